This is an optimization exercise on Yosys and OpenROAD, whose aim is small area, not a production implementation.
Where RTL was checked, it was by simulation tests only, not by an equivalence proof against the original.
Order is by start time. A run may have started before the one above it ended, and the first run may already hold edits.
The series may have gaps, and a smaller design here may also do less where the tests do not look.
No functional check of the RTL was part of run 6.

**flow/design.v**
```verilog
module UDL_CNT #(
    parameter N_BIT=4
) (
    input clk, rst, en, d_nu, pl,
    input [N_BIT-1:0] pin,
    output reg [N_BIT-1:0] cnt
);
    always @(posedge clk or posedge rst) begin
        if (rst) cnt <= 0;
        else begin
            if (en) begin
               if (pl) cnt <= pin;
               else if (d_nu) cnt <= cnt-1;
               else cnt <= cnt+1;
            end
        end
    end
endmodule
module CNT #(
    parameter N_BIT=4
) (
    input clk, rst, en, d_nu,
    output reg [N_BIT-1:0] cnt
);
    always @(posedge clk or posedge rst) begin
        if (rst) cnt <= 0;
        else begin
            if (en) begin
                if (d_nu) cnt <= cnt-1;
                else cnt <= cnt+1;
            end
        end
    end
endmodule
module D_FF_Reg #(parameter N_BIT=1)(
	input clk,rst,en,
    input [N_BIT-1:0] d,
	output reg [N_BIT-1:0] q);
	always @(posedge clk or posedge rst) begin
		if (rst) q <= 0;
		else if (en) q <= d;
	end
endmodule
module T_FF (
    input clk, rst, t,
    output reg q
);
    always @(posedge clk or posedge rst) begin
        if (rst) q<=0;
        else if (t) q<=~q;
    end
endmodule
module Edge_Trigger (
    input clk, rst, in,
    output wire out
);
    reg [1:0] state;
    always @(posedge clk or posedge rst) begin
        if (rst) state <= 0;
        else
            begin
                if (state==0) state <= in ? 1 : 0;
                else if (state==1) state <= in ? 2 : 0;
                else state <= in ? 2 : 0;
            end
    end
    assign out= (state==1) ? 1 : 0;
endmodule
module Sync_Gen #(parameter SYNC = 192, parameter BACK_P = 96,
                parameter DISP = 1280, parameter FRONT_P = 32,
                parameter DISP_OUT = 1) (
    input clk, rst, en,
    output eol,sync,
    output reg d,
    output [$clog2(SYNC+BACK_P+DISP+FRONT_P)-1:0] coord
);
    parameter N_CNT=SYNC+BACK_P+DISP+FRONT_P;
    parameter N_BIT=$clog2(N_CNT);
    wire [N_BIT-1:0] cnt_out, cnt_pin;
    wire p_e;
    assign cnt_pin=0;
    UDL_CNT #(.N_BIT(N_BIT)) Core_CNT (.clk(clk),.rst(rst),.en(en),
                                        .d_nu(1'b0),.pl(p_e),.pin(cnt_pin),
                                        .cnt(cnt_out));
    assign p_e=cnt_out==N_CNT-1;
    assign eol=p_e&en;
    assign sync=cnt_out>SYNC-1;
    always @(cnt_out) begin
        if (DISP_OUT) begin
            if ((cnt_out>(SYNC+BACK_P-1))&(cnt_out<(N_CNT-FRONT_P))) d=1;
            else d=0;
        end else d=1;
    end
    assign coord=d ? cnt_out-SYNC-BACK_P : 0;
endmodule
module VGA_Sync #(
    parameter SYNC_H = 192,
    parameter BP_H = 96,
    parameter DISP_H = 1280,
    parameter FP_H = 32,
    parameter SYNC_V = 2,
    parameter BP_V = 33,
    parameter DISP_V = 480,
    parameter FP_V = 10
)  (
		input clk,rst,en,
		output vga_blank_n,vga_sync_n,vga_hsync,vga_vsync,eof,
        output [$clog2(DISP_H/2)-1:0] x_coord,
        output [$clog2(DISP_V)-1:0] y_coord
);
    parameter N_BIT_H = $clog2(SYNC_H+BP_H+DISP_H+FP_H);
    parameter N_BIT_V = $clog2(SYNC_V+BP_V+DISP_V+FP_V);
    parameter N_BIT_RH = $clog2(DISP_H/2);
    parameter N_BIT_RV = $clog2(DISP_V);
    wire eol, d_h, d_v;
    wire [N_BIT_H-1:0] x_coord_raw;
    wire [N_BIT_V-1:0] y_coord_raw;
	Sync_Gen #(.SYNC(SYNC_H),.BACK_P(BP_H),.DISP(DISP_H),.FRONT_P(FP_H))
                HSYNC (.clk(clk),.rst(rst),.en(en),.eol(eol),
                .sync(vga_hsync),.d(d_h),.coord(x_coord_raw));
	Sync_Gen #(.SYNC(SYNC_V),.BACK_P(BP_V),.DISP(DISP_V),.FRONT_P(FP_V))
                VSYNC (.clk(clk),.rst(rst),.en(eol),.eol(eof),
                .sync(vga_vsync),.d(d_v),.coord(y_coord_raw));
    assign x_coord=x_coord_raw[N_BIT_RH:1];
    assign y_coord=y_coord_raw[N_BIT_RV-1:0];
    assign vga_blank_n=d_h&d_v;
    assign vga_sync_n=1'b0;
endmodule
module CI_Gen #(
    parameter FONT_W=10, parameter FONT_H=12,
    parameter SCREEN_W=640, parameter SCREEN_H=480
) (
    input [$clog2(SCREEN_W)-1:0] px,
    input [$clog2(SCREEN_H)-1:0] py,
    output [$clog2((SCREEN_W/FONT_W) * (SCREEN_H/FONT_H))-1:0] ci,
    output off_limits
);
parameter NCW       =   SCREEN_W/FONT_W;
parameter NCH       =   SCREEN_H/FONT_H;
parameter X_LIM     =   NCW * FONT_W;
parameter Y_LIM     =   NCH * FONT_H;
reg [$clog2(NCW)-1:0] cx;
reg [$clog2(NCH)-1:0] cy;
reg ol_x, ol_y;
assign off_limits = ol_x | ol_y;
always @(*) begin       : X_handler
    if (px<X_LIM) begin
        cx=px/FONT_W;
        ol_x=1'b0;
    end else begin
        cx=0;
        ol_x=1'b1;
    end
end
always @(*) begin       : Y_handler
    if (py<Y_LIM) begin
        cy=py/FONT_H;
        ol_y=1'b0;
    end else begin
        cy=0;
        ol_y=1'b1;
    end
end
assign ci = off_limits ? 0 : NCW*cy+cx;
endmodule
module FI_Gen #(
    parameter FONT_W=8, parameter FONT_H=10,
    parameter SCREEN_W=640, parameter SCREEN_H=480
) (
    input [$clog2(SCREEN_W)-1:0] px,
    input [$clog2(SCREEN_H)-1:0] py,
    output [$clog2(FONT_W*FONT_H)-1:0] fi
);
    wire [$clog2(FONT_W)-1:0] fx;
    wire [$clog2(FONT_H)-1:0] fy;
    assign fx = px%FONT_W;
    assign fy = py%FONT_H;
    assign fi = FONT_W*fy+fx;
endmodule
module Font_BMP #(
    parameter FONT_W=10,
    parameter FONT_H=12
) (
    input en,
    input off_limits,
    input [6:0] cc,
    input [$clog2(FONT_W*FONT_H)-1:0] fi,
    input [FONT_W*FONT_H-1:0]font_mem_dout,
	 output reg [$clog2(95)-1:0]font_mem_addr,
    output reg pxi
);
reg [6:0] cpc;
reg cc_np;
always @(*) begin
    if (cc >= 32 & cc < 127) begin
        cpc=cc-7'd32;
        cc_np=1'b0;
    end else begin
        cpc=7'd0;
        cc_np=1'b1;
    end
end
always @(*) begin
	font_mem_addr = 0;
    if (off_limits | fi>=FONT_W*FONT_H | cc_np) pxi=1'b0;
    else begin
        if (en) begin
			font_mem_addr=cpc;
			pxi=font_mem_dout[fi];
        end else pxi=1'b0;
    end
end
endmodule
module Theme_Handler (
    input pxi,
    input [2:0] theme,
    output reg [7:0] R,G,B
);
    localparam WoK  = 3'd0;  
    localparam KoW  = 3'd1;  
    localparam KoG  = 3'd2;  
    localparam KoGY = 3'd3;  
    localparam GoK  = 3'd4;  
    localparam WoB  = 3'd5;  
    localparam GYoK = 3'd6;  
    localparam PoK  = 3'd7;  
    always @(*) begin
        case (theme)
            WoK: begin
                if (pxi) begin
                    R=8'd255;
                    G=8'd255;
                    B=8'd255;
                end else begin
                    R=8'd0;
                    G=8'd0;
                    B=8'd0;
                end
            end
            KoW: begin
                if (pxi) begin
                    R=8'd0;
                    G=8'd0;
                    B=8'd0;
                end else begin
                    R=8'd255;
                    G=8'd255;
                    B=8'd255;
                end
            end
            KoG: begin
                if (pxi) begin
                    R=8'd0;
                    G=8'd0;
                    B=8'd0;
                end else begin
                    R=8'd42;
                    G=8'd87;
                    B=8'd42;
                end
            end
            KoGY: begin
                if (pxi) begin
                    R=8'd0;
                    G=8'd0;
                    B=8'd0;
                end else begin
                    R=8'd170;
                    G=8'd170;
                    B=8'd170;
                end
            end
            GoK: begin
                if (pxi) begin
                    R=8'd0;
                    G=8'd170;
                    B=8'd0;
                end else begin
                    R=8'd0;
                    G=8'd0;
                    B=8'd0;
                end
            end
            WoB: begin
                if (pxi) begin
                    R=8'd255;
                    G=8'd255;
                    B=8'd255;
                end else begin
                    R=8'd0;
                    G=8'd0;
                    B=8'd60;
                end
            end
            GYoK: begin
                if (pxi) begin
                    R=8'd170;
                    G=8'd170;
                    B=8'd170;
                end else begin
                    R=8'd0;
                    G=8'd0;
                    B=8'd0;
                end
            end
            PoK: begin
                if (pxi) begin
                    R=8'd244;
                    G=8'd112;
                    B=8'd246;
                end else begin
                    R=8'd0;
                    G=8'd0;
                    B=8'd0;
                end
            end
            default: begin
                R=8'd0;
                G=8'd0;
                B=8'd0;
            end
        endcase
    end
endmodule
module BCD_7Seg(
	input [3:0] A,
	output [6:0] HEX0);
	reg [6:0] HEX0_N;
	always @(A) begin
		case (A)
			4'h0: HEX0_N=7'b0111111;
			4'h1: HEX0_N=7'b0000110;
			4'h2: HEX0_N=7'b1011011;
			4'h3: HEX0_N=7'b1001111;
			4'h4: HEX0_N=7'b1100110;
			4'h5: HEX0_N=7'b1101101;
			4'h6: HEX0_N=7'b1111101;
			4'h7: HEX0_N=7'b0000111;
			4'h8: HEX0_N=7'b1111111;
			4'h9: HEX0_N=7'b1101111;
			4'ha: HEX0_N=7'b1110111;
			4'hb: HEX0_N=7'b1111100;
			4'hc: HEX0_N=7'b0111001;
			4'hd: HEX0_N=7'b1011110;
			4'he: HEX0_N=7'b1111001;
			4'hf: HEX0_N=7'b1110001;
			default: HEX0_N=7'd0;
		endcase
	end
	assign HEX0 = ~HEX0_N;
endmodule
module Mem_Controller #(
	parameter M_WIDTH=8,
	parameter M_DEPTH=8192) (
	input clk, rst, 
	input [2:0] cmd,
	input [$clog2(M_DEPTH)-1:0] addr,
	input [M_WIDTH-1:0] din1,din2, mem_out,
	output reg [M_WIDTH-1:0] dout1, dout2, mem_in,
	output reg mem_w_nr,
	output reg [$clog2(M_DEPTH)-1:0] mem_addr,
	output op_cplt_flag);
	reg [3:0] state;
	localparam  idle=4'b0000,
				r1_1=4'b0001,
				r1_2=4'b0010,
				r1_3=4'b0011,
				r2_1=4'b0100,
				r2_2=4'b0101,
				r2_3=4'b0110,
				r2_4=4'b0111,
				w1_1=4'b1000,
				w1_2=4'b1001,
				w2_1=4'b1100,
				w2_2=4'b1101,
				w2_3=4'b1110,
				op_cplt=4'b1111;
	always @(posedge clk or posedge rst) begin : next_state_control
		if (rst) state <= idle;
		else begin
			case (state)
				idle: begin
					case (cmd)
						3'b100: state <= r1_1;
						3'b101: state <= r2_1;
						3'b110: state <= w1_1;
						3'b111: state <= w2_1; 
						default: state <= idle;
					endcase
				end
				r1_1: state <= r1_2;
				r1_2: state <= r1_3;
				r1_3: state <= op_cplt;
				r2_1: state <= r2_2;
				r2_2: state <= r2_3;
				r2_3: state <= r2_4;
				r2_4: state <= op_cplt;
				w1_1: state <= w1_2;
				w1_2: state <= op_cplt;
				w2_1: state <= w2_2;
				w2_2: state <= w2_3;
				w2_3: state <= op_cplt;
				op_cplt: state <= cmd[2] ? op_cplt : idle;
				default: state <= idle; 
			endcase
		end
	end
	assign op_cplt_flag = state==op_cplt ? 1'b1 : 1'b0;
	always @(posedge clk or posedge rst) begin : mem_control
		if (rst) begin
			mem_addr <= 0;
			mem_w_nr <= 0;
			mem_in <= 0;
			dout1 <= 0;
			dout2 <= 0;	
		end else begin
			case (state)
				r1_1: begin
					mem_addr <= addr;
					mem_w_nr <= 1'b0;
				end 
				r1_3: dout1 <= mem_out;
				r2_1: begin
					mem_addr <= addr;
					mem_w_nr <= 1'b0;
				end
				r2_2: mem_addr <= addr+1;
				r2_3: dout1 <= mem_out;
				r2_4: dout2 <= mem_out;
				w1_1: begin
					mem_addr <= addr;
					mem_w_nr <= 1'b1;
					mem_in <= din1;
				end
				w1_2: mem_w_nr <= 1'b0;
				w2_1: begin
					mem_addr <= addr;
					mem_w_nr <= 1'b1;
					mem_in <= din1;
				end
				w2_2: begin
					mem_addr <= addr+1;
					mem_in <= din2;
				end
				w2_3: mem_w_nr <= 1'b0;
			endcase
		end
	end
endmodule
module Axes_Checker #(
	parameter OFFSET=7,
	parameter WIDTH=5,
	parameter W_LEN=600,
	parameter H_LEN=450,
	parameter SCREEN_W=640,
   parameter SCREEN_H=480) (
	input [$clog2(SCREEN_W)-1:0] px,
   input [$clog2(SCREEN_H)-1:0] py,
   input en,
   output pxy_line);
	localparam ARR_LEN=WIDTH*2;
	reg x_ax, y_ax;
	reg x_arr, y_arr;
	assign pxy_line=(x_ax|y_ax|x_arr|y_arr)&en;
	always @(*) begin: x_ax_check
		x_ax=1'b0;
		if (px >= OFFSET & px < OFFSET+W_LEN) begin
			if (py-OFFSET <= WIDTH/2 | OFFSET-py <= WIDTH/2) x_ax=1'b1;
		end
	end
	always @(*) begin: y_ax_check
		y_ax=1'b0;
		if (py >= OFFSET & py < OFFSET+H_LEN) begin
			if (px-OFFSET <= WIDTH/2 | OFFSET-px <= WIDTH/2) y_ax=1'b1;
		end
	end
	always @(*) begin: x_arr_check
		x_arr=1'b0;
		if (px >= OFFSET+W_LEN & px < OFFSET+W_LEN+ARR_LEN) begin
			if (py-OFFSET <= (ARR_LEN-(px-OFFSET-W_LEN))/2 |
				OFFSET-py <= (ARR_LEN-(px-OFFSET-W_LEN))/2) x_arr=1'b1;
		end
	end
	always @(*) begin: y_arr_check
		y_arr=1'b0;
		if (py >= OFFSET+H_LEN & py < OFFSET+H_LEN+ARR_LEN) begin
			if (px-OFFSET <= (ARR_LEN-(py-OFFSET-H_LEN))/2 |
				OFFSET-px <= (ARR_LEN-(py-OFFSET-H_LEN))/2) y_arr=1'b1;
		end
	end
endmodule
module Buff_Controller (
	input clk, rst, en, trg,
	input [7:0] data_in,
	output [12:0] mem_addr,
	output [100*8-1:0] out
);
	localparam START_LOC = 13'h800;
	reg [6:0] tmp_addr;
	wire [6:0] cnt_out;
	wire [7:0] core_buf [99:0];
	wire [99:0] en_line;
	genvar idx;
	generate
		for (idx = 0; idx<100; idx=idx+1) begin: gen_loop
			assign out[8*(idx+1)-1:8*idx]= core_buf[idx];
			D_FF_Reg #(.N_BIT(8)) buf_reg (.clk(clk),.rst(rst),.en(en_line[idx]),.d(data_in),.q(core_buf[idx]));
		end
	endgenerate
	wire cnt_en;
	wire refr;  
	assign cnt_en = trg | refr;
	UDL_CNT #(.N_BIT(7)) buf_line_CNT (
		.clk(clk),.rst(rst),.en(cnt_en),
		.d_nu(1'b0),.pl(cnt_out==7'd100),
		.pin(7'd0),.cnt(cnt_out));
	assign refr = cnt_out > 7'd0;
	assign en_line = refr ? 100'h1 << cnt_out-1 : 100'h0;
	assign mem_addr = en ? START_LOC+cnt_out : 13'h0;
endmodule
module PX_Lin_Interpol #(
    parameter N_COLS=20,
    parameter SCREEN_W=640,
    parameter SCREEN_H=480
) (
    input [8*N_COLS-1:0] col_hs,
    input [$clog2(SCREEN_W)-1:0] px,
    input [$clog2(SCREEN_H)-1:0] py,
    input en,
    output reg pxy_line
);
    parameter DW = SCREEN_W/N_COLS;
    parameter X_MAX = DW*(N_COLS-1);
    wire [7:0] col_hs_mx [N_COLS-1:0];
    genvar idx;
    generate
        for (idx=0;idx<N_COLS;idx=idx+1) begin: col_assign
            assign col_hs_mx[idx]=col_hs[8*(idx+1)-1:8*idx];
        end
    endgenerate
    reg [$clog2(N_COLS)-1:0] col_idx;
    reg [7:0] px_liny;
    reg oob;
    reg [$clog2(DW)+8-1:0]tmp_mul;  
    always @(*) begin: y_interpolation
        col_idx=px/DW;
        oob=0;
        tmp_mul=0;
        if (px > X_MAX) begin
            px_liny=0;
            oob=1;
        end else if (px % DW == 0) begin
            px_liny=col_hs_mx[col_idx];
        end else begin
            if (col_hs_mx[col_idx+1] >= col_hs_mx[col_idx]) begin
                tmp_mul=(col_hs_mx[col_idx+1]-col_hs_mx[col_idx])*(px%DW);
                px_liny=tmp_mul/DW+col_hs_mx[col_idx];
            end else begin
                tmp_mul=(col_hs_mx[col_idx]-col_hs_mx[col_idx+1])*(px%DW);
                px_liny=col_hs_mx[col_idx]-tmp_mul/DW;
            end
        end
    end
    always @(*) begin: px_evaluation
        if (oob | ~en) pxy_line=1'b0;
        else if (py/2==px_liny) pxy_line=1'b1;
        else pxy_line=1'b0;
    end
endmodule
module Graph_TH_Handler (
	input [5:0] px_code,
	output [7:0] graph_R, graph_G, graph_B);
	reg [10:0] tmp_R, tmp_G, tmp_B;  
	localparam HUM_R=255;
	localparam HUM_G=0;
	localparam HUM_B=0;
	localparam TEMP_R=0;
	localparam TEMP_G=255;
	localparam TEMP_B=0;
	localparam MAGX_R=0;
	localparam MAGX_G=0;
	localparam MAGX_B=255;
	localparam MAGY_R=200;
	localparam MAGY_G=0;
	localparam MAGY_B=200;
	localparam MAGZ_R=150;
	localparam MAGZ_G=175;
	localparam MAGZ_B=0;
	always @(*) begin
		tmp_R=(px_code[0] ? HUM_R : 0)+(px_code[1] ? TEMP_R : 0)+
				(px_code[2] ? MAGX_R : 0)+(px_code[3] ? MAGY_R : 0)+
				(px_code[4] ? MAGZ_R : 0);
		tmp_G=(px_code[0] ? HUM_G : 0)+(px_code[1] ? TEMP_G : 0)+
				(px_code[2] ? MAGX_G : 0)+(px_code[3] ? MAGY_G : 0)+
				(px_code[4] ? MAGZ_G : 0);
		tmp_B=(px_code[0] ? HUM_B : 0)+(px_code[1] ? TEMP_B : 0)+
				(px_code[2] ? MAGX_B : 0)+(px_code[3] ? MAGY_B : 0)+
				(px_code[4] ? MAGZ_B : 0);
	end
	assign graph_R=(tmp_R > 255 | px_code[5]) ? 255 : tmp_R;
	assign graph_G=(tmp_G > 255 | px_code[5]) ? 255 : tmp_G;
	assign graph_B=(tmp_B > 255 | px_code[5]) ? 255 : tmp_B;
endmodule
module Font_ROM (
	input clk,
	input [6:0] addr,
	output [314:0] dout
);
	reg [314:0] rom [0:94];
	reg [6:0] addr_q;
	initial $readmemh("font_rom.hex", rom);
	always @(posedge clk) addr_q <= addr;
	assign dout = (addr_q < 7'd95) ? rom[addr_q] : 315'd0;
endmodule
module Txt_Renderer(
	input              CLOCK_50,
	input              RST_N,         
	input       [3:1]  KEY,
	input       [9:0]  SW,
	output      [6:0]  HEX3,
	output      [6:0]  HEX5,
	output             LEDR0,
	input       [31:0] from_hps,
	output      [7:0]  hps_dout1,     
	output      [7:0]  hps_dout2,     
	output             hps_op_cplt,   
	output      [2:0]  hps_sens_mode, 
	output      [3:1]  hps_sens_t,    
	output             hps_graph,     
	output      [12:0] p1_addr,
	output             p1_we,
	output      [7:0]  p1_w,
	input       [7:0]  p1_r,
	output      [12:0] p2_addr,
	input       [7:0]  p2_r,
	output VGA_CLK,
	output VGA_BLANK_N,
	output VGA_HS,
	output VGA_VS,
	output [7:0]VGA_R,
	output [7:0]VGA_B,
	output [7:0]VGA_G
);
	wire rst;
	assign rst = ~RST_N;
	wire [31:0] to_HPS, from_HPS;
	assign from_HPS = from_hps;
	wire [12:0] p2_char_addr, p2_graph_addr;
	wire [314:0] font_data;
	wire [6:0] font_addr;
	Font_ROM font_rom (.clk(CLOCK_50), .addr(font_addr), .dout(font_data));
	 Mem_Controller #(.M_WIDTH(8),.M_DEPTH(8192)) mem_controller
	(
		.clk(CLOCK_50), .rst(rst),
		.cmd(from_HPS[31:29]),
		.addr(from_HPS[28:16]),
		.din1(from_HPS[7:0]),
		.din2(from_HPS[15:8]),
		.mem_out(p1_r),
		.dout1(to_HPS[7:0]),
		.dout2(to_HPS[15:8]),
		.mem_in(p1_w),
		.mem_w_nr(p1_we),
		.mem_addr(p1_addr),
		.op_cplt_flag(to_HPS[31])
	);
	wire screen_eof;
	wire [9:0] px_x, px_x_p1;
	wire [8:0] px_y;
	 VGA_Sync vga_sync (
		.clk(CLOCK_50), .rst(rst), .en(SW[9]),
		.vga_blank_n(VGA_BLANK_N), .vga_sync_n(),
		.vga_hsync(VGA_HS),.vga_vsync(VGA_VS),.eof(screen_eof),
		.x_coord(px_x), .y_coord(px_y));
	assign px_x_p1 = px_x + 1;  
	wire [9:0] ci;  
	wire px_off_lims;
	CI_Gen #(.FONT_W(15),.FONT_H(21),.SCREEN_W(640),.SCREEN_H(480)) char_index_gen (
		.px(px_x_p1), .py(px_y), .ci(ci),.off_limits(px_off_lims));
	wire [8:0] fi;  
	FI_Gen #(.FONT_W(15),.FONT_H(21),.SCREEN_W(640),.SCREEN_H(480)) font_index_gen (
		.px(px_x_p1), .py(px_y), .fi(fi));
	wire [6:0] px_char;
	assign p2_char_addr = {3'b000,ci};
	assign px_char = p2_r[6:0];
	wire pxi;
	Font_BMP #(.FONT_W(15),.FONT_H(21)) font_bitmap_mem (
		.en(SW[9]),
		.off_limits(px_off_lims), .cc(px_char), .fi(fi),
		.font_mem_dout(font_data), .font_mem_addr(font_addr),
		.pxi(pxi));
	wire th_switcher;
	wire [2:0] th;
	Edge_Trigger TH_SW (.clk(CLOCK_50),.rst(rst),.in(~KEY[3]),.out(th_switcher));
	CNT #(.N_BIT(3)) theme (.clk(CLOCK_50), .rst(rst), .en(th_switcher), .d_nu(1'b0), .cnt(th));
	wire [7:0] txt_R, txt_G, txt_B;
	Theme_Handler TH (
		.pxi(pxi),.theme(th),.R(txt_R),.G(txt_G),.B(txt_B));
	T_FF TFF (.clk(CLOCK_50),.rst(rst),.t(1'b1),.q(VGA_CLK));
	wire sens_mode_en;
	wire [2:0] sens_mode;
	Edge_Trigger sens_mode_SW (.clk(CLOCK_50), .rst(rst), .in(~KEY[2]), .out(sens_mode_en));
	CNT #(.N_BIT(3)) sens_mode_CNT (.clk(CLOCK_50), .rst(rst), .en(sens_mode_en), .d_nu(1'b0), .cnt(sens_mode));
	assign to_HPS[30:28] = sens_mode;
	BCD_7Seg sens_mode_7seg (.A({1'b0,sens_mode}),.HEX0(HEX5));
	wire sens_t_en;
	wire [3:0] sens_t, sens_t_mod;
	assign sens_t[3]=1'b0;
	Edge_Trigger sens_t_SW (.clk(CLOCK_50), .rst(rst), .in(~KEY[1]), .out(sens_t_en));
	UDL_CNT #(.N_BIT(3)) sens_t_CNT (.clk(CLOCK_50), .rst(rst), .en(sens_t_en), .d_nu(1'b0),
											.pl(sens_t[2:0]==3'b110),.pin(3'h0),.cnt(sens_t[2:0]));
	assign sens_t_mod = (sens_t+1)<<1;
	assign to_HPS[27:24] = sens_t_mod;
	BCD_7Seg sens_t_7seg (.A(sens_t_mod),.HEX0(HEX3));
	assign p2_addr = SW[0] ? (SW[1] ? 13'h800+SW[8:2] : p2_graph_addr) : p2_char_addr;
	wire hs_update_trg, trg_addr;
	assign trg_addr = p1_addr==13'h8A0;
	Edge_Trigger hs_update_ET (.clk(CLOCK_50), .rst(rst), .in(trg_addr),.out(hs_update_trg));
	reg led_set;
	assign LEDR0=led_set;
	always @(posedge CLOCK_50 or posedge rst) begin
		if (rst) led_set <= 1'b0;
		else if (hs_update_trg) led_set<=1'b1;
	end
	wire [100*8-1:0] hs_buf;
	Buff_Controller Buff_CNTL(
		.clk(CLOCK_50), .rst(rst), .en(SW[0]), .trg(hs_update_trg),
		.data_in(p2_r),
		.mem_addr(p2_graph_addr),
		.out(hs_buf)
	);
	wire [5:0] pxy_control;
	wire [3:0] r_shift;
	assign r_shift=SW[8:6];
	localparam OFFSET=7;
	genvar interpol_idx;
	generate
		for (interpol_idx=0;interpol_idx<5;interpol_idx=interpol_idx+1) begin: PX_Interpolator_Gen
			if (interpol_idx<2) begin
				PX_Lin_Interpol #(
					 .N_COLS(20),
					 .SCREEN_W(640),
					 .SCREEN_H(480)
				) PX_Interpol (
					 .col_hs(hs_buf[(20*(interpol_idx+1)*8)-1:(20*interpol_idx*8)]),
					 .px(px_x-r_shift-OFFSET),.py(480-px_y),.en(SW[0]&sens_mode[interpol_idx]),
					 .pxy_line(pxy_control[interpol_idx])
				);
			end else begin
				PX_Lin_Interpol #(
					 .N_COLS(20),
					 .SCREEN_W(640),
					 .SCREEN_H(480)
				) PX_Interpol (
					 .col_hs(hs_buf[(20*(interpol_idx+1)*8)-1:(20*interpol_idx*8)]),
					 .px(px_x-r_shift-OFFSET),.py(480-px_y),.en(SW[0]&sens_mode[2]),
					 .pxy_line(pxy_control[interpol_idx])
				);
			end
		end
	endgenerate
	Axes_Checker #(
		.OFFSET(7),.WIDTH(5),
		.W_LEN(600),.H_LEN(450),
		.SCREEN_W(640),.SCREEN_H(480)) axes_checker (
		.px(px_x-r_shift),.py(480-px_y),
		.en(SW[0]),
		.pxy_line(pxy_control[5]));
	wire [7:0] graph_R, graph_G, graph_B;
	Graph_TH_Handler G_TH_Handler (.px_code(pxy_control),
												.graph_R(graph_R), .graph_G(graph_G), .graph_B(graph_B));
	assign VGA_R = SW[0] ? graph_R : txt_R;
	assign VGA_G = SW[0] ? graph_G : txt_G;
	assign VGA_B = SW[0] ? graph_B : txt_B;
	assign to_HPS[23] = SW[0];
	assign to_HPS[22:16] = 7'd0;
	assign hps_dout1     = to_HPS[7:0];
	assign hps_dout2     = to_HPS[15:8];
	assign hps_op_cplt   = to_HPS[31];
	assign hps_sens_mode = to_HPS[30:28];
	assign hps_sens_t    = to_HPS[27:25];
	assign hps_graph     = to_HPS[23];
endmodule
```
**flow/font_rom.hex**
```
0000000000000000000000000000000000000000000000000000000000000000000000000000000
0000000000000000000030006000000000010002000400080010002000400000000000000000000
000000000000000000000000000000000000000000090013002200cc00980000000000000000000
00000000000000000000240048000007f00480090012007e0048009001200000000000000000000
000000000000040010001000f8031004000c000e00030002008c00f000800080000000000000000
000000000000000000006001200260049009000cc00100140049011000180000000000000000000
000000000000000000011c01cc038805900920218007001a0024004800600000000000000000000
0000000000000000000000000000000000000000000400180010006000c00000000000000000000
0000000004000800000010002000200080018001000400080010000000800000000000000000000
0000000000800200080010004000800100020004000800180010001000300000000000000000000
000000000000000000000000000110014003000f002500080010000000000000000000000000000
000000000000000000000000000040008001001fc00400080010000000000000000000000000000
0000008002000800100030006000000000000000000000000000000000000000000000000000000
000000000000000000000000000000000000001fc00000000000000000000000000000000000000
0000000000000000000030006000400000000000000000000000000000000000000000000000000
0000000000800100060008001000400080010004000800300040008002000000000000000000000
0000000000000000000038009802100430082032402c80430084018800e00000000000000000000
00000000000000000000fc006000800180020006000800180020006800e00000000000000000000
00000000000000000000fc0018002001800200080010002000c0008800e00000000000000000000
0000000000000000000078018c0200040004000700180060008001cc00e00000000000000000000
0000000000000000000040008001000ff004200880130024005000c001800000000000000000000
0000000000000000000030019802000400080019001e00040008001003e00000000000000000000
0000000000000000000030019802100c30084018c01d80020004011801c00000000000000000000
0000000000000000000010002000400080030004000800300040010003f80000000000000000000
000000000000000000007003100430082018801e002600840108011003c00000000000000000000
000000000000000000001c00c8030004000bc0188020804100c6008800e00000000000000000000
0000000000000000000030006000400000000000000c00180010000000000000000000000000000
000001000400100020006000c000000000000004001800300000000000000000000000000000000
000000000000000000000001000100018001c000800200180040010000000000000000000000000
00000000000000000000000000000007f0000000003f80000000000000000000000000000000000
00000000000000000000000010006001000c0030003000100018001000000000000000000000000
00000000000000000000100070000000000100020018002000c0008001e00000000000000000000
0000000000003e0002000400e40648089013203840408082008c00e000000000000000000000000
00000000000000000000000204060804300fc018801300240068005000c00180000000000000000
000000000000000000000000f803180420184010c01f002300840108031803e0000000000000000
0000000000000000000000007003b800100010006000400080030004011801c0000000000000000
0000000000000000000000007c03900430184020c06100430184010c031001f0000000000000000
000000000000000000000003f800100020004000803f000200040008001007e0000000000000000
0000000000000000000000000400080030002000401f80030002000c000807f0000000000000000
000000000000000000000000f003300c200860104078800100060008023003c0000000000000000
0000000000000000000000030402180410086030403f80410086030402180410000000000000000
000000000000000000000000fc004000800100020004000800100020004003e0000000000000000
00000000000000000000000078019006000800180020004000c00100030007e0000000000000000
0000000000000000000000030c0210062004600d800f801a002600c803180420000000000000000
000000000000000000000003f80010002000c000800100060004000800300020000000000000000
0000000000000000000000010402080c10096016406a805500ca018c07180430000000000000000
0000000000000000000000010c030806200a60164064804b008a011802180430000000000000000
0000000000000000000000007003b00410186020406080410182010c033001c0000000000000000
0000000000000000000000000c0010002000600f8031004301840108031803e0000000000000000
0000000000000000f0002000f003300410186020406080410182010c033001c0000000000000000
0000000000000000000000030c02100620046004801f006301840108031803e0000000000000000
000000000000000000000000f003300400180018001c000e00040008023003c0000000000000000
0000000000000000000000002000c00080010006000400080030002000c00ff0000000000000000
000000000000000000000000f003300420086030402180410086030402180410000000000000000
000000000000000000000000400080008005000a001600640088011002300c20000000000000000
00000000000000000000000188033006700ea015404a80d90132020604080818000000000000000
0000000000000000000000010c03100260048007000c00180068009803100430000000000000000
000000000000000000000000400080030002000c001400680098011004301820000000000000000
000000000000000000000003fc00180060008003000c00100060008003000fe0000000000000000
0000000000003c00040010002000600080008002000200080008002000200780000000000000000
0000000000004000400080010001000200060004000800080010003000200040000000000000000
0000000000000f001000200040008001000200040008001000200040008001e0000000000000000
0000000000000000000000000000000000000000001100220048005000c00180000000000000000
0000000000000001fe0000000000000000000000000000000000000000000000000000000000000
0000000000000000000000000000000000000000000000000000000000000080018001000000000
000000000000000000000001780318041008c01e002000620078000000000000000000000000000
0000000000000000000000000001f00630084010c061004300cc00ec00100030004000c00000000
0000000000000000000000000003e0046000400040018002008c00e000000000000000000000000
000000000000000000000000000178039004300820104021806600b801000200040008000000000
0000000000000000000000000001e00460004000407f8043008400f000000000000000000000000
000000000000000000000000000040008001000200040008001001f80040008003003c000000000
00000000000000001f00c0010403f80010002003c0088031002201f800000000000000000000000
0000000000000000000000000006100430084030c021004300cc00ec00100030004000c00000000
0000000000000000000000000000800100060004000800300020007c00000000060004000000000
0000000000000780080000000000800000000004000000000020003c00000000020000000000000
000000000000000000000000000618042004400d800d80120044010800180020004000800000000
0000000000000000000000000007800180030002000400080010002000400080010003c00000000
0000000000000000000000000006480990112032404c808901b601b400000000000000000000000
0000000000000000000000000006100430084030c021004300cc00e400000000000000000000000
0000000000000000000000000000e006600860104060804300c4007000000000000000000000000
0000000000000100030004000c01f00630084010c061004300cc00e400000000000000000000000
0000000000002000400080010002f007200860104020804300cc017000000000000000000000000
000000000000000000000000000010006000400100030006001401c800000000000000000000000
0000000000000000000000000001e0063008001c000f0002008400f000000000000000000000000
0000000000000000000000000007c000800100030002000c000801f8004000c0000000000000000
00000000000000000000000000027007200c2010c02080410086010400000000000000000000000
0000000000000000000000000000c001c0068009001100420086010400000000000000000000000
00000000000000000000000000032006e00d402a806500920126020400000000000000000000000
0000000000000000000000000002180220068007000c0034004c010800000000000000000000000
00000000000003800c0010002000c000c0068009001100420086010400000000000000000000000
000000000000000000000000000ff000c001000400180060018003f000000000000000000000000
00000000000000006000300020004000800100020003000800100020004000800e0000000000000
0000000000000400080010002000400180010002000400080010006000400080010002000000000
00000000000000000c002000400080030000000c007000200020004000800100038000000000000
0000000000000000000000000000000000000000000000000000000000000000000000000000000
```
**flow/run.sh**
```bash
#!/bin/bash
# synth_recipe.tcl (not shown) runs the flow's synth.tcl, then flattens the netlist and writes it again
# the make line also repeats each setting of config.mk as NAME=value (left out here)
make -C /OpenROAD-flow-scripts/flow DESIGN_CONFIG=/design/flow/config.mk WORK_HOME=/design/flow/orfs CLKGATE_MAP_FILE= SYNTH_SCRIPT=/design/flow/synth_recipe.tcl finish
```
**flow/config.mk**
```make
export PLATFORM = sky130hd
export DESIGN_NAME = Txt_Renderer
export DESIGN_NICKNAME = Txt_Renderer
export VERILOG_FILES = /design/flow/design.v
export SDC_FILE = /design/flow/constraint.sdc
export NUM_CORES = 4
export LEC_CHECK = 0
export CAP_MARGIN = 20
export CORE_MARGIN = 2
export CORE_UTILIZATION = 40
export SLEW_MARGIN = 20
export SYNTH_MEMORY_MAX_BITS = 65536
```
**flow/constraint.sdc**
```tcl
create_clock -name core_clock -period 30.0 [get_ports {CLOCK_50}]
set_input_delay 6.0000 -clock core_clock [delete_from_list [all_inputs] [get_ports {CLOCK_50}]]
set_output_delay 6.0000 -clock core_clock [all_outputs]
set_load 0.01 [all_outputs]
```
==> impl_metrics.yaml, run 1 <==
outcome:
  run_status: "complete, no violations"
setup_path:
  crit_path_end_kind: "output port"
  r2r-start: "vga_sync.VSYNC.Core_CNT.cnt[0]"
  crit_slowest_cell: "nor2_4"
  crit_path_start_kind: "input port"
  r2r_setup_slack_ns: 10.90
  reg2regPathDepth: 58
  crit_arrival_ns: 22.83
  crit_path_max_fanout: 17
  slowest_delay_ns: 0.71
  crit_top_cell: "a21oi_1"
  worstPathRequired_ns: 24.00
  crit_type: "input port to output port"
die:
  die_w_um: 465.6
  ios: 165
  start_util_pct: 40.23
  core_mm2: 0.2119
  rows: 169
  die_h_um: 465.6
  die_area_mm2: 0.2168
drt:
  routedWlPerCell_um: 31.92
  drtIter0Drc: 11580
  post-route-drc-count: 0
  via_count: 83130
  routed_wl_mm: 398.2
  dr.pass1.iters: 9
  ant_nets: 0
  via_per_inst: 6.664
cells_and_area:
  area_delta_synth_final_pct: 11.39
  design_area_mm2: 0.09494
  final_nets: 10390
  drive_gt1_share_pct: 14.98
timing:
  setup_viol: 0
  fin_crit_ns: 28.83
  setup_tns_ns: 0
  rsz0062_at_grt: "no"
  setup_slack_ns: 1.166
  relSlewSlack_pct: 15.44
  finClkSkew_ns: 0.05408
  fin_crit_sh_pct: 96.11
  fmaxAchievable_mhz: 34.68
  tightest_slew_ns: 1.264
  drv_slew: 0
  report.final.hold_viol_count: 0
yosys:
  synth_ff_type: "dfrtp_1"
  synth_edf_count: 0
  ys_ff_latch: 1030
  synth_area_leaders: "dfrtp_1 26%, mux2_2 9.2%, ha_1 7.4%"
  synthesis.instances: 9604
  netlist_area_mm2: 0.08524
  async_flop_share_pct: 86.31
  synth.avg_cell_area_um2: 8.875
  synth.distinct_cells: 128
  ys.warnings.count: 32
  synth_top_area_cell: "dfrtp_1"
  seq_area_frac_synth_pct: 29.41
  synth_top_area_share_pct: 26.10
hold_path:
  min_path_type: "register to register"
  hold_depth: 1
  holdPathEnd: "TFF.q"
  hold_path_startpoint: "TFF.q"
job:
  maxCapViolCount: 0
clock_network:
  numClockSinks: 1030
  cts_tree: "yes"
  numCtsBuffers: 116
  cts_root_buffer: "clkbuf_16"
  clockBufferDepth: 3
  clk_pin_slew_ns: 0.06
  hold_buffers: 0
  postCtsSetupBuffers: 0
  htree_num_levels: 3
  clk_latency_ns: 0.83
global_route:
  gr-usage-all-layers_pct: 35.56
  grt_overflow: 0
  grt_pass1_wl_mm: 570.5
  grt_max_degree: 172
  grt_pass1_vias: 80270
  antenna_found_initial: 20
placed_design:
  io_buffers: 162
  detailedPlace.worstSlack_ns: 1.209
  postPlaceCellArea_mm2: 0.09067
  gp_congestion: 1.054
  hpwl_mm: 275.7
-- synthesized netlist by cell type (128+ instances only) --
| master | number |
|---|---|
| ha_1 | 503 |
| dfrtp_1 | 889 |
| inv_1 | 514 |
| dfxtp_1 | 141 |
| nand3_1 | 216 |
| mux2_2 | 693 |
| nor2_1 | 632 |
| a21o_1 | 128 |
| clkbuf_1 | 524 |
| a22o_1 | 132 |
| o21ai_0 | 524 |
| nor3_1 | 202 |
| nand4_1 | 131 |
| fa_1 | 281 |
| a22oi_1 | 270 |
| nand2_1 | 982 |
| a21oi_1 | 554 |
| and2_1 | 139 |
| xnor2_1 | 272 |
| a221oi_1 | 161 |
| nand2b_1 | 141 |
-- worst max-delay path by stage --
stage / from / to / slack (ns) / cells past startpoint
detailed placement: SW[7] / VGA_R[0] / 1.21 / 69
CTS: SW[7] / VGA_R[0] / 1.20 / 69
finish: SW[8] / VGA_R[0] / 1.17 / 65
floorplan: SW[8] / VGA_R[0] / 4.94 / 66
global placement: SW[7] / VGA_R[0] / 1.28 / 71
global route: SW[7] / VGA_R[0] / 0.12 / 69
-- critical path: cells and delay by family --
| family | cells | cell delay (ns) |
|---|---|---|
| AND/OR/NAND/NOR | 18 | 4.38 |
| adder cells (fa/ha/maj) | 11 | 4.31 |
| buffers and inverters | 10 | 2.20 |
| AO/OA/AOI/OAI | 22 | 4.92 |
| multiplexers | 1 | 0.27 |
| XOR/XNOR | 3 | 0.68 |
-- logic make-up after synthesis --
| group | share of synthesized area (%) |
|---|---|
| AO/OA/AOI/OAI | 20.78 |
| XOR/XNOR | 3.978 |
| adder cells (fa/ha/maj) | 14.02 |
| buffers and inverters | 5.327 |
| flip-flops | 29.41 |
| multiplexers | 11.01 |
| other | 0.004400 |
| AND/OR/NAND/NOR | 15.47 |
-- final cells by class --
class | count | area, um2
antenna | 9 | 22.52
clock buffer | 151 | 3276
clock inverter | 67 | 889.6
fill | 20480 | 116900
inverter | 526 | 1976
multi-input combinational | 7393 | 56090
sequential | 1030 | 25070
tap | 2821 | 3530
timing repair buffer | 478 | 4088
-- placed cells by master, fill, tap and decap left out, types with 60 or more instances in the layout --
| master | synthesis | final |
|---|---|---|
| a211oi_1 | 60 | 60 |
| a21o_1 | 128 | 128 |
| a21oi_1 | 554 | 554 |
| a221oi_1 | 161 | 161 |
| a222oi_1 | 68 | 68 |
| a22o_1 | 132 | 132 |
| a22oi_1 | 270 | 270 |
| a31oi_1 | 103 | 99 |
| and2_1 | 139 | 139 |
| buf_4 | 9 | 314 |
| clkbuf_16 | 0 | 117 |
| clkdlybuf4s50_1 | 0 | 153 |
| dfrtp_1 | 889 | 889 |
| dfxtp_1 | 141 | 141 |
| fa_1 | 281 | 280 |
| ha_1 | 503 | 497 |
| inv_1 | 514 | 511 |
| mux2_2 | 693 | 693 |
| mux2i_1 | 111 | 110 |
| nand2_1 | 982 | 977 |
| nand2b_1 | 141 | 141 |
| nand3_1 | 216 | 216 |
| nand4_1 | 131 | 131 |
| nor2_1 | 632 | 600 |
| nor2b_1 | 65 | 65 |
| nor3_1 | 202 | 176 |
| o211ai_1 | 71 | 71 |
| o21a_1 | 70 | 70 |
| o21ai_0 | 524 | 520 |
| xnor2_1 | 272 | 270 |
| xor2_1 | 107 | 106 |
-- metrics by stage --
step,hold slack (ns),util [%],instances
2_1_floorplan,0.4193,-,9605
3_3_place_gp,0.4203,42.77,12250
3_5_place_dp,0.4337,42.79,12250
4_1_cts,0.4460,44.76,12460
5_1_grt,0.4731,44.80,12470
6_report,0.4380,44.81,12480
-- routing by layer --
metal	track usage, %	share of wire, %
met1	45.95	39
met2	51.52	41
met3	12.62	13
met4	19.48	6.7
met5	0.7027	0.11
-- timing repair --
| item | CTS | global route |
|---|---|---|
| setup endpoints to repair | 0 | 3 |
| resized for setup | 0 | 1 |
| hold endpoints to repair | 0 | 0 |
Power of run 1 is not shown: default switching activity piles up to over one toggle a cycle in this logic, so the estimate is an artifact.
## Run 2: large edit since run 1, in outline
flow/design.v: 783 -> 2120 lines; modules unchanged: 3
  Axes_Checker: edited, 42 -> 22 lines
  PX_Lin_Interpol: edited, 49 -> 44 lines
  Graph_TH_Handler: edited, 34 -> 9 lines
  Font_ROM: edited, 11 -> 1551 lines, shown in part
  Txt_Renderer: edited, 169 -> 258 lines
  removed: UDL_CNT, CNT, D_FF_Reg, T_FF, Edge_Trigger, Sync_Gen, VGA_Sync, CI_Gen, FI_Gen, Font_BMP, Buff_Controller
==> module Axes_Checker as of run 2 <==
module Axes_Checker (
	input [9:0] px,
	input [8:0] py,
	output pxy_line);
	function [2:0] hw(input [3:0] a);
		hw = (4'd10 - a) >> 1;
	endfunction
	function in_arrow(input [3:0] a, input [3:0] d);
		reg [2:0] h;
		begin
			h = hw(a);
			in_arrow = ({1'b0, d} + h >= 5'd7) && ({1'b0, d} <= 5'd7 + h);
		end
	endfunction
	wire px_5_9 = (px >= 10'd5) & (px <= 10'd9);
	wire py_5_9 = (py >= 9'd5) & (py <= 9'd9);
	wire x_ax  = (px >= 10'd7) & (px <= 10'd606) & py_5_9;
	wire y_ax  = (py >= 9'd7) & (py <= 9'd456) & px_5_9;
	wire x_arr = (px >= 10'd607) & (px <= 10'd616) & (py[8:4] == 5'd0) & in_arrow(px[3:0] + 4'd1, py[3:0]);
	wire y_arr = (py >= 9'd457) & (py <= 9'd466) & (px[9:4] == 6'd0) & in_arrow(py[3:0] + 4'd7, px[3:0]);
	assign pxy_line = x_ax | y_ax | x_arr | y_arr;
endmodule
==> module PX_Lin_Interpol as of run 2 <==
module PX_Lin_Interpol (
    input [7:0] E,
    input [7:0] O,
    input w,
    input [4:0] f,
    input [7:0] Y,
    output pxy
);
    function [9:0] add9(input [8:0] a, input [8:0] b, input ci);
        integer k; reg c; reg [8:0] s;
        begin
            c = ci;
            for (k = 0; k < 9; k = k + 1) begin
                s[k] = a[k] ^ b[k] ^ c;
                c = (a[k] & b[k]) | (c & (a[k] ^ b[k]));
            end
            add9 = {c, s};
        end
    endfunction
    wire [7:0] c0 = w ? O : E;
    wire [9:0] d_full = add9({1'b0, O}, ~{1'b0, E}, 1'b1);     
    wire sd = d_full[8];
    wire nz = |d_full[7:0];
    wire neg = w ? (~sd & nz) : sd;
    wire [7:0] x = d_full[7:0] ^ {8{sd}};                       
    reg [12:0] acc;
    reg [12:0] pp, sm;
    reg cr;
    integer b, k;
    always @(*) begin
        acc = sd ? {8'b0, f} : 13'b0;
        for (b = 0; b < 5; b = b + 1) begin
            pp = f[b] ? ({5'b0, x} << b) : 13'b0;
            cr = 1'b0;
            for (k = 0; k < 13; k = k + 1) begin
                sm[k] = acc[k] ^ pp[k] ^ cr;
                cr = (acc[k] & pp[k]) | (cr & (acc[k] ^ pp[k]));
            end
            acc = sm;
        end
    end
    wire [9:0] g_full = add9({1'b0, Y}, ~{1'b0, c0}, ~neg);    
    assign pxy = (g_full[8:0] ^ {9{neg}}) == {1'b0, acc[12:5]};
endmodule
==> module Graph_TH_Handler as of run 2 <==
module Graph_TH_Handler (
	input [5:0] px_code,
	output [7:0] graph_R, graph_G, graph_B);
	wire hum = px_code[0], tmp = px_code[1], mgx = px_code[2];
	wire mgy = px_code[3], mgz = px_code[4], ax = px_code[5];
	assign graph_R = (ax | hum | (mgy & mgz)) ? 8'd255 : mgy ? 8'd200 : mgz ? 8'd150 : 8'd0;
	assign graph_G = (ax | tmp) ? 8'd255 : mgz ? 8'd175 : 8'd0;
	assign graph_B = (ax | mgx) ? 8'd255 : mgy ? 8'd200 : 8'd0;
endmodule
==> module Font_ROM, changes in run 2, first 34 of 1560 lines <==
@@ -1,11 +1,1551 @@
 module Font_ROM (
-	input clk,
-	input [6:0] addr,
-	output [314:0] dout
+	input [6:0] cc,
+	input [4:0] fy,
+	input [3:0] fx,
+	output p
 );
-	reg [314:0] rom [0:94];
-	reg [6:0] addr_q;
-	initial $readmemh("font_rom.hex", rom);
-	always @(posedge clk) addr_q <= addr;
-	assign dout = (addr_q < 7'd95) ? rom[addr_q] : 315'd0;
+wire new_n18, new_n19, new_n20, new_n21, new_n22, new_n23, new_n24,
+    new_n25, new_n26, new_n27, new_n28, new_n29, new_n30, new_n31, new_n32,
+    new_n33, new_n34, new_n35, new_n36, new_n37, new_n38, new_n39, new_n40,
+    new_n41, new_n42, new_n43, new_n44, new_n45, new_n46, new_n47, new_n48,
+    new_n49, new_n50, new_n51, new_n52, new_n53, new_n54, new_n55, new_n56,
+    new_n57, new_n58, new_n59, new_n60, new_n61, new_n62, new_n63, new_n64,
+    new_n65, new_n66, new_n67, new_n68, new_n69, new_n70, new_n71, new_n72,
+    new_n73, new_n74, new_n75, new_n76, new_n77, new_n78, new_n79, new_n80,
+    new_n81, new_n82, new_n83, new_n84, new_n85, new_n86, new_n87, new_n88,
+    new_n89, new_n90, new_n91, new_n92, new_n93, new_n94, new_n95, new_n96,
+    new_n97, new_n98, new_n99, new_n100, new_n101, new_n102, new_n103,
+    new_n104, new_n105, new_n106, new_n107, new_n108, new_n109, new_n110,
+    new_n111, new_n112, new_n113, new_n114, new_n115, new_n116, new_n117,
+    new_n118, new_n119, new_n120, new_n121, new_n122, new_n123, new_n124,
+    new_n125, new_n126, new_n127, new_n128, new_n129, new_n130, new_n131,
+    new_n132, new_n133, new_n134, new_n135, new_n136, new_n137, new_n138,
+    new_n139, new_n140, new_n141, new_n142, new_n143, new_n144, new_n145,
+    new_n146, new_n147, new_n148, new_n149, new_n150, new_n151, new_n152,
+    new_n153, new_n154, new_n155, new_n156, new_n157, new_n158, new_n159,
==> module Txt_Renderer as of run 2 <==
module Txt_Renderer(
	input              CLOCK_50,
	input              RST_N,         
	input       [3:1]  KEY,
	input       [9:0]  SW,
	output      [6:0]  HEX3,
	output      [6:0]  HEX5,
	output             LEDR0,
	input       [31:0] from_hps,
	output      [7:0]  hps_dout1,     
	output      [7:0]  hps_dout2,     
	output             hps_op_cplt,   
	output      [2:0]  hps_sens_mode, 
	output      [3:1]  hps_sens_t,    
	output             hps_graph,     
	output      [12:0] p1_addr,
	output             p1_we,
	output      [7:0]  p1_w,
	input       [7:0]  p1_r,
	output      [12:0] p2_addr,
	input       [7:0]  p2_r,
	output VGA_CLK,
	output VGA_BLANK_N,
	output VGA_HS,
	output VGA_VS,
	output [7:0]VGA_R,
	output [7:0]VGA_B,
	output [7:0]VGA_G
);
	wire rst;
	assign rst = ~RST_N;
	function [11:0] add12(input [11:0] a, input [11:0] b, input ci);
		integer k; reg c; reg [11:0] s;
		begin
			c = ci;
			for (k = 0; k < 12; k = k + 1) begin
				s[k] = a[k] ^ b[k] ^ c;
				c = (a[k] & b[k]) | (c & (a[k] ^ b[k]));
			end
			add12 = s;
		end
	endfunction
	function [12:0] inc13(input [12:0] a);
		integer k; reg c; reg [12:0] s;
		begin
			c = 1'b1;
			for (k = 0; k < 13; k = k + 1) begin
				s[k] = a[k] ^ c;
				c = a[k] & c;
			end
			inc13 = s;
		end
	endfunction
	function [12:0] dec13(input [12:0] a);
		integer k; reg c; reg [12:0] s;
		begin
			c = 1'b1;
			for (k = 0; k < 13; k = k + 1) begin
				s[k] = a[k] ^ c;
				c = ~a[k] & c;
			end
			dec13 = s;
		end
	endfunction
	Mem_Controller mem_controller (
		.clk(CLOCK_50), .rst(rst),
		.cmd(from_hps[31:29]),
		.addr(from_hps[28:16]),
		.din1(from_hps[7:0]),
		.din2(from_hps[15:8]),
		.mem_out(p1_r),
		.dout1(hps_dout1),
		.dout2(hps_dout2),
		.mem_in(p1_w),
		.mem_w_nr(p1_we),
		.mem_addr(p1_addr),
		.op_cplt_flag(hps_op_cplt)
	);
	reg [10:0] hc;
	reg [9:0]  vc;
	wire h_last = hc == 11'd1599;
	wire eol    = SW[9] & (hc == 11'd1311);
	wire [10:0] hc_inc = inc13({2'b0, hc});
	wire [9:0]  vc_dec = dec13({3'b0, vc});
	always @(posedge CLOCK_50 or posedge rst) begin
		if (rst) hc <= 11'd1312;
		else if (SW[9]) hc <= h_last ? 11'd0 : hc_inc;
	end
	always @(posedge CLOCK_50 or posedge rst) begin
		if (rst) vc <= 10'd515;
		else if (eol) vc <= (vc == 10'd0) ? 10'd524 : vc_dec;
	end
	wire dh = ~(hc[10] & (hc[9] | hc[8]));           
	wire dv = (vc != 10'd0) & (vc <= 10'd480);
	wire [9:0] px_x = dh ? hc[10:1] : 10'd0;
	assign VGA_HS      = ~((hc >= 11'd1312) & (hc <= 11'd1503));
	assign VGA_VS      = ~((vc == 10'd515) | (vc == 10'd514));
	assign VGA_BLANK_N = dh & dv;
	reg vclk;
	always @(posedge CLOCK_50 or posedge rst) begin
		if (rst) vclk <= 1'b0;
		else vclk <= ~vclk;
	end
	assign VGA_CLK = vclk;
	reg [3:0] fx;
	reg [5:0] cx;
	reg [4:0] fy;
	reg [4:0] cy;
	wire x_rst = SW[9] & (hc == 11'd1279);
	wire x_inc = SW[9] & hc[0] & (hc < 11'd1279);
	wire y_rst = eol & (vc == 10'd1);
	wire y_inc = eol & (vc >= 10'd2) & (vc <= 10'd480);
	wire fx_wrap = fx == 4'd14;
	wire fy_wrap = fy == 5'd20;
	wire [3:0] fx_n = x_rst ? 4'd1 : x_inc ? (fx_wrap ? 4'd0 : inc13({9'b0, fx})) : fx;
	wire [5:0] cx_n = x_rst ? 6'd0 : (x_inc & fx_wrap) ? inc13({7'b0, cx}) : cx;
	wire [4:0] fy_n = y_rst ? 5'd0 : y_inc ? (fy_wrap ? 5'd0 : inc13({8'b0, fy})) : fy;
	wire [4:0] cy_n = y_rst ? 5'd0 : (y_inc & fy_wrap) ? inc13({8'b0, cy}) : cy;
	always @(posedge CLOCK_50 or posedge rst) begin
		if (rst) begin
			fx <= 4'd1; cx <= 6'd0; fy <= 5'd0; cy <= 5'd0;
		end else begin
			fx <= fx_n; cx <= cx_n; fy <= fy_n; cy <= cy_n;
		end
	end
	wire off_lims = (cx >= 6'd42) | (cy >= 5'd22);
	wire [11:0] ci_sum = add12(add12({2'b0, cy, 5'b0}, {4'b0, cy, 3'b0}, 1'b0),
	                           add12({6'b0, cy, 1'b0}, {6'b0, cx}, 1'b0), 1'b0);
	wire [9:0] ci = off_lims ? 10'd0 : ci_sum[9:0];
	wire [6:0] cc = p2_r[6:0];
	wire cc_ok = (cc[6] | cc[5]) & ~(&cc);            
	wire txt_ok = ~off_lims & cc_ok & SW[9];
	wire font_pix;
	Font_ROM font_rom (.cc(cc), .fy(fy_n), .fx(fx_n), .p(font_pix));
	reg pxr;
	always @(posedge CLOCK_50) pxr <= txt_ok & font_pix;
	wire pxi = txt_ok & pxr;
	reg [3:1] key_q1, key_q2;
	always @(posedge CLOCK_50 or posedge rst) begin
		if (rst) begin
			key_q1 <= 3'b0; key_q2 <= 3'b0;
		end else begin
			key_q1 <= ~KEY; key_q2 <= key_q1;
		end
	end
	wire [3:1] key_edge = key_q1 & ~key_q2;
	reg [2:0] th, sens_mode, sens_t1;    
	always @(posedge CLOCK_50 or posedge rst) begin
		if (rst) begin
			th <= 3'd0; sens_mode <= 3'd0; sens_t1 <= 3'd1;
		end else begin
			if (key_edge[3]) th <= inc13({10'b0, th});
			if (key_edge[2]) sens_mode <= inc13({10'b0, sens_mode});
			if (key_edge[1]) sens_t1 <= (sens_t1 == 3'd7) ? 3'd1 : inc13({10'b0, sens_t1});
		end
	end
	assign hps_sens_mode = sens_mode;
	assign hps_sens_t    = sens_t1;
	assign hps_graph     = SW[0];
	BCD_7Seg sens_mode_7seg (.A({1'b0, sens_mode}), .HEX0(HEX5));
	BCD_7Seg sens_t_7seg    (.A({sens_t1, 1'b0}),   .HEX0(HEX3));
	wire [7:0] txt_R, txt_G, txt_B;
	Theme_Handler TH (.pxi(pxi), .theme(th), .R(txt_R), .G(txt_G), .B(txt_B));
	reg trg_q1, trg_q2;
	always @(posedge CLOCK_50 or posedge rst) begin
		if (rst) begin
			trg_q1 <= 1'b0; trg_q2 <= 1'b0;
		end else begin
			trg_q1 <= p1_addr == 13'h8A0; trg_q2 <= trg_q1;
		end
	end
	wire trg = trg_q1 & ~trg_q2;
	reg led_set;
	always @(posedge CLOCK_50 or posedge rst) begin
		if (rst) led_set <= 1'b0;
		else if (trg) led_set <= 1'b1;
	end
	assign LEDR0 = led_set;
	reg [6:0] cnt;
	reg full;        
	wire refr = cnt != 7'd0;
	always @(posedge CLOCK_50 or posedge rst) begin
		if (rst) begin
			cnt <= 7'd0; full <= 1'b0;
		end else begin
			if (trg | refr) cnt <= (cnt == 7'd100) ? 7'd0 : inc13({6'b0, cnt});
			if (cnt == 7'd100) full <= 1'b1;
		end
	end
	reg [7:0] col [0:99];
	genvar j;
	generate
		for (j = 0; j < 100; j = j + 1) begin : cols
			always @(posedge CLOCK_50)
				if (cnt == j + 1) col[j] <= p2_r;
		end
	endgenerate
	assign p2_addr = SW[0] ? {6'b010000, SW[1] ? SW[8:2] : cnt} : {3'b000, ci};
	wire [2:0] r_shift = SW[8:6];
	wire [9:0] px_a = add12({2'b0, px_x}, {9'h1ff, ~r_shift}, 1'b1);    
	wire [9:0] p0 = add12({2'b0, px_x}, 12'hff9, 1'b0);
	wire [5:0] f_full = add12({7'b0, p0[4:0]}, {9'h1ff, ~r_shift}, 1'b1);
	wire brw = f_full[5];
	wire [4:0] f_g = f_full[4:0];
	wire [4:0] i0 = p0[9:5];
	wire [4:0] i0m = dec13({8'b0, i0});
	wire [4:0] ci_g = brw ? i0m : i0;
	wire oob = (ci_g > 5'd19) | ((ci_g == 5'd19) & (f_g != 5'd0));
	wire [8:0] py   = dv ? vc[8:0] : 9'd480;
	wire [7:0] Y    = py[8:1];
	wire [3:0] h_o0 = i0[4:1];
	wire [3:0] h_e0 = h_o0 + i0[0];
	wire [3:0] h_o1 = i0m[4:1];
	wire [3:0] h_e1 = h_o1 + i0m[0];
	wire sw_eo = ci_g[0];
	reg  [10:0] sel_e;
	reg  [9:0]  sel_o;
	integer n;
	always @(*) begin
		for (n = 0; n < 11; n = n + 1) sel_e[n] = brw ? (h_e1 == n) : (h_e0 == n);
		for (n = 0; n < 10; n = n + 1) sel_o[n] = brw ? (h_o1 == n) : (h_o0 == n);
	end
	wire [11:0] dl0 = add12({5'b0, cnt}, ~{7'b0, i0}, 1'b0);    
	wire [11:0] dl1 = add12({5'b0, cnt}, ~{7'b0, i0}, 1'b1);    
	wire [11:0] dl = brw ? dl1 : dl0;
	wire dl_neg = dl[11];
	wire [4:0] pxy;
	genvar k;
	generate
		for (k = 0; k < 5; k = k + 1) begin : curves
			reg [7:0] ev, od;
			integer m;
			always @(*) begin
				ev = 8'd0; od = 8'd0;
				for (m = 0; m < 10; m = m + 1) begin
					ev = ev | ({8{sel_e[m]}} & col[20*k + 2*m]);
					od = od | ({8{sel_o[m]}} & col[20*k + 2*m + 1]);
				end
			end
			wire v0 = full | (~dl_neg & (dl[10:0] >= 20*k + 1));
			wire v1 = full | (~dl_neg & (dl[10:0] >= 20*k + 2));
			wire [7:0] e_m = ev & {8{sw_eo ? v1 : v0}};
			wire [7:0] o_m = od & {8{sw_eo ? v0 : v1}};
			wire hit;
			PX_Lin_Interpol lerp (.E(e_m), .O(o_m), .w(sw_eo), .f(f_g), .Y(Y), .pxy(hit));
			wire en_k = (k < 2) ? sens_mode[k] : sens_mode[2];
			assign pxy[k] = hit & ~oob & en_k;
		end
	endgenerate
	wire axes;
	Axes_Checker axes_checker (.px(px_a), .py(py), .pxy_line(axes));
	wire [7:0] graph_R, graph_G, graph_B;
	Graph_TH_Handler G_TH_Handler (.px_code({axes, pxy}),
		.graph_R(graph_R), .graph_G(graph_G), .graph_B(graph_B));
	assign VGA_R = SW[0] ? graph_R : txt_R;
	assign VGA_G = SW[0] ? graph_G : txt_G;
	assign VGA_B = SW[0] ? graph_B : txt_B;
endmodule
removed: flow/font_rom.hex
==> run 2 against run 1 <==
Net effect: still clean on timing, DRC and antenna; setup slack got worse by 0.21 ns; final area down 36%; final cell count down 46%; area after synthesis down 37%; critical endpoint is now VGA_B[6].
==> impl_metrics.yaml, run 2 <==
cells_and_area:
  regMostFlops: "col"
  layout.cells.non_filler: 6758
  mostFrequentLayoutCell: "edfxtp_1"
  seq_area_mm2: 0.02681
  largest_reg_flops: 800
  top_regs: "col: 800 flops, mem_controller.mem_addr: 13 flops, hc: 11 flops"
  area_delta_synth_final_pct: 13.69
  final_nets: 5388
  final_cell_mix: "800 x edfxtp_1, 524 x nand2_1, 452 x nor2_1"
  nFillCells: 12200
  design_area_mm2: 0.06075
  drive_gt1_share_pct: 9.428
  multi_input_area_mm2: 0.02501
yosys:
  synthAdderAreaFrac_pct: 13.13
  synth_most_common_cell: "edfxtp_1"
  async_flop_share_pct: 12.07
  synth_compound_area_share_pct: 14.60
  synth.distinct_cells: 121
  synth_top_area_share_pct: 44.96
  seq_area_frac_synth_pct: 50.17
  synth_top_area_cell: "edfxtp_1"
  ys_ff_latch: 911
  synth_ff_type: "edfxtp_1"
  synth.avg_cell_area_um2: 11.18
  netlist_area_mm2: 0.05343
  synth_area_leaders: "edfxtp_1 45%, fa_1 9.4%, dfrtp_1 4.8%"
  synthesis.instances: 4780
  ys.warnings.count: 7
  synth-xor-area-share_pct: 2.147
  synth.top_cells.by_count: "800 x edfxtp_1, 524 x nand2_1, 456 x nor2_1"
  synth_edf_count: 800
  synthSimpleGateAreaFrac_pct: 15.09
  synth_top_family_by_area: "simple AND/OR/NAND/NOR gates"
  synth_mux_area_share_pct: 1.328
setup_path:
  worstPathRequired_ns: 24.00
  crit_path_max_fanout: 27
  crit_arrival_ns: 23.05
  crit_path_start_kind: "input port"
  crit_top_cell: "fa_1"
  crit_slowest_cell: "nor3b_4"
  crit_type: "input port to output port"
  slowest_delay_ns: 0.62
  crit_path_end_kind: "output port"
placed_design:
  dp_cells: 6585
  hpwl_mm: 158.0
  io_buffers: 162
  gp_congestion: 1.067
  detailedPlace.worstSlack_ns: 0.7061
  postPlaceCellArea_mm2: 0.05756
timing:
  setup_tns_ns: 0
  setup_viol: 0
  finClkSkew_ns: 0.05766
  fin_crit_sh_pct: 96.83
  rsz0062_at_grt: "no"
  tightest_slew_ns: 1.277
  setup_slack_ns: 0.9518
  fmaxAchievable_mhz: 34.43
  fin_crit_ns: 29.05
  relSlewSlack_pct: 14.29
  report.final.hold_viol_count: 0
  drv_slew: 0
clock_network:
  clk_pin_slew_ns: 0.06
  cts_root_buffer: "clkbuf_16"
  htree_num_levels: 3
  cts_tree: "yes"
  hold_buffers: 0
  clockBufferDepth: 3
  numCtsBuffers: 94
  numClockSinks: 911
  clk_latency_ns: 0.71
die:
  die_h_um: 369.5
  die_w_um: 369.5
  die_area_mm2: 0.1365
  ios: 165
  start_util_pct: 40.19
  core_mm2: 0.1330
  rows: 134
drt:
  routedWlPerCell_um: 31.95
  dr.pass1.iters: 6
  via_per_inst: 6.234
  post-route-drc-count: 0
  routed_wl_mm: 215.9
  drtIter0Drc: 5363
  via_count: 42130
  ant_nets: 0
hold_path:
  min_path_type: "register to register"
global_route:
  grt_pass1_vias: 40900
  grt_max_degree: 89
  antenna_found_initial: 17
  grt_overflow: 0
  gr-usage-all-layers_pct: 31.30
  grt_pass1_wl_mm: 306.4
job:
  maxCapViolCount: 0
outcome:
  run_status: "complete, no violations"
-- run 2: what timing repair did --
| action | in CTS | in global routing |
|---|---|---|
| endpoints found under the setup margin | 0 | 15 |
| resized for setup | 0 | 10 |
| setup buffers | 0 | 2 |
-- run 2: kinds of logic after synthesis --
family	after synthesis
xor+xnor	131
fa+ha+maj	411
other cells	1
flops	911
buf+inv	475
simple gates	1669
compound gates	1115
mux	67
-- run 2: metrics by stage --
stage               hold slack, ns  util, %
finish                      0.3802    45.69
global route                0.3954    45.68
CTS                         0.3816    45.63
detailed placement          0.3668    43.29
global placement            0.3633    43.28
floorplan                   0.3546        -
-- run 2: cell type report --
cell class | instances | area share, %
diodes | 5 | 0.02060
clock buffers | 116 | 4.041
clock inverters | 50 | 1.069
inverters | 193 | 1.193
multi-input cells | 3395 | 41.16
flip-flops and latches | 911 | 44.12
well taps | 1768 | 3.641
repair buffers | 320 | 4.749
-- run 2: worst paths after layout --
path,cells after the start,start,to,slack (ns)
min in group asynchronous,1,RST_N,sens_mode[0],5.34
hold / removal,0,trg_q1,trg_q2,0.38
setup reg to reg,22,hc[0],pxr,20.98
hold reg to reg,0,trg_q1,trg_q2,0.38
max in group asynchronous,2,RST_N,mem_controller.mem_addr[6],23.20
setup / recovery,56,SW[6],VGA_B[6],0.95
-- run 2: critical path: cells and delay by family --
kind	cells	cell delay, ns
xor gates and xnor gates	2	0.58
and+or+nand+nor	8	2.19
muxes	1	0.56
buffers and inverters	12	2.44
AOI/OAI and AO/OA	5	0.97
adders and majority gates	28	10.28
-- run 2: metal layers --
layer	routed length, um	global-route usage (%)
met1	96240	46.26
met2	87980	43.76
met3	25370	10.14
met4	6261	8.257
met5	52	0
Power of run 2 is left out for the same reason.
==> run 3: changes to the inputs <==
==> flow/config.mk (replaced) <==
export PLATFORM = sky130hd
export DESIGN_NAME = Txt_Renderer
export DESIGN_NICKNAME = Txt_Renderer
export VERILOG_FILES = /design/flow/design.v
export SDC_FILE = /design/flow/constraint.sdc
export NUM_CORES = 4
export LEC_CHECK = 0
export CAP_MARGIN = 5
export CORE_MARGIN = 2
export CORE_UTILIZATION = 55
export PLACE_DENSITY = 0.72
export SLEW_MARGIN = 5
export SYNTH_MEMORY_MAX_BITS = 65536
==> run 3 against run 2 <==
Net effect: global-route usage rose by 9.7 points; count of clock-buffer cells in the layout fell by 9; die area fell by 27%; final cell count fell by 7.5%; synthesized cell count did not move; via count rose by 2.6%; sequential share of layout area rose by 0.70 points; area after synthesis did not move; maximum frequency fell by 0.84%; setup slack got worse by 0.25 ns.
==> impl_metrics.yaml, run 3 <==
hold_path:
  min_path_type: "register to register"
  hold_path_startpoint: "key_q1[1]"
global_route:
  grt_overflow: 0
  grt_pass1_vias: 41330
  antenna_found_initial: 17
  gr-usage-all-layers_pct: 41.04
  grt_max_degree: 87
  grt_pass1_wl_mm: 293.2
yosys:
  netlist_area_mm2: 0.05343
  seq_area_frac_synth_pct: 50.17
  synth_top_area_cell: "edfxtp_1"
  synth.top_cells.by_count: "800 x edfxtp_1, 524 x nand2_1, 456 x nor2_1"
  synth_area_leaders: "edfxtp_1 45%, fa_1 9.4%, dfrtp_1 4.8%"
  synth.avg_cell_area_um2: 11.18
  synth_most_common_cell: "edfxtp_1"
  synth_top_area_share_pct: 44.96
  synth.distinct_cells: 121
  ys_ff_latch: 911
  ys.warnings.count: 7
  synth_ff_type: "edfxtp_1"
  synth_edf_count: 800
  async_flop_share_pct: 12.07
  synthesis.instances: 4780
clock_network:
  numCtsBuffers: 88
  cts_tree: "yes"
  cts_root_buffer: "clkbuf_16"
  clk_latency_ns: 0.69
  hold_buffers: 0
  clk_pin_slew_ns: 0.06
  numClockSinks: 911
  htree_num_levels: 3
  clockBufferDepth: 3
setup_path:
  crit_arrival_ns: 23.29
  worstPathRequired_ns: 24.00
  crit_path_max_fanout: 27
  crit_slowest_cell: "xor2_1"
  crit_top_cell: "fa_1"
  crit_path_end_kind: "output port"
  crit_path_start_kind: "input port"
  crit_type: "input port to output port"
  r2r-start: "hc[0]"
  worstSetupStartpoint: "SW[6]"
  slowest_delay_ns: 0.63
placed_design:
  postPlaceCellArea_mm2: 0.05688
  detailedPlace.worstSlack_ns: 0.6261
  io_buffers: 162
  gp_congestion: 1.103
  hpwl_mm: 145.5
drt:
  ant_nets: 0
  via_per_inst: 6.918
  routedWlPerCell_um: 32.86
  dr.pass1.iters: 10
  drtIter0Drc: 6402
  post-route-drc-count: 0
  via_count: 43220
  routed_wl_mm: 205.3
cells_and_area:
  drive_gt1_share_pct: 9.160
  design_area_mm2: 0.05980
  regMostFlops: "col"
  area_delta_synth_final_pct: 11.91
  nFillCells: 7561
  final_cell_mix: "800 x edfxtp_1, 524 x nand2_1, 451 x nor2_1"
  top_regs: "col: 800 flops, mem_controller.mem_addr: 13 flops, hc: 11 flops"
  largest_reg_flops: 800
  final_nets: 5370
  mostFrequentLayoutCell: "edfxtp_1"
timing:
  setup_slack_ns: 0.7055
  relSlewSlack_pct: 10.61
  rsz0062_at_grt: "no"
  finalHoldWorstSlack_ns: 0.3781
  fmaxAchievable_mhz: 34.14
  tightest_slew_ns: 1.341
  drv_slew: 0
  report.final.hold_viol_count: 0
  setup_tns_ns: 0
  fin_crit_ns: 29.29
  fin_crit_sh_pct: 97.65
  finClkSkew_ns: 0.03645
  setup_viol: 0
die:
  die_w_um: 315.7
  ios: 165
  die_area_mm2: 0.09966
  rows: 114
  start_util_pct: 55.42
  core_mm2: 0.09642
  die_h_um: 315.7
job:
  maxCapViolCount: 0
outcome:
  run_status: "complete, no violations"
==> run 3: cell types whose count changed in the layout (fill, tap and decap cells not counted), moves of 3 or more <==
cell       change
bufinv_16      -6
nor4_1         -9
nor3_2         -3
clkbuf_16      -6
nor4_2         +9
nor3_1         +3
buf_4         -10
clkinv_1       +5
==> run 3: cell type report <==
| class | instances | area (um2) | area share [%] |
|---|---|---|---|
| clock inverter | 53 | 561.8 | 0.9395 |
| antenna | 5 | 12.51 | 0.02092 |
| multi-input combinational | 3395 | 25040 | 41.88 |
| clock buffer | 107 | 2283 | 3.819 |
| sequential | 911 | 26810 | 44.83 |
| tap | 1276 | 1597 | 2.670 |
| timing repair buffer | 308 | 2770 | 4.633 |
| inverter | 193 | 724.4 | 1.211 |
==> run 3: critical path: cells and delay by family <==
kind                       cells  cell delay (ns)
xor gates and xnor gates       3             1.36
adders and majority gates     28            10.41
AOI/OAI and AO/OA              5             1.22
buffers and inverters         11             2.22
and+or+nand+nor                9             2.03
==> run 3: path summary, 6_finish.rpt <==
| path | end | slack [ns] | cells past startpoint |
|---|---|---|---|
| max | VGA_B[6] | 0.71 | 56 |
| min reg2reg | key_q2[1] | 0.38 | 0 |
| min | key_q2[1] | 0.38 | 0 |
| max reg2reg | pxr | 20.85 | 22 |
| max in group asynchronous | mem_controller.mem_addr[8] | 23.25 | 2 |
| min in group asynchronous | th[1] | 5.40 | 1 |
==> run 3: metrics by stage <==
stage | util, % | std cells
after floorplan | - | 4781
after global placement | 58.99 | 6083
final | 62.02 | 6248
after global routing | 62.00 | 6243
after CTS | 61.94 | 6243
after detailed placement | 58.99 | 6083
==> run 3: kinds of logic after synthesis <==
kind of cell / share of synthesized area [%]
flip-flops: 50.17
XOR/XNOR: 2.147
adder cells (fa/ha/maj): 13.13
multiplexers: 1.328
other: 0.007018
AND/OR/NAND/NOR: 15.09
buffers and inverters: 3.533
AO/OA/AOI/OAI: 14.60
==> run 3: what timing repair did <==
item / CTS / global route
endpoints found under the setup margin: 0 / 22
gates resized for setup: 0 / 11
buffers inserted: 0 / 0
==> run 3: routing by layer <==
| layer | vias up | wire, um | share of wire [%] | track usage, % |
|---|---|---|---|---|
| met1 | 21430 | 77170 | 38 | 55.03 |
| met5 | - | 115 | 0.056 | 0 |
| li1 | 17900 | - | - | - |
| met2 | 3141 | 88020 | 43 | 59.99 |
| met3 | 726 | 27490 | 13 | 13.67 |
| met4 | 18 | 12500 | 6.1 | 20.58 |
Power of run 3 is left out for the same reason.
==> run 4: changes to the inputs <==
--- a/flow/design.v
+++ b/flow/design.v
@@ -144,7 +144,7 @@
 	input [$clog2(M_DEPTH)-1:0] addr,
 	input [M_WIDTH-1:0] din1,din2, mem_out,
 	output reg [M_WIDTH-1:0] dout1, dout2, mem_in,
-	output reg mem_w_nr,
+	output mem_w_nr,
 	output reg [$clog2(M_DEPTH)-1:0] mem_addr,
 	output op_cplt_flag);
 	reg [3:0] state;
@@ -193,43 +193,33 @@
 		end
 	end
 	assign op_cplt_flag = state==op_cplt ? 1'b1 : 1'b0;
+	assign mem_w_nr = (state == w1_2) | (state == w2_2) | (state == w2_3);
 	always @(posedge clk or posedge rst) begin : mem_control
 		if (rst) begin
 			mem_addr <= 0;
-			mem_w_nr <= 0;
 			mem_in <= 0;
 			dout1 <= 0;
 			dout2 <= 0;	
 		end else begin
 			case (state)
-				r1_1: begin
-					mem_addr <= addr;
-					mem_w_nr <= 1'b0;
-				end 
+				r1_1: mem_addr <= addr; 
 				r1_3: dout1 <= mem_out;
-				r2_1: begin
-					mem_addr <= addr;
-					mem_w_nr <= 1'b0;
-				end
+				r2_1: mem_addr <= addr;
 				r2_2: mem_addr <= addr+1;
 				r2_3: dout1 <= mem_out;
 				r2_4: dout2 <= mem_out;
 				w1_1: begin
 					mem_addr <= addr;
-					mem_w_nr <= 1'b1;
 					mem_in <= din1;
 				end
-				w1_2: mem_w_nr <= 1'b0;
 				w2_1: begin
 					mem_addr <= addr;
-					mem_w_nr <= 1'b1;
 					mem_in <= din1;
 				end
 				w2_2: begin
 					mem_addr <= addr+1;
 					mem_in <= din2;
 				end
-				w2_3: mem_w_nr <= 1'b0;
 			endcase
 		end
 	end
@@ -2039,22 +2029,18 @@
 	end
 	assign LEDR0 = led_set;
 	reg [6:0] cnt;
-	reg full;        
 	wire refr = cnt != 7'd0;
 	always @(posedge CLOCK_50 or posedge rst) begin
-		if (rst) begin
-			cnt <= 7'd0; full <= 1'b0;
-		end else begin
-			if (trg | refr) cnt <= (cnt == 7'd100) ? 7'd0 : inc13({6'b0, cnt});
-			if (cnt == 7'd100) full <= 1'b1;
-		end
+		if (rst) cnt <= 7'd0;
+		else if (trg | refr) cnt <= (cnt == 7'd100) ? 7'd0 : inc13({6'b0, cnt});
 	end
 	reg [7:0] col [0:99];
+	wire [7:0] col_d = p2_r & {8{RST_N}};
 	genvar j;
 	generate
 		for (j = 0; j < 100; j = j + 1) begin : cols
 			always @(posedge CLOCK_50)
-				if (cnt == j + 1) col[j] <= p2_r;
+				if (rst | (cnt == j + 1)) col[j] <= col_d;
 		end
 	endgenerate
 	assign p2_addr = SW[0] ? {6'b010000, SW[1] ? SW[8:2] : cnt} : {3'b000, ci};
@@ -2082,10 +2068,6 @@
 		for (n = 0; n < 11; n = n + 1) sel_e[n] = brw ? (h_e1 == n) : (h_e0 == n);
 		for (n = 0; n < 10; n = n + 1) sel_o[n] = brw ? (h_o1 == n) : (h_o0 == n);
 	end
-	wire [11:0] dl0 = add12({5'b0, cnt}, ~{7'b0, i0}, 1'b0);    
-	wire [11:0] dl1 = add12({5'b0, cnt}, ~{7'b0, i0}, 1'b1);    
-	wire [11:0] dl = brw ? dl1 : dl0;
-	wire dl_neg = dl[11];
 	wire [4:0] pxy;
 	genvar k;
 	generate
@@ -2099,12 +2081,8 @@
 					od = od | ({8{sel_o[m]}} & col[20*k + 2*m + 1]);
 				end
 			end
-			wire v0 = full | (~dl_neg & (dl[10:0] >= 20*k + 1));
-			wire v1 = full | (~dl_neg & (dl[10:0] >= 20*k + 2));
-			wire [7:0] e_m = ev & {8{sw_eo ? v1 : v0}};
-			wire [7:0] o_m = od & {8{sw_eo ? v0 : v1}};
 			wire hit;
-			PX_Lin_Interpol lerp (.E(e_m), .O(o_m), .w(sw_eo), .f(f_g), .Y(Y), .pxy(hit));
+			PX_Lin_Interpol lerp (.E(ev), .O(od), .w(sw_eo), .f(f_g), .Y(Y), .pxy(hit));
 			wire en_k = (k < 2) ? sens_mode[k] : sens_mode[2];
 			assign pxy[k] = hit & ~oob & en_k;
 		end
==> flow/flow/run.sh (new file) <==
#!/bin/bash
# Layout flow: the standard layout (standard.sh, ORFS make targets) run
# with a copy of the ORFS scripts that changes how the layout is made, not
# what it must meet:
#  - synthesis maps to cells with flow/abc_area.script, an area-oriented ABC
#    script (delay relaxed in &nf, no buffering or upsizing; the later ORFS
#    repair steps still fix slew, capacitance and timing);
#  - clock tree synthesis inserts no dummy loads;
#  - port buffers are buf_1 cells;
#  - after global routing, non-critical gates are downsized (RECOVER_POWER).
# Every tool's output goes to ORFS's logs under orfs/logs; make's own output
# goes to flow_make.log here.
set -euo pipefail
rm -rf scripts_area
cp -r "$FLOW_HOME/scripts" scripts_area
cp flow/abc_area.script scripts_area/abc_speed.script
sed -i 's/^  -sink_clustering_enable \\$/  -sink_clustering_enable -dont_use_dummy_load \\/' scripts_area/cts.tcl
grep -q -- '-dont_use_dummy_load' scripts_area/cts.tcl
bash standard.sh SCRIPTS_DIR="$PWD/scripts_area" \
  "BUFFER_PORTS_ARGS=-buffer_cell sky130_fd_sc_hd__buf_1" \
  RECOVER_POWER=100 finish > flow_make.log 2>&1
==> flow/flow/abc_area.script (new file) <==
&get -n
&st
&dch
&nf -R 1000 -p
&st
&syn2
&if -g -K 6
&synch2
&nf -R 1000 -p
&st
&syn2
&if -g -K 6
&synch2
&nf -R 1000 -p
&put
topo
stime -c
dnsize -c
==> flow/standard.sh (new file) <==
#!/bin/bash
# synth_recipe.tcl (not shown) runs the flow's synth.tcl, then flattens the netlist and writes it again
# the make line also repeats each setting of config.mk as NAME=value (left out here)
make -C /OpenROAD-flow-scripts/flow DESIGN_CONFIG=/design/flow/config.mk WORK_HOME=/design/flow/orfs CLKGATE_MAP_FILE= SYNTH_SCRIPT=/design/flow/synth_recipe.tcl "${@:-finish}"
==> flow/config.mk (replaced) <==
export PLATFORM = sky130hd
export DESIGN_NAME = Txt_Renderer
export DESIGN_NICKNAME = Txt_Renderer
export VERILOG_FILES = /design/flow/design.v
export SDC_FILE = /design/flow/constraint.sdc
export NUM_CORES = 4
export LEC_CHECK = 0
export CAP_MARGIN = 20
export CORE_MARGIN = 2
export CORE_UTILIZATION = 40
export CTS_CLUSTER_DIAMETER = 80
export CTS_CLUSTER_SIZE = 30
export SLEW_MARGIN = 20
export SYNTH_MEMORY_MAX_BITS = 65536
removed: flow/run.sh
==> run 4 against run 3 <==
Net effect: first-iteration DRC count shrank 17%; global-route usage shrank 11 points; flip-flop and latch count shrank 2; area after synthesis shrank 7.7%; core utilization shrank 17 points; highest routed layer unchanged; wire length shrank 7.0%; now fails the layout checks on capacitance limit, slew limit.
==> impl_metrics.yaml, run 4 <==
cells_and_area:
  layout.cells.non_filler: 6012
  mostFrequentLayoutCell: "edfxtp_1"
  top_regs: "col: 800 flops, mem_controller.mem_addr: 13 flops, hc: 11 flops"
  seq_area_mm2: 0.02676
  design_area_mm2: 0.05451
  final_cell_mix: "800 x edfxtp_1, 346 x nand2_1, 309 x nor2_1"
  regMostFlops: "col"
  area_delta_synth_final_pct: 10.53
  drive_gt1_share_pct: 4.472
  final_nets: 4854
  multi_input_area_mm2: 0.02194
  largest_reg_flops: 800
  nFillCells: 11410
timing:
  setup_viol: 0
  drv_slew: 1448
  rsz0062_at_grt: "no"
  relSlewSlack_pct: -421.8
  setup_tns_ns: 0
  finClkSkew_ns: 0.1207
  fmaxAchievable_mhz: 35.24
  fin_crit_ns: 28.38
  fin_crit_sh_pct: 94.59
  report.final.hold_viol_count: 0
  tightest_slew_ns: 7.827
global_route:
  grt_pass1_vias: 36830
  gr-usage-all-layers_pct: 29.76
  grt_overflow: 0
  antenna_found_initial: 8
  grt_max_degree: 162
  grt_pass1_wl_mm: 271.8
clock_network:
  clk_latency_ns: 0.67
  numCtsBuffers: 51
  cts_root_buffer: "clkbuf_16"
  clockBufferDepth: 3
  hold_buffers: 0
  cts_tree: "yes"
  numClockSinks: 909
  cts_resized: 0
  clk_pin_slew_ns: 0.11
  htree_num_levels: 2
  postCtsSetupBuffers: 0
setup_path:
  worstSetupStartpoint: "SW[6]"
  slowest_delay_ns: 0.66
  worst-path-buf-inv: 10
  r2r_setup_slack_ns: 19.31
  worstPathRequired_ns: 24.00
  crit_path_max_fanout: 39
  crit_top_cell: "fa_1"
  worstReg2RegEnd: "pxr"
  crit_type: "input port to output port"
  path_delay_family: "adder cells"
  r2r-start: "vc[4]"
  crit_path_end_kind: "output port"
  crit_arrival_ns: 22.38
  cp.depth: 55
  crit_path_start_kind: "input port"
  critical_path.endpoint: "VGA_B[6]"
  reg2regPathDepth: 28
  crit_slowest_cell: "fa_1"
drt:
  routedWlPerCell_um: 31.75
  post-route-drc-count: 0
  ant_nets: 0
  routed_wl_mm: 190.9
  via_per_inst: 6.373
  dr.pass1.iters: 7
  drtIter0Drc: 5315
  via_count: 38320
yosys:
  synth_area_leaders: "edfxtp_1 49%, fa_1 10%, dfrtp_1 5.1%"
  synth_edf_count: 800
  ys_ff_latch: 909
  synth.top_cells.by_count: "800 x edfxtp_1, 347 x nand2_1, 327 x nor2_1"
  synth.avg_cell_area_um2: 12.39
  ys.warnings.count: 7
  netlist_area_mm2: 0.04932
  synth_top_area_share_pct: 48.71
  synth_most_common_cell: "edfxtp_1"
  seq_area_frac_synth_pct: 54.25
  synth.distinct_cells: 69
  synth_top_area_cell: "edfxtp_1"
  async_flop_share_pct: 11.88
  synth_ff_type: "edfxtp_1"
  synthesis.instances: 3979
die:
  die_h_um: 355.1
  die_area_mm2: 0.1261
  die_w_um: 355.1
  rows: 128
  core_mm2: 0.1220
  ios: 165
  start_util_pct: 40.41
hold_path:
  min_path_type: "register to register"
  hold_depth: 0
outcome:
  run_status: "failed layout checks"
  check-failures: "capacitance limit, slew limit"
placed_design:
  dp_cells: 5955
  postPlaceCellArea_mm2: 0.05363
  io_buffers: 162
  gp_congestion: 1.079
  hpwl_mm: 135.3
job:
  maxCapViolCount: 37
-- run 4: how the worst min path moves through the flow --
stage | endpoint | startpoint | slack, ns
2_1_floorplan | key_q2[2] | key_q1[2] | 0.35
3_3_place_gp | key_q2[2] | key_q1[2] | 0.36
4_1_cts | trg_q2 | trg_q1 | 0.31
3_5_place_dp | key_q2[2] | key_q1[2] | 0.37
6_report | trg_q2 | trg_q1 | 0.31
5_1_grt | trg_q2 | trg_q1 | 0.32
-- run 4: cells by family (layout without fill, tap and decap cells) --
logic type                 after synthesis  in the layout  share of synthesized area [%]
and+or+nand+nor                       1258           1258                          12.38
AOI/OAI and AO/OA                     1036           1036                          14.52
other                                    1              6                       0.007604
DFF                                    909            909                          54.25
muxes                                   38             38                         0.8347
xor gates and xnor gates               126            126                          2.238
buffers and inverters                  205            608                          1.659
adders and majority gates              406            406                          14.11
-- run 4: layout make-up --
class,count,area share [%]
flip-flops and latches,909,49.08
multi-input cells,2866,40.24
well taps,1625,3.730
repair buffers,365,3.264
clock buffers,51,2.341
inverters,192,1.322
diodes,4,0.01836
-- run 4: metal layers --
layer  GRT usage, %  vias to the layer above  wire length [um]
met5              0                        -                40
met4          12.03                        6              9372
met3          7.169                      474             20720
met2          43.91                     2265             82070
met1          42.18                    19400             78690
li1               -                    16170                 -
-- run 4: worst register-to-register path, delay by kind of cell (launching register included) --
family | cells | cell delay [ns]
flops | 1 | 0.43
fa+ha+maj | 1 | 0.46
buf+inv | 7 | 2.93
compound gates | 7 | 2.51
simple gates | 13 | 4.13
-- run 4: stage by stage --
step                      setup slack (ns)  utilization, %  hold slack (ns)
after floorplan                      2.391               -           0.3465
after global placement               1.973           43.90           0.3578
after detailed placement             1.722           43.95           0.3656
after CTS                            1.700           44.99           0.3108
after global routing                0.7119           44.66           0.3173
final                                1.623           44.67           0.3079
Power of run 4 is left out for the same reason.
==> run 5: changes to the inputs <==
==> flow/flow/run.sh (replaced) <==
#!/bin/bash
# Layout flow: the standard layout (standard.sh, all ORFS steps unchanged)
# run with a copy of the ORFS scripts in which only the ABC script that
# synthesis uses for technology mapping is replaced by flow/abc_area.script,
# an area-oriented variant (delay relaxed in &nf, no buffering or upsizing;
# the later ORFS repair steps still fix slew, capacitance and timing).
set -euo pipefail
rm -rf scripts_area
cp -r "$FLOW_HOME/scripts" scripts_area
cp flow/abc_area.script scripts_area/abc_speed.script
bash standard.sh SCRIPTS_DIR="$PWD/scripts_area" finish > flow_make.log 2>&1
--- a/flow/config.mk
+++ b/flow/config.mk
@@ -8,7 +8,5 @@
 export CAP_MARGIN = 20
 export CORE_MARGIN = 2
 export CORE_UTILIZATION = 40
-export CTS_CLUSTER_DIAMETER = 80
-export CTS_CLUSTER_SIZE = 30
 export SLEW_MARGIN = 20
 export SYNTH_MEMORY_MAX_BITS = 65536
==> run 5 against run 4 <==
Net effect: die area did not move; count of clock-buffer cells in the layout is 84 higher; sequential share of layout area down 2.8 points; flip-flop and latch count stayed put; the run now finishes clean; maximum frequency decreased by 2.2%; largest cell class unchanged; clock skew is 0.086 ns lower; critical path depth is the same; area after synthesis unchanged; final cell count increased by 2.2%; wire length grew 4.4%; non-clock buffer count is 11 higher; via count down 0.40%.
==> impl_metrics.yaml, run 5 <==
timing:
  tightest_slew_ns: 1.215
  setup_tns_ns: 0
  fin_crit_sh_pct: 96.69
  report.final.hold_viol_count: 0
  fin_crit_ns: 29.01
  relSlewSlack_pct: 19.02
  finClkSkew_ns: 0.03421
  setup_slack_ns: 0.9939
  rsz0062_at_grt: "no"
  drv_slew: 0
  setup_viol: 0
  fmaxAchievable_mhz: 34.48
clock_network:
  numClockSinks: 909
  clk_pin_slew_ns: 0.05
  htree_num_levels: 3
  numCtsBuffers: 95
  cts_resized: 0
  clk_latency_ns: 0.71
  cts_root_buffer: "clkbuf_16"
  clockBufferDepth: 3
  postCtsSetupBuffers: 0
  cts_tree: "yes"
  hold_buffers: 0
setup_path:
  worstPathRequired_ns: 24.00
  worst-path-buf-inv: 9
  crit_path_start_kind: "input port"
  crit_top_cell: "fa_1"
  crit_arrival_ns: 23.01
  crit_slowest_cell: "fa_1"
  crit_type: "input port to output port"
  crit_path_end_kind: "output port"
  path_delay_family: "adder cells"
  slowest_delay_ns: 0.67
  crit_path_max_fanout: 25
placed_design:
  postPlaceCellArea_mm2: 0.05471
  hpwl_mm: 144.0
  gp_congestion: 1.046
  detailedPlace.worstSlack_ns: 0.9821
  io_buffers: 162
yosys:
  synth_most_common_cell: "edfxtp_1"
  ys.warnings.count: 7
  synth_ff_type: "edfxtp_1"
  synth_top_area_cell: "edfxtp_1"
  ys_ff_latch: 909
  seq_area_frac_synth_pct: 54.25
  synthesis.instances: 3979
  synth_top_area_share_pct: 48.71
  synth.distinct_cells: 69
  async_flop_share_pct: 11.88
  synth_edf_count: 800
  synth.top_cells.by_count: "800 x edfxtp_1, 347 x nand2_1, 327 x nor2_1"
  netlist_area_mm2: 0.04932
  synth_area_leaders: "edfxtp_1 49%, fa_1 10%, dfrtp_1 5.1%"
  synth.avg_cell_area_um2: 12.39
drt:
  wl_met2_mm: 88.47
  routed_wl_mm: 199.4
  ant_nets: 0
  via_per_inst: 6.210
  drtIter0Drc: 4958
  routedWlPerCell_um: 32.44
  highest_layer: "met5"
  wl_met3_mm: 16.90
  via_count: 38160
  post-route-drc-count: 0
  wl_met1_mm: 83.46
  dr.pass1.iters: 8
cells_and_area:
  nFillCells: 11110
  largest_reg_flops: 800
  top_regs: "col: 800 flops, mem_controller.mem_addr: 13 flops, hc: 11 flops"
  area_delta_synth_final_pct: 17.13
  design_area_mm2: 0.05777
  regMostFlops: "col"
  final_cell_mix: "800 x edfxtp_1, 346 x nand2_1, 310 x nor2_1"
  mostFrequentLayoutCell: "edfxtp_1"
  final_nets: 4909
  drive_gt1_share_pct: 8.610
global_route:
  grt_pass1_wl_mm: 283.6
  grt_max_degree: 101
  grt_pass1_vias: 37470
  antenna_found_initial: 14
  gr-usage-all-layers_pct: 31.37
  grt_overflow: 0
die:
  rows: 128
  core_mm2: 0.1220
  ios: 165
  die_h_um: 355.1
  die_w_um: 355.1
  start_util_pct: 40.41
  die_area_mm2: 0.1261
hold_path:
  min_path_type: "register to register"
job:
  maxCapViolCount: 0
outcome:
  run_status: "complete, no violations"
## run 5: cell types whose count changed in the layout (fill, tap and decap cells not counted), moves of 29 or more
cell / delta
clkbuf_1: -60
o21ai_1: +29
buf_1: -159
clkbuf_16: +45
o21ai_0: -31
buf_4: +101
clkdlybuf4s50_1: +160
## run 5: worst reg2reg max path: cells and delay by family, from the launching register on
kind | cells | cell delay, ns
buffers and inverters | 6 | 1.82
AOI/OAI and AO/OA | 8 | 3.68
adders and majority gates | 1 | 0.27
DFF | 1 | 0.42
and+or+nand+nor | 7 | 2.98
## run 5: kinds of logic (layout without fill, tap and decap cells)
family | count (synthesis) | count (layout) | synth area share (%)
AOI/OAI and AO/OA | 1036 | 1036 | 14.52
xor gates and xnor gates | 126 | 126 | 2.238
adders and majority gates | 406 | 406 | 14.11
buffers and inverters | 205 | 743 | 1.659
DFF | 909 | 909 | 54.25
muxes | 38 | 38 | 0.8347
other | 1 | 4 | 0.007604
and+or+nand+nor | 1258 | 1258 | 12.38
## run 5: final timing paths
| path | start | end | slack (ns) | cells past startpoint |
|---|---|---|---|---|
| worst max-delay path | SW[6] | VGA_R[0] | 0.99 | 55 |
| max in group asynchronous | RST_N | cnt[2] | 23.34 | 2 |
| worst min register to register | key_q1[3] | key_q2[3] | 0.38 | 0 |
| worst min-delay path | key_q1[3] | key_q2[3] | 0.38 | 0 |
| worst max register to register | hc[2] | pxr | 20.66 | 22 |
| min in group asynchronous | RST_N | vclk | 5.32 | 1 |
## run 5: layer usage
| layer | vias up | GRT usage [%] |
|---|---|---|
| met1 | 19470 | 43.86 |
| met5 | - | 0 |
| met4 | 10 | 14.83 |
| met3 | 421 | 5.385 |
| li1 | 16350 | - |
| met2 | 1915 | 47.66 |
## run 5: area by class of cell
type / instances / area (um2) / share of cell area [%]
Timing Repair Buffer: 376 / 3262 / 5.647
Antenna cell: 2 / 5.005 / 0.008664
Clock inverter: 40 / 451.7 / 0.7819
Inverter: 192 / 720.7 / 1.248
Tap cell: 1625 / 2033 / 3.520
Sequential cell: 909 / 26760 / 46.32
Multi-Input combinational cell: 2866 / 21970 / 38.03
Clock buffer: 135 / 2569 / 4.447
## run 5: stage by stage
stage,std cells,hold WS [ns],util (%)
floorplan,3980,0.3465,-
global placement,5966,0.3655,44.82
detailed placement,5967,0.3721,44.83
CTS,6142,0.3849,47.31
global route,6143,0.3956,47.33
finish,6145,0.3815,47.33
Power of run 5 is left out for the same reason.
==> run 6: changes to the inputs <==
--- a/flow/design.v
+++ b/flow/design.v
@@ -268,8 +268,7 @@
     wire [7:0] c0 = w ? O : E;
     wire [9:0] d_full = add9({1'b0, O}, ~{1'b0, E}, 1'b1);     
     wire sd = d_full[8];
-    wire nz = |d_full[7:0];
-    wire neg = w ? (~sd & nz) : sd;
+    wire neg = w ^ sd;
     wire [7:0] x = d_full[7:0] ^ {8{sd}};                       
     reg [12:0] acc;
     reg [12:0] pp, sm;
==> flow/flow/run.sh (replaced) <==
#!/bin/bash
# Layout flow: the standard layout (standard.sh, ORFS make targets) run
# with a copy of the ORFS scripts that changes how the layout is made, not
# what it must meet:
#  - synthesis maps to cells with flow/abc_area.script, an area-oriented ABC
#    script (delay relaxed in &nf, no buffering or upsizing; the later ORFS
#    repair steps still fix slew, capacitance and timing);
#  - clock tree synthesis inserts no dummy loads;
#  - port buffers are buf_1 cells.
# Every tool's output goes to ORFS's logs under orfs/logs; make's own output
# goes to flow_make.log here.
set -euo pipefail
rm -rf scripts_area
cp -r "$FLOW_HOME/scripts" scripts_area
cp flow/abc_area.script scripts_area/abc_speed.script
sed -i 's/^  -sink_clustering_enable \\$/  -sink_clustering_enable -dont_use_dummy_load \\/' scripts_area/cts.tcl
grep -q -- '-dont_use_dummy_load' scripts_area/cts.tcl
bash standard.sh SCRIPTS_DIR="$PWD/scripts_area" \
  "BUFFER_PORTS_ARGS=-buffer_cell sky130_fd_sc_hd__buf_1" \
  finish > flow_make.log 2>&1
--- a/flow/config.mk
+++ b/flow/config.mk
@@ -8,5 +8,7 @@
 export CAP_MARGIN = 20
 export CORE_MARGIN = 2
 export CORE_UTILIZATION = 40
+export CTS_CLUSTER_DIAMETER = 80
+export CTS_CLUSTER_SIZE = 30
 export SLEW_MARGIN = 20
 export SYNTH_MEMORY_MAX_BITS = 65536
==> run 6 against run 5 <==
Net effect: still clean on timing, DRC and antenna; die area is 0.14% higher; area after synthesis is 0.14% higher; synthesized cell count rose by 1.6%; worst hold slack got worse by 0.020 ns; final cell count decreased by 1.2%; final area down 4.9%; global-route usage down 2.6 points; maximum frequency is 0.51% higher; critical endpoint is now VGA_G[5]; highest routed layer unchanged.
==> impl_metrics.yaml, run 6 <==
yosys:
  synth.top_cells.by_count: "800 x edfxtp_1, 419 x nand2_1, 331 x nor2_1"
  synth.avg_cell_area_um2: 12.22
  seq_area_frac_synth_pct: 54.18
  ys_ff_latch: 909
  ys.warnings.count: 7
  synth_ff_type: "edfxtp_1"
  synth_most_common_cell: "edfxtp_1"
  netlist_area_mm2: 0.04939
  synth_top_area_share_pct: 48.64
  synthesis.instances: 4042
  async_flop_share_pct: 11.88
  synth_edf_count: 800
  synth_area_leaders: "edfxtp_1 49%, fa_1 10%, dfrtp_1 5.1%"
  synth.distinct_cells: 70
  synth_top_area_cell: "edfxtp_1"
drt:
  drtIter0Drc: 5297
  ant_nets: 0
  routedWlPerCell_um: 30.36
  via_count: 37910
  dr.pass1.iters: 9
  routed_wl_mm: 184.3
  post-route-drc-count: 0
  via_per_inst: 6.244
die:
  die_area_mm2: 0.1263
  rows: 128
  core_mm2: 0.1222
  die_h_um: 355.4
  die_w_um: 355.4
  start_util_pct: 40.42
  ios: 165
cells_and_area:
  largest_reg_flops: 800
  seq_area_mm2: 0.02676
  mostFrequentLayoutCell: "edfxtp_1"
  final_nets: 4914
  area_delta_synth_final_pct: 11.22
  regMostFlops: "col"
  multi_input_area_mm2: 0.02206
  drive_gt1_share_pct: 6.707
  final_cell_mix: "800 x edfxtp_1, 419 x nand2_1, 316 x nor2_1"
  nFillCells: 11330
  top_regs: "col: 800 flops, mem_controller.mem_addr: 13 flops, hc: 11 flops"
placed_design:
  gp_congestion: 1.062
  io_buffers: 162
  hpwl_mm: 130.9
clock_network:
  clk_latency_ns: 0.69
  htree_num_levels: 2
  cts_tree: "yes"
  numCtsBuffers: 47
  clk_pin_slew_ns: 0.04
  hold_buffers: 0
  clockBufferDepth: 3
  cts_resized: 0
  cts_root_buffer: "clkbuf_16"
  numClockSinks: 909
  postCtsSetupBuffers: 0
timing:
  fin_crit_ns: 28.86
  drv_slew: 0
  finClkSkew_ns: 0.1056
  setup_viol: 0
  report.final.hold_viol_count: 0
  fmaxAchievable_mhz: 34.65
  tightest_slew_ns: 1.230
  rsz0062_at_grt: "no"
  setup_tns_ns: 0
  fin_crit_sh_pct: 96.20
  relSlewSlack_pct: 17.29
setup_path:
  reg2regPathDepth: 25
  worstPathRequired_ns: 24.00
  crit_path_end_kind: "output port"
  crit_arrival_ns: 22.86
  r2r_setup_slack_ns: 21.36
  crit_top_cell: "fa_1"
  crit_slowest_cell: "a221oi_1"
  worstSetupStartpoint: "SW[6]"
  crit_path_max_fanout: 31
  r2r-start: "hc[10]"
  crit_path_start_kind: "input port"
  worstReg2RegEnd: "pxr"
  slowest_delay_ns: 0.77
  crit_type: "input port to output port"
global_route:
  grt_pass1_wl_mm: 264.4
  grt_max_degree: 101
  gr-usage-all-layers_pct: 28.79
  grt_overflow: 0
  grt_pass1_vias: 36620
  antenna_found_initial: 9
job:
  maxCapViolCount: 0
outcome:
  run_status: "complete, no violations"
hold_path:
  hold_path_startpoint: "key_q1[2]"
  min_path_type: "register to register"
  hold_depth: 0
  holdPathEnd: "key_q2[2]"
## run 6: per-stage QoR
| stage | util (%) | cell area (um2) | instances | hold WS [ns] | worst slack (ns) |
|---|---|---|---|---|---|
| 6_report | 44.95 | 54930 | 6072 | 0.3612 | 1.140 |
| 4_1_cts | 44.90 | 54870 | 6066 | 0.3625 | 1.144 |
| 5_1_grt | 44.94 | 54920 | 6069 | 0.3869 | 0.3529 |
| 3_5_place_dp | 43.94 | 53690 | 6019 | 0.3529 | 1.153 |
| 2_1_floorplan | - | 49390 | 4043 | 0.3465 | 0.3797 |
| 3_3_place_gp | 43.92 | 53670 | 6017 | 0.3488 | 1.449 |
## run 6: worst max path at each step
stage,endpoint,slack (ns),cells past startpoint
global placement,VGA_G[5],1.45,56
floorplan,VGA_G[2],0.38,49
CTS,VGA_G[5],1.14,56
detailed placement,VGA_G[5],1.15,56
finish,VGA_G[5],1.14,56
global route,VGA_G[5],0.35,56
## run 6: cells by family (layout without fill, tap and decap cells)
family / after synthesis / after routing / synth area share (%)
AOI/OAI and AO/OA: 1028 / 1028 / 14.17
DFF: 909 / 909 / 54.18
and+or+nand+nor: 1322 / 1322 / 12.67
other: 1 / 6 / 0.007593
muxes: 41 / 41 / 0.8918
xor gates and xnor gates: 134 / 134 / 2.376
adders and majority gates: 406 / 406 / 14.09
buffers and inverters: 201 / 601 / 1.626
## run 6: critical path: cells and delay by family
family / cells / cell delay, ns
buf+inv: 11 / 1.36
xor+xnor: 3 / 0.91
simple gates: 9 / 1.22
compound gates: 5 / 1.89
fa+ha+maj: 28 / 11.41
## run 6: layout make-up
class                   instances  area share [%]
well taps                    1625           3.702
diodes                          4         0.01822
flip-flops and latches        909           48.71
inverters                     188           1.285
repair buffers                366           3.986
clock buffers                  47           2.141
multi-input cells            2933           40.16
## run 6: routing by layer
layer / up-vias / global-route usage (%) / part of all wire [%]
met4: 4 / 11.48 / 5.0
met5: - / 0 / 0.016
met1: 19180 / 40.14 / 41
met2: 2085 / 44.25 / 44
li1: 16210 / - / -
met3: 435 / 5.692 / 9.5
Power of run 6 is left out for the same reason.
==> run 7: changes to the inputs <==
--- a/flow/design.v
+++ b/flow/design.v
@@ -225,25 +225,24 @@
 	end
 endmodule
 module Axes_Checker (
-	input [9:0] px,
+	input [9:0] p,
 	input [8:0] py,
 	output pxy_line);
 	function [2:0] hw(input [3:0] a);
 		hw = (4'd10 - a) >> 1;
 	endfunction
-	function in_arrow(input [3:0] a, input [3:0] d);
-		reg [2:0] h;
-		begin
-			h = hw(a);
-			in_arrow = ({1'b0, d} + h >= 5'd7) && ({1'b0, d} <= 5'd7 + h);
-		end
-	endfunction
-	wire px_5_9 = (px >= 10'd5) & (px <= 10'd9);
+	wire px_5_9 = (p >= 10'd1022) | (p <= 10'd2);             
 	wire py_5_9 = (py >= 9'd5) & (py <= 9'd9);
-	wire x_ax  = (px >= 10'd7) & (px <= 10'd606) & py_5_9;
+	wire x_ax  = (p <= 10'd599) & py_5_9;                      
 	wire y_ax  = (py >= 9'd7) & (py <= 9'd456) & px_5_9;
-	wire x_arr = (px >= 10'd607) & (px <= 10'd616) & (py[8:4] == 5'd0) & in_arrow(px[3:0] + 4'd1, py[3:0]);
-	wire y_arr = (py >= 9'd457) & (py <= 9'd466) & (px[9:4] == 6'd0) & in_arrow(py[3:0] + 4'd7, px[3:0]);
+	wire [3:0] ax = p[3:0] + 4'd8;                             
+	wire [2:0] hx = hw(ax);
+	wire x_arr = (p >= 10'd600) & (p <= 10'd609) & (py[8:4] == 5'd0) &
+	             ({1'b0, py[3:0]} + hx >= 5'd7) & ({1'b0, py[3:0]} <= 5'd7 + hx);
+	wire [3:0] ay = py[3:0] + 4'd7;                            
+	wire [2:0] hy = hw(ay);
+	wire [9:0] p_abs = p[9] ? -p : p;
+	wire y_arr = (py >= 9'd457) & (py <= 9'd466) & (p_abs <= {7'd0, hy});
 	assign pxy_line = x_ax | y_ax | x_arr | y_arr;
 endmodule
 module PX_Lin_Interpol (
@@ -2033,18 +2032,24 @@
 		if (rst) cnt <= 7'd0;
 		else if (trg | refr) cnt <= (cnt == 7'd100) ? 7'd0 : inc13({6'b0, cnt});
 	end
+	reg [7:0]  cnt_lo;
+	reg [15:0] cnt_hi;
+	integer q;
+	always @(*) begin
+		for (q = 0; q < 8; q = q + 1)  cnt_lo[q] = rst | (cnt[2:0] == q);
+		for (q = 0; q < 16; q = q + 1) cnt_hi[q] = rst | (cnt[6:3] == q);
+	end
 	reg [7:0] col [0:99];
 	wire [7:0] col_d = p2_r & {8{RST_N}};
 	genvar j;
 	generate
 		for (j = 0; j < 100; j = j + 1) begin : cols
 			always @(posedge CLOCK_50)
-				if (rst | (cnt == j + 1)) col[j] <= col_d;
+				if (cnt_lo[(j + 1) % 8] & cnt_hi[(j + 1) / 8]) col[j] <= col_d;
 		end
 	endgenerate
 	assign p2_addr = SW[0] ? {6'b010000, SW[1] ? SW[8:2] : cnt} : {3'b000, ci};
 	wire [2:0] r_shift = SW[8:6];
-	wire [9:0] px_a = add12({2'b0, px_x}, {9'h1ff, ~r_shift}, 1'b1);    
 	wire [9:0] p0 = add12({2'b0, px_x}, 12'hff9, 1'b0);
 	wire [5:0] f_full = add12({7'b0, p0[4:0]}, {9'h1ff, ~r_shift}, 1'b1);
 	wire brw = f_full[5];
@@ -2087,7 +2092,7 @@
 		end
 	endgenerate
 	wire axes;
-	Axes_Checker axes_checker (.px(px_a), .py(py), .pxy_line(axes));
+	Axes_Checker axes_checker (.p({ci_g, f_g}), .py(py), .pxy_line(axes));
 	wire [7:0] graph_R, graph_G, graph_B;
 	Graph_TH_Handler G_TH_Handler (.px_code({axes, pxy}),
 		.graph_R(graph_R), .graph_G(graph_G), .graph_B(graph_B));
--- a/flow/flow/run.sh
+++ b/flow/flow/run.sh
@@ -3,7 +3,8 @@
 # with a copy of the ORFS scripts that changes how the layout is made, not
 # what it must meet:
 #  - synthesis maps to cells with flow/abc_area.script, an area-oriented ABC
-#    script (delay relaxed in &nf, no buffering or upsizing; the later ORFS
+#    script (rounds of &dc2, &dch and &nf with delay relaxed, no buffering
+#    or upsizing; the later ORFS
 #    repair steps still fix slew, capacitance and timing);
 #  - clock tree synthesis inserts no dummy loads;
 #  - port buffers are buf_1 cells.
==> flow/flow/abc_area.script (replaced) <==
&get -n
&st
&dc2
&dch -f
&nf -R 1000 -p
&st
&dc2
&dch -f
&nf -R 1000 -p
&st
&dc2
&dch -f
&nf -R 1000 -p
&st
&dc2
&dch -f
&nf -R 1000 -p
&put
topo
stime -c
--- a/flow/config.mk
+++ b/flow/config.mk
@@ -8,7 +8,7 @@
 export CAP_MARGIN = 20
 export CORE_MARGIN = 2
 export CORE_UTILIZATION = 40
-export CTS_CLUSTER_DIAMETER = 80
-export CTS_CLUSTER_SIZE = 30
+export CTS_CLUSTER_DIAMETER = 60
+export CTS_CLUSTER_SIZE = 25
 export SLEW_MARGIN = 20
 export SYNTH_MEMORY_MAX_BITS = 65536
==> run 7 against run 6 <==
Net effect: still clean on timing, DRC and antenna; first-iteration DRC count up 5.0%; count of clock-buffer cells in the layout up 30; setup slack better by 0.45 ns; global-route usage down 0.081 points; highest routed layer unchanged.
==> impl_metrics.yaml, run 7 <==
yosys:
  synth_top_family_by_area: "adder cells"
  synth_top_area_share_pct: 49.99
  async_flop_share_pct: 11.88
  ys.warnings.count: 7
  synth-xor-area-share_pct: 2.096
  seq_area_frac_synth_pct: 55.68
  synth_top_area_cell: "edfxtp_1"
  synth.avg_cell_area_um2: 12.73
  synth_most_common_cell: "edfxtp_1"
  synth_area_leaders: "edfxtp_1 50%, fa_1 10%, dfrtp_1 5.2%"
  synth_ff_type: "edfxtp_1"
  ys_ff_latch: 909
  netlist_area_mm2: 0.04806
  synth.distinct_cells: 71
  synth_compound_area_share_pct: 13.37
  synthesis.instances: 3776
  synthSimpleGateAreaFrac_pct: 12.34
  synth_mux_area_share_pct: 0.8306
  synth.top_cells.by_count: "800 x edfxtp_1, 426 x nor2_1, 282 x nand2_1"
  synthAdderAreaFrac_pct: 14.06
  synth_edf_count: 800
setup_path:
  crit_slowest_cell: "fa_1"
  path_delay_family: "adder cells"
  crit_arrival_ns: 22.42
  worstPathRequired_ns: 24.00
  reg2regPathDepth: 26
  crit_top_cell: "fa_1"
  r2r-start: "hc[1]"
  r2r_setup_slack_ns: 18.29
  crit_path_end_kind: "output port"
  crit_path_max_fanout: 19
  worst-path-buf-inv: 9
  crit_type: "input port to output port"
  worstReg2RegEnd: "pxr"
  crit_path_start_kind: "input port"
  slowest_delay_ns: 0.69
cells_and_area:
  top_regs: "col: 800 flops, mem_controller.mem_addr: 13 flops, hc: 11 flops"
  largest_reg_flops: 800
  drive_gt1_share_pct: 6.651
  design_area_mm2: 0.05394
  final_cell_mix: "800 x edfxtp_1, 416 x nor2_1, 282 x nand2_1"
  mostFrequentLayoutCell: "edfxtp_1"
  area_delta_synth_final_pct: 12.24
  final_nets: 4607
  regMostFlops: "col"
  nFillCells: 11080
clock_network:
  cts_root_buffer: "clkbuf_16"
  clockBufferDepth: 3
  htree_num_levels: 3
  hold_buffers: 0
  postCtsSetupBuffers: 0
  cts_tree: "yes"
  numClockSinks: 909
  clk_pin_slew_ns: 0.04
  clk_latency_ns: 0.69
  cts_resized: 0
  numCtsBuffers: 77
hold_path:
  hold_depth: 0
  hold_path_startpoint: "key_q1[1]"
  holdPathEnd: "key_q2[1]"
  min_path_type: "register to register"
timing:
  report.final.hold_viol_count: 0
  finClkSkew_ns: 0.07715
  fin_crit_sh_pct: 94.72
  tightest_slew_ns: 1.255
  drv_slew: 0
  setup_viol: 0
  relSlewSlack_pct: 15.80
  fmaxAchievable_mhz: 35.19
  setup_tns_ns: 0
  fin_crit_ns: 28.42
  finalHoldWorstSlack_ns: 0.3620
  rsz0062_at_grt: "no"
die:
  die_h_um: 350.6
  start_util_pct: 40.22
  die_w_um: 350.6
  die_area_mm2: 0.1229
  ios: 165
  rows: 127
  core_mm2: 0.1195
global_route:
  gr-usage-all-layers_pct: 28.71
  grt_overflow: 0
  grt_max_degree: 101
  grt_pass1_wl_mm: 254.6
  grt_pass1_vias: 35050
  antenna_found_initial: 6
drt:
  via_count: 36150
  routedWlPerCell_um: 30.83
  routed_wl_mm: 177.7
  ant_nets: 0
  drtIter0Drc: 5560
  via_per_inst: 6.271
  post-route-drc-count: 0
  dr.pass1.iters: 9
job:
  maxCapViolCount: 0
placed_design:
  hpwl_mm: 126.4
  io_buffers: 162
  postPlaceCellArea_mm2: 0.05195
  gp_congestion: 1.049
outcome:
  run_status: "complete, no violations"
==> run 7: cell count changes after synthesis, sizes merged, moves of 31 or more <==
cell    before  now
o21ai      290  164
nand2      419  282
a221o       33    1
a21boi       4   84
a22o        42   11
nor2       331  426
a22oi       63    8
a21oi      205  155
a221oi      53    8
a222oi     118  240
==> run 7: worst register-to-register path, stage by stage, from the launching register on <==
cell and delay, ns:
dfrtp_1 0.40, ha_1 0.19, nand3_1 0.11, or3_1 0.38, nor2_1 0.64, nand2_1 0.12, a31oi_1 0.85, nor2b_1 0.34
nor2_1 0.17, nand2_1 0.36, clkinv_1 0.13, buf_4 0.27, ha_1 0.66, nor3_1 0.13, nand2_1 0.39, o21ai_0 0.26
a211oi_1 1.06, nand4b_1 0.61, a31o_1 0.46, a2111oi_0 0.94, a21oi_1 0.08, or3_1 0.67, o21ai_0 0.84, o21ai_0 0.31
a2111oi_0 0.85, nor4_1 0.23, nor2_1 0.13
==> run 7: how the worst max path moves through the flow <==
| stage | from | to | slack [ns] | depth (start not counted) |
|---|---|---|---|---|
| 3_5_place_dp | SW[6] | VGA_R[5] | 1.65 | 55 |
| 2_1_floorplan | SW[6] | VGA_R[4] | 1.77 | 51 |
| 3_3_place_gp | SW[6] | VGA_G[1] | 1.82 | 53 |
| 4_1_cts | SW[6] | VGA_R[5] | 1.66 | 53 |
| 6_report | SW[6] | VGA_R[5] | 1.58 | 55 |
| 5_1_grt | SW[6] | VGA_B[6] | 0.95 | 54 |
==> run 7: per-stage QoR <==
| stage | std cells | utilization, % | setup WS [ns] |
|---|---|---|---|
| floorplan | 3777 | - | 1.773 |
| global placement | 5683 | 43.47 | 1.822 |
| detailed placement | 5683 | 43.48 | 1.651 |
| CTS | 5760 | 45.09 | 1.661 |
| global route | 5762 | 45.13 | 0.9549 |
| finish | 5764 | 45.14 | 1.585 |
==> run 7: layout make-up <==
type / count / area [um2] / area share (%)
well taps: 1612 / 2017 / 3.739
multi-input cells: 2674 / 20740 / 38.46
repair buffers: 309 / 1810 / 3.357
diodes: 2 / 5.005 / 0.009279
clock buffers: 77 / 1927 / 3.572
inverters: 181 / 679.4 / 1.260
flip-flops and latches: 909 / 26760 / 49.60
==> run 7: routing by layer <==
layer  wire length, um  vias up  GRT usage [%]
li1                  -    15310              -
met1             72840    18360          40.15
met2             77460     2072          42.74
met3             19470      398          7.131
met4              7899        6          11.76
met5                34        -              0
==> run 7: cell families after synthesis <==
logic type,after synthesis
mux,37
other cells,1
simple gates,1252
buf+inv,194
compound gates,876
xor+xnor,115
flops,909
fa+ha+maj,392
Power of run 7 is left out for the same reason.
==> run 8: changes to the inputs <==
==> flow/config.mk (replaced) <==
export PLATFORM = sky130hd
export DESIGN_NAME = Txt_Renderer
export DESIGN_NICKNAME = Txt_Renderer
export VERILOG_FILES = /design/flow/design.v
export SDC_FILE = /design/flow/constraint.sdc
export NUM_CORES = 4
export LEC_CHECK = 0
export CAP_MARGIN = 10
export CORE_MARGIN = 2
export CORE_UTILIZATION = 55
export CTS_CLUSTER_DIAMETER = 60
export CTS_CLUSTER_SIZE = 25
export PLACE_DENSITY = 0.7
export SLEW_MARGIN = 10
export SYNTH_MEMORY_MAX_BITS = 65536
==> run 8 against run 7 <==
Net effect: count of clock-buffer cells in the layout decreased by 9; synthesized cell count unchanged; final cell count decreased by 8.4%; flip-flop and latch count unchanged; die area decreased by 27%; setup slack got worse by 0.017 ns; critical path type unchanged; register-to-register slack improved by 0.65 ns; critical endpoint unchanged; global-route usage increased by 10 points; sequential share of layout area increased by 0.98 points; largest cell class unchanged; final area decreased by 1.9%; worst hold slack improved by 0.0039 ns; still clean on timing, DRC and antenna; first-iteration DRC count increased by 14%.
==> impl_metrics.yaml, run 8 <==
cells_and_area:
  drive_gt1_share_pct: 5.851
  largest_reg_flops: 800
  final_nets: 4576
  nFillCells: 6800
  area_delta_synth_final_pct: 10.07
  mostFrequentLayoutCell: "edfxtp_1"
  regMostFlops: "col"
  final_cell_mix: "800 x edfxtp_1, 416 x nor2_1, 281 x nand2_1"
  top_regs: "col: 800 flops, mem_controller.mem_addr: 13 flops, hc: 11 flops"
die:
  ios: 165
  core_mm2: 0.08662
  die_w_um: 299.6
  die_h_um: 299.6
  rows: 108
  start_util_pct: 55.48
  die_area_mm2: 0.08975
setup_path:
  crit_top_cell: "fa_1"
  r2r-start: "hc[0]"
  crit_path_start_kind: "input port"
  slowest_delay_ns: 0.81
  crit_path_max_fanout: 26
  crit_type: "input port to output port"
  crit_path_end_kind: "output port"
  worstPathRequired_ns: 24.00
  r2r_setup_slack_ns: 18.94
  crit_arrival_ns: 22.43
  worst-path-buf-inv: 9
  worstSetupStartpoint: "SW[6]"
  crit_slowest_cell: "nor3b_2"
  path_delay_family: "adder cells"
  reg2regPathDepth: 30
  cp.depth: 50
outcome:
  run_status: "complete, no violations"
timing:
  fin_crit_ns: 28.43
  relSlewSlack_pct: 9.706
  drv_slew: 0
  rsz0062_at_grt: "no"
  setup_tns_ns: 0
  setup_viol: 0
  finClkSkew_ns: 0.09359
  tightest_slew_ns: 1.342
  fmaxAchievable_mhz: 35.17
  fin_crit_sh_pct: 94.77
  report.final.hold_viol_count: 0
yosys:
  synth_most_common_cell: "edfxtp_1"
  synth_area_leaders: "edfxtp_1 50%, fa_1 10%, dfrtp_1 5.2%"
  async_flop_share_pct: 11.88
  ys_ff_latch: 909
  synth_top_area_cell: "edfxtp_1"
  seq_area_frac_synth_pct: 55.68
  synthesis.instances: 3776
  ys.warnings.count: 7
  netlist_area_mm2: 0.04806
  synth_edf_count: 800
  synth_ff_type: "edfxtp_1"
  synth.avg_cell_area_um2: 12.73
  synth.top_cells.by_count: "800 x edfxtp_1, 426 x nor2_1, 282 x nand2_1"
  synth_top_area_share_pct: 49.99
  synth.distinct_cells: 71
clock_network:
  clockBufferDepth: 3
  postCtsSetupBuffers: 0
  numClockSinks: 909
  cts_root_buffer: "clkbuf_16"
  hold_buffers: 0
  clk_pin_slew_ns: 0.04
  cts_resized: 0
  cts_tree: "yes"
  htree_num_levels: 3
  numCtsBuffers: 68
  clk_latency_ns: 0.68
drt:
  drtIter0Drc: 6355
  post-route-drc-count: 0
  dr.pass1.iters: 7
  routed_wl_mm: 175.7
  routedWlPerCell_um: 33.28
  via_per_inst: 6.966
  via_count: 36780
  ant_nets: 0
job:
  maxCapViolCount: 0
hold_path:
  min_path_type: "register to register"
  hold_path_startpoint: "key_q1[1]"
  hold_depth: 0
global_route:
  grt_overflow: 0
  antenna_found_initial: 7
  grt_max_degree: 101
  gr-usage-all-layers_pct: 39.18
  grt_pass1_wl_mm: 252.7
  grt_pass1_vias: 35540
placed_design:
  hpwl_mm: 124.9
  gp_congestion: 1.081
  io_buffers: 162
==> run 8: final timing paths <==
path,end
worst max-delay path,VGA_R[5]
worst min-delay path,key_q2[1]
worst max register to register,pxr
worst min register to register,key_q2[1]
max in group asynchronous,mem_controller.mem_in[7]
min in group asynchronous,hc[1]
==> run 8: logic make-up (layout without fill, tap and decap cells) <==
family / after synthesis / after routing / share of synthesized area, %
buffers and inverters: 194 / 536 / 1.617
other: 1 / 8 / 0.007803
xor gates and xnor gates: 115 / 115 / 2.096
DFF: 909 / 909 / 55.68
and+or+nand+nor: 1252 / 1252 / 12.34
AOI/OAI and AO/OA: 876 / 876 / 13.37
muxes: 37 / 37 / 0.8306
adders and majority gates: 392 / 392 / 14.06
==> run 8: layer usage <==
layer | up-vias | global-route usage, % | share of wire, %
met5 | - | 0 | 0.0074
met4 | 2 | 17.64 | 5.2
met3 | 464 | 10.97 | 13
met2 | 2709 | 57.58 | 43
met1 | 18340 | 54.71 | 38
li1 | 15270 | - | -
==> run 8: layout make-up <==
type,count,area (um2),area share (%)
diodes,6,15.01,0.02839
clock buffers,68,1702,3.217
inverters,181,679.4,1.284
multi-input cells,2674,20720,39.18
flip-flops and latches,909,26760,50.58
well taps,1155,1445,2.732
repair buffers,287,1575,2.978
==> run 8: stage by stage <==
| stage | area [um2] | instances | hold slack (ns) | setup WS (ns) | utilization, % |
|---|---|---|---|---|---|
| after global routing | 52880 | 5275 | 0.3849 | 0.7437 | 61.05 |
| final | 52890 | 5280 | 0.3660 | 1.568 | 61.06 |
| after floorplan | 48060 | 3777 | 0.3465 | 1.773 | - |
| after CTS | 52880 | 5274 | 0.3707 | 1.754 | 61.05 |
| after detailed placement | 51180 | 5206 | 0.3649 | 1.783 | 59.08 |
| after global placement | 51180 | 5206 | 0.3531 | 2.081 | 59.08 |
Power of run 8 is left out for the same reason.
==> run 9: changes to the inputs <==
--- a/flow/config.mk
+++ b/flow/config.mk
@@ -8,8 +8,9 @@
 export CAP_MARGIN = 10
 export CORE_MARGIN = 2
 export CORE_UTILIZATION = 55
-export CTS_CLUSTER_DIAMETER = 60
-export CTS_CLUSTER_SIZE = 25
+export CTS_CLUSTER_DIAMETER = 70
+export CTS_CLUSTER_SIZE = 28
+export GPL_TIMING_DRIVEN = 0
 export PLACE_DENSITY = 0.7
 export SLEW_MARGIN = 10
 export SYNTH_MEMORY_MAX_BITS = 65536
==> run 9 against run 8 <==
Net effect: the layout now fails its checks (capacitance limit); final area shrank 0.22%; core utilization fell by 0.13 points; critical path type unchanged; clock skew is 0.0041 ns higher; wire length fell by 2.3%.
==> impl_metrics.yaml, run 9 <==
outcome:
  run_status: "failed layout checks"
  check-failures: "capacitance limit"
clock_network:
  hold_buffers: 0
  postCtsSetupBuffers: 0
  clockBufferDepth: 3
  clk_latency_ns: 0.68
  htree_num_levels: 2
  numClockSinks: 909
  clk_pin_slew_ns: 0.04
  cts_tree: "yes"
  cts_resized: 0
  cts_root_buffer: "clkbuf_16"
  numCtsBuffers: 47
placed_design:
  postPlaceCellArea_mm2: 0.05156
  hpwl_mm: 124.0
  gp_congestion: 1.075
  io_buffers: 162
cells_and_area:
  area_delta_synth_final_pct: 9.826
  regMostFlops: "col"
  final_nets: 4517
  design_area_mm2: 0.05278
  largest_reg_flops: 800
  drive_gt1_share_pct: 5.074
  top_regs: "col: 800 flops, mem_controller.mem_addr: 13 flops, hc: 11 flops"
  final_cell_mix: "800 x edfxtp_1, 414 x nor2_1, 281 x nand2_1"
  mostFrequentLayoutCell: "edfxtp_1"
global_route:
  grt_pass1_wl_mm: 245.9
  grt_max_degree: 82
  grt_overflow: 0
  antenna_found_initial: 7
  gr-usage-all-layers_pct: 38.01
  grt_pass1_vias: 35060
yosys:
  seq_area_frac_synth_pct: 55.68
  synth_ff_type: "edfxtp_1"
  ys_ff_latch: 909
  synth_compound_area_share_pct: 13.37
  synth_edf_count: 800
  synth_most_common_cell: "edfxtp_1"
  synth.top_cells.by_count: "800 x edfxtp_1, 426 x nor2_1, 282 x nand2_1"
  synth_area_leaders: "edfxtp_1 50%, fa_1 10%, dfrtp_1 5.2%"
  synth_mux_area_share_pct: 0.8306
  synthesis.instances: 3776
  netlist_area_mm2: 0.04806
  synth_top_family_by_area: "adder cells"
  synthAdderAreaFrac_pct: 14.06
  synth-xor-area-share_pct: 2.096
  synthSimpleGateAreaFrac_pct: 12.34
  async_flop_share_pct: 11.88
  synth.avg_cell_area_um2: 12.73
  ys.warnings.count: 7
  synth_top_area_share_pct: 49.99
  synth_top_area_cell: "edfxtp_1"
  synth.distinct_cells: 71
drt:
  via_count: 36290
  routedWlPerCell_um: 32.90
  via_per_inst: 6.957
  drtIter0Drc: 5993
  routed_wl_mm: 171.6
  ant_nets: 0
  dr.pass1.iters: 13
  post-route-drc-count: 0
setup_path:
  crit_top_cell: "fa_1"
  worstPathRequired_ns: 24.00
  crit_path_end_kind: "output port"
  r2r_setup_slack_ns: 16.79
  crit_path_start_kind: "input port"
  crit_type: "input port to output port"
  crit_slowest_cell: "o21ai_0"
  crit_path_max_fanout: 19
  path_delay_family: "adder cells"
  slowest_delay_ns: 0.90
  crit_arrival_ns: 23.27
  worst-path-buf-inv: 12
timing:
  fin_crit_sh_pct: 97.57
  fin_crit_ns: 29.27
  relSlewSlack_pct: 1.186
  finClkSkew_ns: 0.09771
  setup_tns_ns: 0
  report.final.hold_viol_count: 0
  rsz0062_at_grt: "no"
  fmaxAchievable_mhz: 34.16
  setup_viol: 0
  drv_slew: 0
  tightest_slew_ns: 1.482
die:
  die_area_mm2: 0.08975
  ios: 165
  core_mm2: 0.08662
  die_w_um: 299.6
  rows: 108
  die_h_um: 299.6
  start_util_pct: 55.48
job:
  maxCapViolCount: 1
hold_path:
  min_path_type: "register to register"
-- run 9: cell families after synthesis --
kind of cell             Yosys count
AND/OR/NAND/NOR                 1252
flip-flops                       909
AO/OA/AOI/OAI                    876
adder cells (fa/ha/maj)          392
buffers and inverters            194
XOR/XNOR                         115
multiplexers                      37
other                              1
-- run 9: per-stage QoR --
stage,hold slack (ns),instances,setup WS [ns],util (%)
after floorplan,0.3465,3777,1.773,-
after global placement,0.3573,5094,-4.015,57.86
after detailed placement,0.3592,5167,0.6168,59.53
after CTS,0.3668,5214,0.5497,60.89
after global routing,0.3874,5215,0.02680,60.93
final,0.3654,5216,0.7283,60.93
-- run 9: per-layer routing --
layer	part of all wire [%]	track usage, %	vias to the layer above
li1	-	-	15140
met1	39	53.63	18250
met2	44	56.85	2467
met3	12	9.908	420
met4	4.5	14.81	6
met5	0.027	0	-
-- run 9: path summary, 6_finish.rpt --
| kind | from | end | cells after the start |
|---|---|---|---|
| min | key_q1[2] | key_q2[2] | 0 |
| max in group asynchronous | RST_N | fx[0] | 3 |
| min in group asynchronous | RST_N | mem_controller.mem_addr[9] | 1 |
| max | SW[6] | VGA_R[5] | 55 |
| max reg2reg | hc[0] | pxr | 28 |
| min reg2reg | key_q1[2] | key_q2[2] | 0 |
-- run 9: final cells by class --
class                           instances  area, um2
Antenna cell                            1      2.502
Clock buffer                           47       1176
Inverter                              181      679.4
Multi-Input combinational cell       2674      20820
Sequential cell                       909      26760
Tap cell                             1155       1445
Timing Repair Buffer                  236       1800
Buffer                                 13      97.59
Fill cell                            6807      33840
Power of run 9 is left out for the same reason.
==> run 10: changes to the inputs <==
--- a/flow/config.mk
+++ b/flow/config.mk
@@ -8,8 +8,8 @@
 export CAP_MARGIN = 10
 export CORE_MARGIN = 2
 export CORE_UTILIZATION = 55
-export CTS_CLUSTER_DIAMETER = 70
-export CTS_CLUSTER_SIZE = 28
+export CTS_CLUSTER_DIAMETER = 60
+export CTS_CLUSTER_SIZE = 25
 export GPL_TIMING_DRIVEN = 0
 export PLACE_DENSITY = 0.7
 export SLEW_MARGIN = 10
==> run 10 against run 9 <==
Net effect: now clean on timing, DRC and antenna; final cell count is 0.27% higher; synthesized cell count unchanged; count of clock-buffer cells in the layout increased by 14; sequential share of layout area shrank 0.33 points; highest routed layer unchanged; critical endpoint is now VGA_R[4]; clock skew about the same; register-to-register slack improved by 0.09 ns; wire length up 0.10%; worst hold slack better by 0.0030 ns; die area did not move.
==> impl_metrics.yaml, run 10 <==
setup_path:
  crit_arrival_ns: 23.11
  r2r_setup_slack_ns: 16.88
  slowest_delay_ns: 0.67
  crit_path_max_fanout: 19
  crit_path_start_kind: "input port"
  crit_slowest_cell: "fa_1"
  worstPathRequired_ns: 24.00
  r2r-start: "hc[0]"
  worstReg2RegEnd: "pxr"
  reg2regPathDepth: 28
  crit_type: "input port to output port"
  crit_path_end_kind: "output port"
  crit_top_cell: "fa_1"
timing:
  fin_crit_ns: 29.11
  relSlewSlack_pct: 2.852
  tightest_slew_ns: 1.457
  report.final.hold_viol_count: 0
  drv_slew: 0
  fmaxAchievable_mhz: 34.35
  setup_slack_ns: 0.8919
  fin_crit_sh_pct: 97.03
  rsz0062_at_grt: "no"
  setup_viol: 0
  finClkSkew_ns: 0.09786
yosys:
  synth_edf_count: 800
  async_flop_share_pct: 11.88
  synth_top_area_share_pct: 49.99
  synth_most_common_cell: "edfxtp_1"
  synth_area_leaders: "edfxtp_1 50%, fa_1 10%, dfrtp_1 5.2%"
  synth.avg_cell_area_um2: 12.73
  synth_ff_type: "edfxtp_1"
  seq_area_frac_synth_pct: 55.68
  netlist_area_mm2: 0.04806
  synth_top_area_cell: "edfxtp_1"
  ys.warnings.count: 7
  synth.top_cells.by_count: "800 x edfxtp_1, 426 x nor2_1, 282 x nand2_1"
  ys_ff_latch: 909
  synth.distinct_cells: 71
  synthesis.instances: 3776
cells_and_area:
  drive_gt1_share_pct: 5.400
  regMostFlops: "col"
  top_regs: "col: 800 flops, mem_controller.mem_addr: 13 flops, hc: 11 flops"
  final_cell_mix: "800 x edfxtp_1, 414 x nor2_1, 281 x nand2_1"
  design_area_mm2: 0.05313
  area_delta_synth_final_pct: 10.56
  final_core_util_pct: 61.34
  mostFrequentLayoutCell: "edfxtp_1"
  largest_reg_flops: 800
  final_nets: 4531
drt:
  wl_met3_mm: 21.02
  post-route-drc-count: 0
  highest_layer: "met5"
  via_per_inst: 6.937
  via_count: 36280
  drtIter0Drc: 6221
  dr.pass1.iters: 10
  ant_nets: 0
  routedWlPerCell_um: 32.85
  wl_met1_mm: 67.19
  wl_met2_mm: 75.48
  routed_wl_mm: 171.8
global_route:
  antenna_found_initial: 6
  grt_max_degree: 82
  grt_pass1_vias: 35070
  gr-usage-all-layers_pct: 38.04
  grt_pass1_wl_mm: 246.2
  grt_overflow: 0
hold_path:
  holdPathEnd: "key_q2[2]"
  hold_path_startpoint: "key_q1[2]"
  hold_depth: 0
  min_path_type: "register to register"
die:
  start_util_pct: 55.48
  ios: 165
  core_mm2: 0.08662
  die_area_mm2: 0.08975
  rows: 108
  die_w_um: 299.6
  die_h_um: 299.6
clock_network:
  cts_tree: "yes"
  postCtsSetupBuffers: 0
  htree_num_levels: 2
  numClockSinks: 909
  clockBufferDepth: 3
  cts_root_buffer: "clkbuf_16"
  clk_latency_ns: 0.70
  clk_pin_slew_ns: 0.05
  numCtsBuffers: 61
placed_design:
  hpwl_mm: 124.0
  postPlaceCellArea_mm2: 0.05156
  gp_congestion: 1.075
  detailedPlace.worstSlack_ns: 0.6168
  io_buffers: 162
job:
  maxCapViolCount: 0
outcome:
  run_status: "complete, no violations"
-- run 10: cell types whose count changed in the layout (fill, tap and decap cells not counted) --
cell	delta
clkbuf_16	+14
-- run 10: worst max-delay path, delay by kind of cell --
| family | cells | cell delay [ns] |
|---|---|---|
| buffers and inverters | 13 | 1.73 |
| AND/OR/NAND/NOR | 9 | 2.36 |
| AO/OA/AOI/OAI | 6 | 1.53 |
| adder cells (fa/ha/maj) | 28 | 10.85 |
| XOR/XNOR | 2 | 0.63 |
-- run 10: layout make-up --
type	instances	area, um2
multi-input combinational	2674	20820
timing repair buffer	236	1800
clock buffer	61	1526
inverter	181	679.4
antenna	1	2.502
tap	1155	1445
fill	6733	33490
buffer	13	97.59
sequential	909	26760
-- run 10: metrics by stage --
step	TNS, ns	std cells	hold slack (ns)
after floorplan	0	3777	0.3465
after global placement	-90.27	5094	0.3573
after detailed placement	0	5167	0.3592
after CTS	0	5228	0.3691
after global routing	0	5229	0.3894
final	0	5230	0.3684
-- run 10: worst max-delay path by stage --
stage	startpoint	to	slack [ns]	cells after the start
finish	SW[6]	VGA_R[4]	0.89	58
global route	SW[6]	VGA_R[4]	0.04	59
CTS	SW[6]	VGA_R[4]	0.58	58
detailed placement	SW[6]	VGA_R[4]	0.62	58
global placement	SW[6]	VGA_G[7]	-4.02	54
floorplan	SW[6]	VGA_R[4]	1.77	51
-- run 10: kinds of logic (layout without fill, tap and decap cells) --
group	after synthesis	after routing	synth area share [%]
AND/OR/NAND/NOR	1252	1252	12.34
XOR/XNOR	115	115	2.096
AO/OA/AOI/OAI	876	876	13.37
buffers and inverters	194	491	1.617
adder cells (fa/ha/maj)	392	392	14.06
other	1	3	0.007803
multiplexers	37	37	0.8306
flip-flops	909	909	55.68
-- run 10: layer usage --
layer	global-route usage (%)	vias up
met4	15.11	6
met5	0	-
met2	56.55	2476
met1	54.33	18220
met3	9.241	421
li1	-	15160
-- run 10: timing repair --
item | 4_1_cts | 5_1_grt
resized for setup | 0 | 2
hold buffers | 0 | 0
endpoints found under the setup margin | 0 | 8
Power of run 10 is left out for the same reason.
==> run 11: changes to the inputs <==
--- a/flow/config.mk
+++ b/flow/config.mk
@@ -8,9 +8,8 @@
 export CAP_MARGIN = 10
 export CORE_MARGIN = 2
 export CORE_UTILIZATION = 55
-export CTS_CLUSTER_DIAMETER = 60
-export CTS_CLUSTER_SIZE = 25
-export GPL_TIMING_DRIVEN = 0
+export CTS_CLUSTER_DIAMETER = 70
+export CTS_CLUSTER_SIZE = 28
 export PLACE_DENSITY = 0.7
 export SLEW_MARGIN = 10
 export SYNTH_MEMORY_MAX_BITS = 65536
==> run 11 against run 10 <==
Net effect: still clean; area after synthesis unchanged; non-clock buffer count up 38; synthesized cell count unchanged; sequential share of layout area up 0.73 points; clock skew down 0.0089 ns; flip-flop and latch count unchanged; core utilization down 0.88 points; wire length up 2.0%.
==> impl_metrics.yaml, run 11 <==
outcome:
  run_status: "complete, no violations"
drt:
  dr.pass1.iters: 9
  ant_nets: 0
  routedWlPerCell_um: 33.32
  post-route-drc-count: 0
  via_per_inst: 6.992
  routed_wl_mm: 175.3
  drtIter0Drc: 6273
  via_count: 36780
hold_path:
  hold_depth: 0
  min_path_type: "register to register"
  holdPathEnd: "key_q2[1]"
  hold_path_startpoint: "key_q1[1]"
global_route:
  grt_pass1_vias: 35170
  gr-usage-all-layers_pct: 38.93
  grt_pass1_wl_mm: 251.3
  antenna_found_initial: 7
  grt_overflow: 0
  grt_max_degree: 101
setup_path:
  worstReg2RegEnd: "pxr"
  crit_path_max_fanout: 22
  r2r_setup_slack_ns: 18.86
  path_delay_family: "adder cells"
  crit_path_end_kind: "output port"
  r2r-start: "hc[0]"
  crit_type: "input port to output port"
  crit_arrival_ns: 22.42
  crit_path_start_kind: "input port"
  reg2regPathDepth: 30
  crit_slowest_cell: "fa_1"
  worst-path-buf-inv: 9
  worstPathRequired_ns: 24.00
  crit_top_cell: "fa_1"
  slowest_delay_ns: 0.67
yosys:
  synth_top_area_cell: "edfxtp_1"
  synth_ff_type: "edfxtp_1"
  synth.avg_cell_area_um2: 12.73
  synth.top_cells.by_count: "800 x edfxtp_1, 426 x nor2_1, 282 x nand2_1"
  async_flop_share_pct: 11.88
  synth.distinct_cells: 71
  synth_edf_count: 800
  netlist_area_mm2: 0.04806
  seq_area_frac_synth_pct: 55.68
  synthesis.instances: 3776
  synth_most_common_cell: "edfxtp_1"
  ys_ff_latch: 909
  ys.warnings.count: 7
  synth_top_area_share_pct: 49.99
  synth_area_leaders: "edfxtp_1 50%, fa_1 10%, dfrtp_1 5.2%"
timing:
  drv_slew: 0
  relSlewSlack_pct: 7.491
  fin_crit_sh_pct: 94.73
  report.final.hold_viol_count: 0
  finClkSkew_ns: 0.08894
  setup_tns_ns: 0
  rsz0062_at_grt: "no"
  fmaxAchievable_mhz: 35.19
  fin_crit_ns: 28.42
  setup_viol: 0
  tightest_slew_ns: 1.375
clock_network:
  htree_num_levels: 2
  cts_tree: "yes"
  numCtsBuffers: 47
  postCtsSetupBuffers: 0
  clk_pin_slew_ns: 0.04
  hold_buffers: 0
  clk_latency_ns: 0.68
  cts_root_buffer: "clkbuf_16"
  numClockSinks: 909
  cts_resized: 0
  clockBufferDepth: 3
cells_and_area:
  regMostFlops: "col"
  largest_reg_flops: 800
  area_delta_synth_final_pct: 8.977
  mostFrequentLayoutCell: "edfxtp_1"
  drive_gt1_share_pct: 5.368
  final_nets: 4555
  final_cell_mix: "800 x edfxtp_1, 416 x nor2_1, 281 x nand2_1"
  top_regs: "col: 800 flops, mem_controller.mem_addr: 13 flops, hc: 11 flops"
placed_design:
  io_buffers: 162
  hpwl_mm: 124.9
  gp_congestion: 1.081
job:
  maxCapViolCount: 0
die:
  rows: 108
  start_util_pct: 55.48
  die_area_mm2: 0.08975
  ios: 165
  core_mm2: 0.08662
  die_h_um: 299.6
  die_w_um: 299.6
## run 11: logic make-up (layout without fill, tap and decap cells)
logic type / count (synthesis) / count (layout) / synth area share [%]
other: 1 / 9 / 0.007803
XOR/XNOR: 115 / 115 / 2.096
AO/OA/AOI/OAI: 876 / 876 / 13.37
buffers and inverters: 194 / 515 / 1.617
flip-flops: 909 / 909 / 55.68
adder cells (fa/ha/maj): 392 / 392 / 14.06
multiplexers: 37 / 37 / 0.8306
AND/OR/NAND/NOR: 1252 / 1252 / 12.34
## run 11: how the worst max path moves through the flow
stage / from / endpoint / slack, ns / depth (start not counted)
2_1_floorplan: SW[6] / VGA_R[4] / 1.77 / 51
3_3_place_gp: SW[6] / VGA_G[1] / 2.08 / 53
3_5_place_dp: SW[6] / VGA_R[5] / 1.78 / 54
4_1_cts: SW[6] / VGA_R[5] / 1.77 / 54
5_1_grt: SW[6] / VGA_R[5] / 0.74 / 54
6_report: SW[6] / VGA_R[5] / 1.58 / 50
## run 11: routing by layer
layer	part of all wire [%]	vias to the layer above	global-route usage, %
li1	-	15200	-
met1	38	18340	54.72
met2	44	2762	57.68
met3	13	479	10.24
met4	5.1	2	16.70
met5	0.0074	-	0
## run 11: cell type report
cell class              instances  area (um2)
diodes                          7       17.52
clock buffers                  47        1176
fillers                      6873       34250
inverters                     181       679.4
multi-input cells            2674       20720
flip-flops and latches        909       26760
well taps                    1155        1445
repair buffers                287        1575
## run 11: per-stage QoR
step	util (%)	instances	hold slack [ns]	cell area [um2]	setup slack, ns
after floorplan	-	3777	0.3465	48060	1.773
after global placement	59.08	5206	0.3531	51180	2.081
after detailed placement	59.08	5206	0.3649	51180	1.783
after CTS	60.44	5253	0.3710	52350	1.771
after global routing	60.44	5254	0.3844	52360	0.7399
final	60.46	5260	0.3665	52370	1.580
Power of run 11 is left out for the same reason.

[port drivers added, routing unchanged]
The results above use ideal ports. As a check the final layouts listed here were re-extracted and re-timed, cells and wires unchanged. Step 1 sets driving cells, clkbuf_16 on the clock port and buf_2 on the other inputs (assumed; they add their load-dependent delay and slew). Step 2 times the ports against the registers' clock, not the clock port: input delays grow and output delays shrink by t, the midpoint of the rising clock arrivals with the driver on. Three values: ideal ports, drivers, drivers and shift; two values: the first two.
run | t, ns | setup WS [ns] | clock arrival spread, ns | worst data-port slew with drivers (ns)
run 1 | 0.883 | 1.166 / 1.143 / 1.143 | 0.065 / 0.065 | 0.09
run 2 | 0.748 | 0.952 / 0.917 / 0.917 | 0.061 / 0.061 | 0.07
run 3 | 0.750 | 0.706 / 0.666 / 0.666 | 0.043 / 0.043 | 0.06
run 4 | 0.706 | 1.623 / 1.601 / 1.601 | 0.170 / 0.170 | 0.06
run 5 | 0.775 | 0.994 / 0.957 / 0.957 | 0.047 / 0.048 | 0.06
run 6 | 0.706 | 1.140 / 1.104 / 1.104 | 0.106 / 0.107 | 0.04
run 7 | 0.719 | 1.585 / 1.559 / 1.559 | 0.101 / 0.101 | 0.06
run 8 | 0.689 | 1.568 / 1.540 / 1.540 | 0.119 / 0.119 | 0.14
run 9 | 0.690 | 0.728 / 0.706 / 0.706 | 0.122 / 0.122 | 0.07
run 10 | 0.713 | 0.892 / 0.870 / 0.870 | 0.110 / 0.110 | 0.06
run 11 | 0.706 | 1.580 / 1.552 / 1.552 | 0.111 / 0.111 | 0.13
The setup slack of run 3, which loses most, moves by -0.040 ns with the drivers and by -0.040 ns with both steps.
